This is an optimization exercise on Yosys and OpenROAD, whose aim is small area, not a production implementation.
RTL that was checked went through simulation tests only; none was proved equivalent to the original.
Order is by start time. A run may have started before the one above it ended, and the first run may already hold edits.
Not every run is shown, and edits may drop behaviour that the tests do not exercise.
For run 4, only the layout was checked, not whether the RTL still works.

===== run.sh =====
#!/bin/bash
# synth_recipe.tcl (not shown) runs the flow's synth.tcl, then flattens the netlist and writes it again
# the make line also repeats each setting of config.mk as NAME=value (left out here)
make -C /OpenROAD-flow-scripts/flow DESIGN_CONFIG=/design/flow/config.mk WORK_HOME=/design/flow/orfs CLKGATE_MAP_FILE= SYNTH_SCRIPT=/design/flow/synth_recipe.tcl finish

===== config.mk =====
export PLATFORM = sky130hd
export DESIGN_NAME = DECA_Gesture_Light_Sensor
export DESIGN_NICKNAME = DECA_Gesture_Light_Sensor
export VERILOG_FILES = /design/flow/design.v
export SDC_FILE = /design/flow/constraint.sdc
export NUM_CORES = 4
export LEC_CHECK = 0
export CAP_MARGIN = 20
export CORE_MARGIN = 2
export CORE_UTILIZATION = 40
export PLACE_DENSITY = 0.6
export SLEW_MARGIN = 20

===== constraint.sdc =====
create_clock -name core_clock -period 20.0 [get_ports {MAX10_CLK1_50}]
set_input_delay 4.0000 -clock core_clock [delete_from_list [all_inputs] [get_ports {MAX10_CLK1_50}]]
set_output_delay 4.0000 -clock core_clock [all_outputs]
set_load 0.01 [all_outputs]

===== design.v =====
module DECA_Gesture_Light_Sensor(
	input 		          		MAX10_CLK1_50,
	input 		          		RESET_N,
	output		     [7:0]		LED,
	output		          		LIGHT_I2C_SCL,
	output		          		LIGHT_I2C_SDA_OE,
	input 		          		LIGHT_I2C_SDA_IN
);
localparam [1:0] OP_G = 2'd0, OP_W = 2'd1, OP_P = 2'd2, OP_R = 2'd3;
wire clk  = MAX10_CLK1_50;
wire sdai = LIGHT_I2C_SDA_IN;
reg [6:0] div;
always @(posedge clk or negedge RESET_N)
  if (!RESET_N) div <= 7'd0; else div <= div + 7'd1;
wire tick = (div == 7'd63);
reg [1:0] op;
reg [6:0] t;
reg       rp;      
reg [3:0] idx;     
reg       nz;      
wire rep = (idx == 4'd3) || (idx >= 4'd5);
wire dz  = (idx == 4'd3) || (idx == 4'd6) || (idx == 4'd8);
wire succ = dz ^ nz;
always @(posedge clk or negedge RESET_N) begin
  if (!RESET_N) begin
    op <= OP_G; t <= 7'd9; rp <= 1'b0; idx <= 4'd0;
  end else if (tick) begin
    case (op)
      OP_G: if (t == 7'd11) begin op <= OP_W; t <= 7'd0; end
            else t <= t + 7'd1;
      OP_W: if (t == 7'd116 && rep) begin op <= OP_P; t <= 7'd0; end
            else if (t == 7'd117) begin op <= OP_W; t <= 7'd0; idx <= idx + 4'd1; end
            else t <= t + 7'd1;
      OP_P: if (t == 7'd41 && sdai) t <= 7'd2;
            else if (t == 7'd85) begin op <= OP_R; t <= 7'd0; end
            else t <= t + 7'd1;
      OP_R: if (t == 7'd83) begin
              if (rp) begin
                if (idx == 4'd10) begin op <= OP_G; t <= 7'd0; rp <= 1'b0; idx <= 4'd0; end
                else begin op <= OP_P; t <= 7'd0; idx <= idx + 4'd1; end
              end else if (succ) t <= 7'd84;
              else begin op <= OP_P; t <= 7'd0; end
            end else if (t == 7'd84) begin
              if (idx == 4'd9) begin op <= OP_P; t <= 7'd0; rp <= 1'b1; idx <= 4'd0; end
              else begin op <= OP_W; t <= 7'd0; idx <= idx + 4'd1; end
            end else t <= t + 7'd1;
    endcase
  end
end
reg [7:0] wptr, wdat, rptr;
always @* begin
  case (idx)
    4'd0: begin wptr = 8'h07; wdat = 8'h17; end
    4'd1: begin wptr = 8'h0F; wdat = 8'hFF; end
    4'd2: begin wptr = 8'h10; wdat = 8'h0F; end
    4'd4: begin wptr = 8'h17; wdat = 8'h37; end
    4'd5: begin wptr = 8'h18; wdat = 8'hA1; end
    4'd7: begin wptr = 8'h18; wdat = 8'h81; end
    4'd9: begin wptr = 8'h18; wdat = 8'h07; end
    default: begin wptr = 8'h18; wdat = 8'h00; end
  endcase
  case (idx)
    4'd0: rptr = 8'h00;
    4'd1: rptr = 8'h26;
    4'd2: rptr = 8'h27;
    4'd3: rptr = 8'h28;
    4'd4: rptr = 8'h29;
    4'd5: rptr = 8'h2A;
    4'd6: rptr = 8'h2B;
    4'd7: rptr = 8'h20;
    4'd8: rptr = 8'h30;
    4'd9: rptr = 8'h21;
    default: rptr = 8'h2E;
  endcase
end
wire [4:0] slot = t[6:2];
wire [1:0] ph   = t[1:0];
wire [7:0] pbyte = rp ? rptr : 8'h20;
reg bw, bp, br;    
always @* begin
  bw = 1'b1; bp = 1'b1; br = 1'b1;
  case (slot)
    5'd1: begin bw = 1'b1; bp = 1'b1; br = 1'b1; end
    5'd2: begin bw = 1'b0; bp = 1'b0; br = 1'b0; end
    5'd3: begin bw = 1'b1; bp = 1'b1; br = 1'b1; end
    5'd4: begin bw = 1'b1; bp = 1'b1; br = 1'b1; end
    5'd5: begin bw = 1'b0; bp = 1'b0; br = 1'b0; end
    5'd6: begin bw = 1'b1; bp = 1'b1; br = 1'b1; end
    5'd7: begin bw = 1'b0; bp = 1'b0; br = 1'b0; end
    5'd8: begin bw = 1'b0; bp = 1'b0; br = 1'b1; end
    5'd9: begin bw = 1'b1; bp = 1'b1; br = 1'b1; end
    5'd10: bw = wptr[7];
    5'd11: begin bw = wptr[6]; bp = pbyte[7]; end
    5'd12: begin bw = wptr[5]; bp = pbyte[6]; end
    5'd13: begin bw = wptr[4]; bp = pbyte[5]; end
    5'd14: begin bw = wptr[3]; bp = pbyte[4]; end
    5'd15: begin bw = wptr[2]; bp = pbyte[3]; end
    5'd16: begin bw = wptr[1]; bp = pbyte[2]; end
    5'd17: begin bw = wptr[0]; bp = pbyte[1]; end
    5'd18: begin bw = 1'b1;    bp = pbyte[0]; end
    5'd19: bw = wdat[7];
    5'd20: bw = wdat[6];
    5'd21: bw = wdat[5];
    5'd22: bw = wdat[4];
    5'd23: bw = wdat[3];
    5'd24: bw = wdat[2];
    5'd25: bw = wdat[1];
    5'd26: bw = wdat[0];
    default: ;
  endcase
end
localparam [31:0] MW = 32'h0FFF_FFFE, MP = 32'h000F_F802 | 32'h0000_03FE, MR = 32'h0000_03FE, MRD = 32'h0007_FC00;
reg sda, scl;
always @* begin
  sda = 1'b1; scl = 1'b1;
  case (op)
    OP_G: ;
    OP_W: begin
      if (MW[slot]) begin
        sda = (ph == 2'd0) ? 1'b0 : bw;
        scl = (ph == 2'd2);
      end else if (t == 7'd3 || t == 7'd113) sda = 1'b0;
      else if (t == 7'd112) begin sda = 1'b0; scl = 1'b0; end
    end
    OP_P: begin
      if (MP[slot] && !(slot == 5'd9 && ph == 2'd3)) begin
        sda = (ph == 2'd0) ? 1'b0 : bp;
        scl = (ph == 2'd2);
      end else if (t == 7'd3 || t == 7'd81) sda = 1'b0;
      else if (t == 7'd42 || t == 7'd43) scl = 1'b0;
      else if (t == 7'd80) begin sda = 1'b0; scl = 1'b0; end
    end
    OP_R: begin
      if (MR[slot]) begin
        sda = (ph == 2'd0) ? 1'b0 : br;
        scl = (ph == 2'd2);
      end else if (MRD[slot]) scl = (ph == 2'd1);
      else if (t == 7'd3 || t == 7'd79) sda = 1'b0;
      else if (t == 7'd76 || t == 7'd77) scl = 1'b0;
      else if (t == 7'd78) begin sda = 1'b0; scl = 1'b0; end
    end
  endcase
end
assign LIGHT_I2C_SCL    = scl;
assign LIGHT_I2C_SDA_OE = ~sda;
localparam [31:0] MS = 32'h0003_FC00;
wire samp = tick && op == OP_R && MS[slot] && ph == 2'd0;
always @(posedge clk)
  if (op == OP_P) nz <= 1'b0;
  else if (samp && sdai) nz <= 1'b1;
reg  [16:0] acc;
wire acc_en = samp && sdai && rp && (idx == 4'd1 || idx == 4'd2 || idx == 4'd3 ||
                                     idx == 4'd4 || idx == 4'd5 || idx == 4'd6);
reg  [16:0] cy;
integer i;
always @* begin
  cy[0] = 1'b0;
  for (i = 0; i < 17; i = i + 1) begin
    if (i < 16)
      cy[i] = (acc_en && slot[2:0] == ((17 - (i % 8)) % 8) && idx[0] == (i < 8))
              || (i > 0 && cy[i-1] && acc[i-1]);
    else
      cy[i] = cy[i-1] && acc[i-1];
  end
end
always @(posedge clk)
  if (!rp) acc <= 17'd0;
  else acc <= {acc[16] | cy[16], acc[15:0] ^ cy[15:0]};
function ge;    
  input [9:0] x; input [9:0] c;
  integer n;
  begin
    ge = 1'b1;
    for (n = 0; n < 10; n = n + 1)
      ge = c[n] ? (x[n] & ge) : (x[n] | ge);
  end
endfunction
wire [9:0] sh = acc[15:6];
reg [7:0] level;
wire latch = tick && op == OP_R && rp && idx == 4'd10 && t == 7'd82;
always @(posedge clk or negedge RESET_N)
  if (!RESET_N) level <= 8'd0;
  else if (latch) level <= {8{acc[16]}} | {
      ge(sh, 10'd675), ge(sh, 10'd582), ge(sh, 10'd489), ge(sh, 10'd396),
      ge(sh, 10'd303), ge(sh, 10'd210), ge(sh, 10'd117), ge(sh, 10'd24) };
assign LED = ~level;
endmodule

==> results of run 1 <==
-- cells by family (layout without fill, tap and decap cells) --
family          Yosys count  count (layout)
xor+xnor                  4               4
flops                    47              47
fa+ha+maj                27              27
buf+inv                  57              50
simple gates            171             171
compound gates          136             136
mux                       6               6
-- metrics by stage --
step | hold slack (ps) | utilization, %
after floorplan | 423 | -
after global placement | 443 | 43.3
final | 453 | 44.3
after global routing | 480 | 44.3
after detailed placement | 452 | 43.3
after CTS | 466 | 44.3
-- area by class of cell --
cell class | instances | share of cell area, %
Clock inverter | 3 | 0.482
Clock buffer | 5 | 1.77
Tap cell | 108 | 3.47
Inverter | 27 | 2.66
Multi-Input combinational cell | 344 | 60.0
Timing Repair Buffer | 15 | 3.66
Sequential cell | 47 | 27.9
-- cells in the final DEF, fill, tap and decap left out, types with 16 or more instances in the layout --
master	Yosys	final
nand2_1	35	35
dfrtp_1	27	27
inv_1	26	26
a21oi_1	26	26
ha_1	26	26
o21ai_0	25	25
nand3_1	25	25
nor2_1	19	19
dfxtp_1	18	18
and2_1	17	17
o21bai_1	16	16
-- registers in the layout, indices dropped and copies added (netlist names) --
name	flops
acc	17
div	7
idx	4
level	8
nz	1
op	2
rp	1
t	7
-- final timing paths --
check                                   startpoint              endpoint  slack, ps
worst max-delay path              LIGHT_I2C_SDA_IN    acc[15]$_SDFF_PN0_       9820
worst min-delay path              div[0]$_DFF_PN0_      div[0]$_DFF_PN0_        450
worst max register to register  idx[0]$_DFFE_PN0P_    acc[15]$_SDFF_PN0_      12590
worst min register to register    div[0]$_DFF_PN0_      div[0]$_DFF_PN0_        450
max in group asynchronous                  RESET_N      t[0]$_DFFE_PN1N_      15580
min in group asynchronous                  RESET_N  level[3]$_DFFE_PN0P_       4090
-- worst max-delay path, delay by kind of cell --
family	cells	cell delay, ps
adder cells (fa/ha/maj)	16	2880
buffers and inverters	1	460
AO/OA/AOI/OAI	15	2260
AND/OR/NAND/NOR	5	790
-- per-layer routing --
layer	share of wire (%)	vias to the layer above	wire length, um	GRT usage, %
li1	-	1628	-	-
met1	48	1632	4500	28.3
met2	47	76	4390	31.8
met3	3.7	8	349	2.32
met4	1.0	0	95	4.21
met5	0	-	0	0
==> results.sh, run 1 <==
export IMPL_status="finished clean"
export IMPL_synth_compound_gate_area_share_pct=25.3
export IMPL_fin_skew_ps=6.91
export IMPL_synth_mux_area_fraction_pct=1.74
export IMPL_via_per_inst=6.09
export IMPL_synthesis_area_sq_mm=0.00366
export IMPL_synth_edf_count=0
export IMPL_period_share_pct=50.9
export IMPL_register_area_sq_mm=0.00109
export IMPL_cts_root_buf="clkbuf_8"
export IMPL_cp_arrival_ps=10380
export IMPL_syn_to_final_growth_pct=6.39
export IMPL_ys_top_cells_by_count="nand2_1, dfrtp_1, a21oi_1, ha_1, inv_1"
export IMPL_ant_nets=0
export IMPL_hpwl_um=6640
export IMPL_fill_cells=887
export IMPL_first_global_vias=3216
export IMPL_synth_seq_cells=47
export IMPL_synth_distinct_cells=76
export IMPL_die_width_um=99.7
export IMPL_synth_yosys_seq_area_share_pct=29.7
export IMPL_synth_top_cell_by_area="dfrtp_1"
export IMPL_hold_viol_final=0
export IMPL_ios=13
export IMPL_fin_crit_ps=10180
export IMPL_synth_simple_gate_area_share_pct=26.7
export IMPL_grt_pass1_wl_um=16200
export IMPL_path_common_cell="ha_1"
export IMPL_crit_slowest_cell="clkdlybuf4s50_1"
export IMPL_drive_gt1_share_pct=6.12
export IMPL_place_area_sq_mm=0.00381
export IMPL_postCtsHoldBufs=0
export IMPL_dp_cells=541
export IMPL_synth_top_cell_area_share_pct=18.4
export IMPL_rsz0062_at_grt="false"
export IMPL_ys_top_cells_by_area="dfrtp_1, dfxtp_1, ha_1, nand2_1, a21oi_1"
export IMPL_cts_resized=0
export IMPL_grt_ovfl_total=0
export IMPL_htreeDepth=2
export IMPL_synth_nets=477
export IMPL_holdPathStages=1
export IMPL_vias=3344
export IMPL_diodes=0
export IMPL_portBuffers=12
export IMPL_clock_fmax_mhz=98.2
export IMPL_clk_pin_slew_worst_paths_ps=90
export IMPL_setup_viol=0
export IMPL_die_area_sq_mm=0.00994
export IMPL_final_area_sq_mm=0.00390
export IMPL_rows=34
export IMPL_synth_xor_area_share_pct=0.956
export IMPL_relSlewSlack_pct=40.2
export IMPL_drc=0
export IMPL_fin_ws_ps=9820
export IMPL_start_util_pct=41.6
export IMPL_drtIter0Drc=246
export IMPL_synth_most_common_cell="nand2_1"
export IMPL_clock_latency_ps=290
export IMPL_max_stage_delay_ps=460
export IMPL_hp_class="flop to flop"
export IMPL_synthAdderAreaFrac_pct=9.15
export IMPL_nNetsFinal=469
export IMPL_critPathMaxFanout=4
export IMPL_cts_made_buffers=5
export IMPL_gp_congestion=0.932
export IMPL_crit_path_end_kind="flop"
export IMPL_cts_tree="yes"
export IMPL_grt_max_degree=37
export IMPL_tightest_slew_ps=890
export IMPL_grt_usage_pct=19.7
export IMPL_postCtsSetupRepairBufs=0
export IMPL_yosysWarnings=3
export IMPL_synthArstFlopShare_pct=61.7
export IMPL_die_height_um=99.7
export IMPL_fin_tns_setup_ps=0
export IMPL_synth_area_per_cell_sq_um=8.18
export IMPL_numClockSinks=47
export IMPL_criticalPathCategory="primary input to flop"
export IMPL_reg2reg_depth=40
export IMPL_wl_per_cell_um=17.0
export IMPL_cap_violations=0
export IMPL_multi_input_area_sq_mm=0.00234
export IMPL_core_area_sq_mm=0.00881
export IMPL_worstPathRequired_ps=20200
export IMPL_drv_slew=0
export IMPL_cts_buffer_depth=2
export IMPL_antenna_found_initial=0
export IMPL_synthCells=448
export IMPL_drtPass1Iterations=5
export IMPL_instances_no_fill=549
export IMPL_ys_dominant_reg_cell="dfrtp_1"
export IMPL_synth_top_family_by_area="simple AND/OR/NAND/NOR gates"
export IMPL_preCtsSetupSlack_ps=9470
export IMPL_crit_path_start_kind="primary input"
export IMPL_routed_wl_um=9330
Power of run 1 is not shown: the default activity estimate is doubtful for this run.
==> run 2, diff against run 1 <==
--- a/design.v
+++ b/design.v
@@ -150,20 +150,19 @@
   else if (samp && sdai) nz <= 1'b1;
-reg  [16:0] acc;
-wire acc_en = samp && sdai && rp && (idx == 4'd1 || idx == 4'd2 || idx == 4'd3 ||
-                                     idx == 4'd4 || idx == 4'd5 || idx == 4'd6);
-reg  [16:0] cy;
-integer i;
-always @* begin
-  cy[0] = 1'b0;
-  for (i = 0; i < 17; i = i + 1) begin
-    if (i < 16)
-      cy[i] = (acc_en && slot[2:0] == ((17 - (i % 8)) % 8) && idx[0] == (i < 8))
-              || (i > 0 && cy[i-1] && acc[i-1]);
-    else
-      cy[i] = cy[i-1] && acc[i-1];
+reg  [15:0] ring;
+reg         sbig, cy, pend;
+wire        in_ps = rp && (idx == 4'd1 || idx == 4'd2 || idx == 4'd3 ||
+                           idx == 4'd4 || idx == 4'd5 || idx == 4'd6);
+wire [3:0]  pos = {~idx[0], 3'd1 - slot[2:0]};
+wire        win = (div[6:4] == 3'd4);
+wire        e   = cy | (pend && win && div[3:0] == pos);
+always @(posedge clk) begin
+  if (tick) pend <= samp && sdai && in_ps;
+  if (!rp) begin
+    ring <= 16'd0; sbig <= 1'b0; cy <= 1'b0;
+  end else begin
+    ring <= {ring[0] ^ e, ring[15:1]};
+    cy   <= ring[0] && e && div[3:0] != 4'd15;
+    if (ring[0] && e && div[3:0] == 4'd15) sbig <= 1'b1;
   end
 end
-always @(posedge clk)
-  if (!rp) acc <= 17'd0;
-  else acc <= {acc[16] | cy[16], acc[15:0] ^ cy[15:0]};
 function ge;    
@@ -177,3 +176,3 @@
 endfunction
-wire [9:0] sh = acc[15:6];
+wire [9:0] sh = {ring[0], ring[15:7]};
 reg [7:0] level;
@@ -182,3 +181,3 @@
   if (!RESET_N) level <= 8'd0;
-  else if (latch) level <= {8{acc[16]}} | {
+  else if (latch) level <= {8{sbig}} | {
       ge(sh, 10'd675), ge(sh, 10'd582), ge(sh, 10'd489), ge(sh, 10'd396),
==> run 2 against run 1 <==
Against the previous run: synthesized area fell by 7.6%; global-route usage is 0.48 points lower; fmax increased by 43%; worst hold slack worse by 16 ps; cell count down 4.7%; via count fell by 7.0%; critical path type is now flop to output port.
==> results.sh, run 2 <==
export IMPL_grt_usage_pct=19.2
export IMPL_ys_dominant_reg_cell="dfrtp_1"
export IMPL_cts_resized=0
export IMPL_fin_tns_setup_ps=0
export IMPL_cts_buffer_depth=2
export IMPL_clk_pin_slew_worst_paths_ps=90
export IMPL_grt_ovfl_total=0
export IMPL_syn_to_final_growth_pct=7.25
export IMPL_reg_top3="ring: 16 flops, level: 8 flops"
export IMPL_rsz0062_at_grt="false"
export IMPL_diodes=0
export IMPL_ios=13
export IMPL_whs_ps=437
export IMPL_ant_nets=0
export IMPL_drtIter0Drc=298
export IMPL_setup_viol=0
export IMPL_hpwl_um=6040
export IMPL_synth_most_common_cell="nand2_1"
export IMPL_postCtsHoldBufs=0
export IMPL_grt_max_degree=30
export IMPL_synth_area_per_cell_sq_um=7.91
export IMPL_rows=33
export IMPL_portBuffers=12
export IMPL_fin_util_pct=44.2
export IMPL_critPathMaxFanout=23
export IMPL_numClockSinks=49
export IMPL_ys_top_cells_by_area="dfrtp_1, dfxtp_1, ha_1, nand2_1, a21oi_1"
export IMPL_synthArstFlopShare_pct=59.2
export IMPL_htreeDepth=2
export IMPL_wl_per_cell_um=16.3
export IMPL_synthCells=428
export IMPL_hp_class="flop to flop"
export IMPL_crit_path_end_kind="output port"
export IMPL_via_per_inst=5.95
export IMPL_worstPathRequired_ps=16000
export IMPL_drtPass1Iterations=5
export IMPL_cp_arrival_ps=3100
export IMPL_grt_pass1_wl_um=13800
export IMPL_routed_wl_um=8500
export IMPL_synth_seq_cells=49
export IMPL_hold_viol_final=0
export IMPL_die_height_um=96.0
export IMPL_crit_path_start_kind="flop"
export IMPL_cts_tree="yes"
export IMPL_tightest_slew_ps=725
export IMPL_max_stage_delay_ps=820
export IMPL_clock_latency_ps=290
export IMPL_final_common_cell="nand2_1"
export IMPL_relSlewSlack_pct=51.7
export IMPL_drc=0
export IMPL_synth_edf_count=1
export IMPL_cts_root_buf="clkbuf_8"
export IMPL_period_share_pct=35.5
export IMPL_synth_top_cell_by_area="dfrtp_1"
export IMPL_path_cells="nor2b_1 -> o21ai_0 -> a21oi_1 -> a21oi_1 -> nor2b_1 -> o21ai_0 -> o211a_1 -> clkdlybuf4s50_1"
export IMPL_first_global_vias=2688
export IMPL_synth_yosys_seq_area_share_pct=33.6
export IMPL_core_area_sq_mm=0.00822
export IMPL_most_common_layout_cells="nand2_1, dfrtp_1, inv_1, nor2_1, a21oi_1"
export IMPL_synthesis_area_sq_mm=0.00338
export IMPL_criticalPathCategory="flop to output port"
export IMPL_die_area_sq_mm=0.00921
export IMPL_nNetsFinal=433
export IMPL_synth_top_cell_area_share_pct=20.0
export IMPL_drive_gt1_share_pct=3.83
export IMPL_ys_top_cells_by_count="nand2_1, dfrtp_1, inv_1, nor2_1, a21oi_1"
export IMPL_clock_fmax_mhz=141
export IMPL_fin_skew_ps=6.74
export IMPL_synth_nets=444
export IMPL_vias=3110
export IMPL_start_util_pct=41.2
export IMPL_antenna_found_initial=0
export IMPL_regMostFlops="ring"
export IMPL_status="finished clean"
export IMPL_cap_violations=0
export IMPL_largest_reg_flops=16
export IMPL_gp_congestion=0.932
export IMPL_drv_slew=0
export IMPL_synth_distinct_cells=68
export IMPL_fin_crit_ps=7100
export IMPL_fill_cells=821
export IMPL_postCtsSetupRepairBufs=0
export IMPL_crit_slowest_cell="dfstp_2"
export IMPL_cts_made_buffers=5
export IMPL_yosysWarnings=1
export IMPL_die_width_um=96.0
==> run 2: per-stage QoR <==
stage               cell area (sq um)  instances  setup slack [ps]
global placement                 3510        515             13230
CTS                              3630        523             12960
floorplan                        3380        428             14060
detailed placement               3510        515             13290
finish                           3630        523             12900
global route                     3630        523             12640
==> run 2: metal layers <==
metal	GRT usage [%]	vias to the layer above	wire, um
met4	4.29	0	142
li1	-	1508	-
met1	28.8	1478	4090
met3	3.99	12	532
met5	0	-	0
met2	28.1	112	3730
==> run 2: area by class of cell <==
cell class / instances / area, sq um / area share, %
well taps: 105 / 131 / 3.62
clock inverters: 2 / 36.3 / 1.00
clock buffers: 6 / 82.6 / 2.28
multi-input cells: 321 / 2010 / 55.4
repair buffers: 13 / 128 / 3.52
inverters: 27 / 101 / 2.79
flip-flops and latches: 49 / 1140 / 31.4
==> run 2: cell families (layout without fill, tap and decap cells) <==
family / after synthesis / count (layout) / synth area share (%)
simple gates: 167 / 167 / 25.5
compound gates: 127 / 127 / 25.2
buf+inv: 58 / 48 / 6.91
flops: 49 / 49 / 33.6
fa+ha+maj: 13 / 13 / 4.81
xor+xnor: 9 / 9 / 2.33
mux: 5 / 5 / 1.55
==> run 2: path summary, 6_finish.rpt <==
kind | from | to | slack [ps] | cells after the start
setup / recovery | t[3]$_DFFE_PN1N_ | LIGHT_I2C_SCL | 12900 | 8
hold / removal | ring[1]$_SDFF_PN0_ | ring[0]$_SDFF_PN0_ | 440 | 1
setup reg to reg | div[0]$_DFF_PN0_ | level[7]$_DFFE_PN0P_ | 17340 | 7
hold reg to reg | ring[1]$_SDFF_PN0_ | ring[0]$_SDFF_PN0_ | 440 | 1
max in group asynchronous | RESET_N | t[3]$_DFFE_PN1N_ | 15580 | 2
min in group asynchronous | RESET_N | t[5]$_DFFE_PN0N_ | 4090 | 2
==> run 2: critical path, delay by kind of cell (launching register included) <==
family	cells	cell delay (ps)
AOI/OAI and AO/OA	5	790
buffers and inverters	1	520
DFF	1	820
and+or+nand+nor	2	680
Power of run 2 is not shown: the default activity estimate is doubtful for this run.
==> run 3, diff against run 2 <==
--- a/config.mk
+++ b/config.mk
@@ -10,2 +10,5 @@
 export CORE_UTILIZATION = 40
+export CTS_BUF_LIST = sky130_fd_sc_hd__clkbuf_8
+export CTS_CLUSTER_DIAMETER = 200
+export CTS_CLUSTER_SIZE = 60
 export PLACE_DENSITY = 0.6
==> run 3 against run 2 <==
Against the previous run: still clean; synthesized cell count is the same; cell count is the same; global-route usage is the same; non-clock buffer count is the same; sequential cell count is the same; die area is the same; synthesized area is the same; sequential share of layout area is the same; count of clock-buffer cells in the layout is the same; via count is the same; critical endpoint unchanged.
==> results.sh, run 3 <==
export IMPL_drv_slew=0
export IMPL_r2r_end="level[7]$_DFFE_PN0P_"
export IMPL_path_cells="nor2b_1 -> o21ai_0 -> a21oi_1 -> a21oi_1 -> nor2b_1 -> o21ai_0 -> o211a_1 -> clkdlybuf4s50_1"
export IMPL_cts_root_buf="clkbuf_8"
export IMPL_rsz0062_at_grt="false"
export IMPL_setup_viol=0
export IMPL_crit_path_start_kind="flop"
export IMPL_ys_top_cells_by_area="dfrtp_1, dfxtp_1, ha_1, nand2_1, a21oi_1"
export IMPL_portBuffers=12
export IMPL_clock_latency_ps=290
export IMPL_fin_crit_ps=7100
export IMPL_die_height_um=96.0
export IMPL_gp_congestion=0.932
export IMPL_fin_skew_ps=6.74
export IMPL_regMostFlops="ring"
export IMPL_yosysWarnings=1
export IMPL_ff2ff_setup_slack_ps=17340
export IMPL_hpwl_um=6040
export IMPL_routed_wl_um=8500
export IMPL_relSlewSlack_pct=51.7
export IMPL_criticalPathCategory="flop to output port"
export IMPL_drtPass1Iterations=5
export IMPL_syn_to_final_growth_pct=7.25
export IMPL_reg2reg_depth=7
export IMPL_min_to="ring[0]$_SDFF_PN0_"
export IMPL_cp_top_family="flip-flops"
export IMPL_ys_dominant_reg_cell="dfrtp_1"
export IMPL_drtIter0Drc=298
export IMPL_synth_edf_count=1
export IMPL_die_area_sq_mm=0.00921
export IMPL_rows=33
export IMPL_synth_nets=444
export IMPL_crit_path_end_kind="output port"
export IMPL_fin_ws_ps=12900
export IMPL_hp_class="flop to flop"
export IMPL_cts_buffer_depth=2
export IMPL_preCtsSetupSlack_ps=13290
export IMPL_synth_top_cell_area_share_pct=20.0
export IMPL_drive_gt1_share_pct=3.83
export IMPL_grt_ovfl_total=0
export IMPL_synth_most_common_cell="nand2_1"
export IMPL_first_global_vias=2688
export IMPL_start_util_pct=41.2
export IMPL_largest_reg_flops=16
export IMPL_grt_pass1_wl_um=13800
export IMPL_path_buf_inv=1
export IMPL_min_from="ring[1]$_SDFF_PN0_"
export IMPL_postCtsHoldBufs=0
export IMPL_tightest_slew_ps=725
export IMPL_drc=0
export IMPL_ios=13
export IMPL_cts_tree="yes"
export IMPL_cap_violations=0
export IMPL_most_common_layout_cells="nand2_1, dfrtp_1, inv_1, nor2_1, a21oi_1"
export IMPL_synthesis_area_sq_mm=0.00338
export IMPL_wl_per_cell_um=16.3
export IMPL_via_per_inst=5.95
export IMPL_synth_seq_cells=49
export IMPL_critPathMaxFanout=23
export IMPL_fill_cells=821
export IMPL_nNetsFinal=433
export IMPL_htreeDepth=2
export IMPL_grt_usage_pct=19.2
export IMPL_vias=3110
export IMPL_r2r_start="div[0]$_DFF_PN0_"
export IMPL_postCtsSetupRepairBufs=0
export IMPL_cts_made_buffers=5
export IMPL_hold_viol_final=0
export IMPL_numClockSinks=49
export IMPL_antenna_found_initial=0
export IMPL_period_share_pct=35.5
export IMPL_clock_fmax_mhz=141
export IMPL_diodes=0
export IMPL_fin_tns_setup_ps=0
export IMPL_ys_top_cells_by_count="nand2_1, dfrtp_1, inv_1, nor2_1, a21oi_1"
export IMPL_whs_ps=437
export IMPL_cp_arrival_ps=3100
export IMPL_cts_resized=0
export IMPL_synthArstFlopShare_pct=59.2
export IMPL_max_stage_delay_ps=820
export IMPL_crit_slowest_cell="dfstp_2"
export IMPL_ant_nets=0
export IMPL_holdPathStages=1
export IMPL_core_area_sq_mm=0.00822
export IMPL_synth_distinct_cells=68
export IMPL_status="finished clean"
export IMPL_grt_max_degree=30
export IMPL_final_common_cell="nand2_1"
export IMPL_reg_top3="ring: 16 flops, level: 8 flops"
export IMPL_clk_pin_slew_worst_paths_ps=90
export IMPL_synth_area_per_cell_sq_um=7.91
export IMPL_synthCells=428
export IMPL_synth_yosys_seq_area_share_pct=33.6
export IMPL_worstPathRequired_ps=16000
export IMPL_die_width_um=96.0
export IMPL_path_depth=8
export IMPL_synth_top_cell_by_area="dfrtp_1"
[run 3: layer usage]
metal / vias to the layer above / part of all wire [%] / routed length, um / track usage [%]
met3: 12 / 6.3 / 532 / 3.99
li1: 1508 / - / - / -
met2: 112 / 44 / 3730 / 28.1
met1: 1478 / 48 / 4090 / 28.8
met4: 0 / 1.7 / 142 / 4.29
met5: - / 0 / 0 / 0
[run 3: through the flow]
stage	std cells	cell area, sq um	utilization [%]
final	523	3630	44.2
after global routing	523	3630	44.2
after floorplan	428	3380	-
after detailed placement	515	3510	42.7
after global placement	515	3510	42.7
after CTS	523	3630	44.2
[run 3: cells by family after synthesis]
kind of cell             count (synthesis)  synth area share [%]
AO/OA/AOI/OAI                          127                  25.2
buffers and inverters                   58                  6.91
multiplexers                             5                  1.55
AND/OR/NAND/NOR                        167                  25.5
XOR/XNOR                                 9                  2.33
adder cells (fa/ha/maj)                 13                  4.81
flip-flops                              49                  33.6
[run 3: worst max-delay path by stage]
stage                       start                to  slack, ps
3_3_place_gp     t[3]$_DFFE_PN1N_     LIGHT_I2C_SCL      13230
6_report         t[3]$_DFFE_PN1N_     LIGHT_I2C_SCL      12900
4_1_cts        idx[0]$_DFFE_PN0P_  LIGHT_I2C_SDA_OE      12960
3_5_place_dp     t[3]$_DFFE_PN1N_     LIGHT_I2C_SCL      13290
5_1_grt        idx[0]$_DFFE_PN0P_  LIGHT_I2C_SDA_OE      12640
2_1_floorplan    t[0]$_DFFE_PN1N_  LIGHT_I2C_SDA_OE      14060
[run 3: cell type report]
| cell class | count | area (sq um) | share of cell area (%) |
|---|---|---|---|
| clock buffer | 6 | 82.6 | 2.28 |
| inverter | 27 | 101 | 2.79 |
| multi-input combinational | 321 | 2010 | 55.4 |
| clock inverter | 2 | 36.3 | 1.00 |
| tap | 105 | 131 | 3.62 |
| timing repair buffer | 13 | 128 | 3.52 |
| sequential | 49 | 1140 | 31.4 |
Power of run 3 is not shown: the default activity estimate is doubtful for this run.
==> run 4, diff against run 3 <==
==> design.v (replaced) <==
module DECA_Gesture_Light_Sensor(
	input 		          		MAX10_CLK1_50,
	input 		          		RESET_N,
	output		     [7:0]		LED,
	output		          		LIGHT_I2C_SCL,
	output		          		LIGHT_I2C_SDA_OE,
	input 		          		LIGHT_I2C_SDA_IN
);
localparam [1:0] OP_G = 2'd0, OP_W = 2'd1, OP_P = 2'd2, OP_R = 2'd3;
wire clk  = MAX10_CLK1_50;
wire sdai = LIGHT_I2C_SDA_IN;
reg [6:0] div;
always @(posedge clk or negedge RESET_N)
  if (!RESET_N) div <= 7'd0; else div <= div + 7'd1;
wire tick = (div == 7'd63);
reg [1:0] op;
reg [6:0] t;
reg       rp;      
reg [3:0] idx;     
reg       f;       
wire [4:0] slot = t[6:2];
wire [1:0] ph   = t[1:0];
wire isG = (op == OP_G), isW = (op == OP_W), isP = (op == OP_P), isR = (op == OP_R);
wire t11  = t[3] & t[1] & t[0];
wire t116 = t[6] & t[5] & t[4] & t[2] & ~t[0];
wire t117 = t[6] & t[5] & t[4] & t[2] & t[0];
wire t41  = (t == 7'd41);
wire t85  = t[6] & t[4] & t[2] & t[0];
wire t82  = t[6] & t[4] & t[1] & ~t[0];
wire t83  = t[6] & t[4] & t[1] & t[0];
wire t84  = t[6] & t[4] & t[2];
wire rep = (idx[3] | idx[2] & idx[0] | idx[2] & idx[1] | idx[1] & idx[0]);
wire dz  = (idx == 4'd3) | (idx == 4'd6) | (idx == 4'd8);
wire succ = dz ^ f;
wire endG  = isG & t11;
wire endW1 = isW & t116 & rep;            
wire x35   = (isW & t117) | (isR & t84);   
wire endP  = isP & t85;
wire endR  = isR & t83;
wire nack  = isP & t41 & sdai;
wire goR84 = endR & ~rp & succ;           
wire last  = (idx == 4'd10);
wire to0   = endG | endW1 | x35 | endP | (endR & ~goR84);
always @(posedge clk or negedge RESET_N) begin
  if (!RESET_N) begin
    op <= OP_G; t <= 7'd9; rp <= 1'b0; idx <= 4'd0;
  end else begin
    if (tick & to0)       t <= 7'd0;
    else if (tick & nack) t <= 7'd2;
    else                  t <= t + {6'd0, tick};
    if (tick) begin
      if (endG | x35 & ~(rp | idx == 4'd9) ) op <= OP_W;
      else if (endW1 | endR & ~goR84 & ~(rp & last) | x35 & idx == 4'd9) op <= OP_P;
      else if (endP) op <= OP_R;
      else if (endR & rp & last) op <= OP_G;
    end
    if (tick & (x35 & idx == 4'd9 | endR & rp & last)) idx <= 4'd0;
    else idx <= idx + {3'd0, tick & (x35 | endR & rp)};
    if (tick & x35 & idx == 4'd9) rp <= 1'b1;
    else if (tick & endR & rp & last) rp <= 1'b0;
  end
end
reg [7:0] wptr, wdat, rptr;
always @* begin
  case (idx)
    4'd0: begin wptr = 8'h07; wdat = 8'h17; end
    4'd1: begin wptr = 8'h0F; wdat = 8'hFF; end
    4'd2: begin wptr = 8'h10; wdat = 8'h0F; end
    4'd4: begin wptr = 8'h17; wdat = 8'h37; end
    4'd5: begin wptr = 8'h18; wdat = 8'hA1; end
    4'd7: begin wptr = 8'h18; wdat = 8'h81; end
    4'd9: begin wptr = 8'h18; wdat = 8'h07; end
    default: begin wptr = 8'h18; wdat = 8'h00; end
  endcase
  case (idx)
    4'd0: rptr = 8'h00;
    4'd1: rptr = 8'h26;
    4'd2: rptr = 8'h27;
    4'd3: rptr = 8'h28;
    4'd4: rptr = 8'h29;
    4'd5: rptr = 8'h2A;
    4'd6: rptr = 8'h2B;
    4'd7: rptr = 8'h20;
    4'd8: rptr = 8'h30;
    4'd9: rptr = 8'h21;
    default: rptr = 8'h2E;
  endcase
end
wire [7:0] pbyte = rp ? rptr : 8'h20;
reg bitv;
always @* begin
  bitv = 1'b1;
  case (slot)
    5'd2, 5'd5, 5'd7: bitv = 1'b0;
    5'd8:  bitv = isR;
    5'd10: bitv = ~isW | wptr[7];
    5'd11: bitv = isW ? wptr[6] : pbyte[7];
    5'd12: bitv = isW ? wptr[5] : pbyte[6];
    5'd13: bitv = isW ? wptr[4] : pbyte[5];
    5'd14: bitv = isW ? wptr[3] : pbyte[4];
    5'd15: bitv = isW ? wptr[2] : pbyte[3];
    5'd16: bitv = isW ? wptr[1] : pbyte[2];
    5'd17: bitv = isW ? wptr[0] : pbyte[1];
    5'd18: bitv = ~isP | pbyte[0];
    5'd19: bitv = ~isW | wdat[7];
    5'd20: bitv = wdat[6];
    5'd21: bitv = wdat[5];
    5'd22: bitv = wdat[4];
    5'd23: bitv = wdat[3];
    5'd24: bitv = wdat[2];
    5'd25: bitv = wdat[1];
    5'd26: bitv = wdat[0];
    default: ;
  endcase
end
localparam K_IDLE = 3'd0, K_START = 3'd1, K_BIT = 3'd2, K_STOP = 3'd3,
           K_ACK9 = 3'd4, K_ACK10 = 3'd5, K_READ = 3'd6, K_R19 = 3'd7;
reg [2:0] kind;
always @* begin
  kind = K_IDLE;
  if (!isG) begin
    if (slot == 5'd0) kind = K_START;
    else if (isW) kind = (slot == 5'd28) ? K_STOP : (slot < 5'd28) ? K_BIT : K_IDLE;
    else if (isP) kind = (slot == 5'd9) ? K_ACK9 : (slot == 5'd10) ? K_ACK10 :
                         (slot == 5'd20) ? K_STOP : (slot < 5'd20) ? K_BIT : K_IDLE;
    else kind = (slot < 5'd10) ? K_BIT : (slot < 5'd19) ? K_READ :
                (slot == 5'd19) ? K_R19 : K_IDLE;
  end
end
reg sda, scl;
always @* begin
  case (kind)
    K_START: begin scl = 1'b1;         sda = ~(ph == 2'd3); end             
    K_BIT:   begin scl = (ph == 2'd2); sda = (ph != 2'd0) & bitv; end      
    K_STOP:  begin scl = (ph != 2'd0); sda = ph[1]; end                    
    K_ACK9:  begin scl = ph[1];        sda = (ph != 2'd0); end             
    K_ACK10: begin scl = ~ph[1];       sda = 1'b1; end                     
    K_READ:  begin scl = (ph == 2'd1); sda = 1'b1; end                     
    K_R19:   begin scl = (ph == 2'd3); sda = ~ph[1]; end                   
    default: begin scl = 1'b1;         sda = 1'b1; end
  endcase
end
assign LIGHT_I2C_SCL    = scl;
assign LIGHT_I2C_SDA_OE = ~sda;
wire samp = isR & ph == 2'd0 & (slot >= 5'd10) & (slot <= 5'd17);
always @(posedge clk)
  if (tick) f <= (samp & sdai) | (f & ~rp & ~isP);
reg  [15:0] ring;
reg         sbig, cy;
wire        in_ps = (idx != 4'd0) & (idx <= 4'd6);
wire [3:0]  pos = {~idx[0], 3'd1 - slot[2:0]};
wire        e   = cy | (f & in_ps & div[6:4] == 3'd4 & div[3:0] == pos);
wire        top = (div[3:0] == 4'd15);
always @(posedge clk) begin
  ring <= {rp & (ring[0] ^ e), ring[15:1]};
  cy   <= ring[0] & e & ~top;
  sbig <= rp & (sbig | ring[0] & e & top);
end
function ge;    
  input [9:0] x; input [9:0] c;
  integer n;
  begin
    ge = 1'b1;
    for (n = 0; n < 10; n = n + 1)
      ge = c[n] ? (x[n] & ge) : (x[n] | ge);
  end
endfunction
wire [9:0] sh = {ring[0], ring[15:7]};
reg [7:0] level;
always @(posedge clk or negedge RESET_N)
  if (!RESET_N) level <= 8'd0;
  else if (tick & isR & rp & last & t82) level <= {8{sbig}} | {
      ge(sh, 10'd675), ge(sh, 10'd582), ge(sh, 10'd489), ge(sh, 10'd396),
      ge(sh, 10'd303), ge(sh, 10'd210), ge(sh, 10'd117), ge(sh, 10'd24) };
assign LED = ~level;
endmodule
==> flow/run.sh (new file) <==
#!/bin/bash
# Own flow: the standard synthesis (standard.sh synth, unchanged), then the
# combinational logic between the registers is mapped again with an
# area-oriented ABC script (flip-flop cells, their names and types are kept),
# then the standard layout from the floorplan on (standard.sh).
# Each tool writes its full output to a log file in this folder.
set -euo pipefail
W=$(pwd)
R=$W/orfs/results/$FLOW_PLATFORM/DECA_Gesture_Light_Sensor/base
PDIR=$FLOW_HOME/platforms/$FLOW_PLATFORM
LIB=$PDIR/lib/sky130_fd_sc_hd__tt_025C_1v80.lib
YOSYS=$FLOW_HOME/../tools/install/yosys/bin/yosys
[ -x "$YOSYS" ] || YOSYS=yosys

bash standard.sh synth > synth_standard.log 2>&1
cp "$R/1_2_yosys.v" std_synth.v

python3 flow/mkmap.py "$LIB" std_synth.v > cellmap.v 2> mkmap.log
DU=$(sed -n '/DONT_USE_CELLS/,/^$/p' "$PDIR/config.mk" | grep -o 'sky130_fd_sc_hd__[a-z0-9_]*' | sed 's/^/-dont_use /' | tr '\n' ' ')
sed -e "s#{LIB}#$LIB#g; s#{NET}#$W/std_synth.v#; s#{TOP}#$FLOW_TOP#; s#{MAP}#$W/cellmap.v#; s#{DONTUSE}#$DU#; s#{ABC}#$W/flow/deepsyn.abc#; s#{OUT}#$W/reopt.v#" flow/reopt.ys > reopt_run.ys
"$YOSYS" -l reopt.log reopt_run.ys > reopt_stdout.log 2>&1

cp reopt.v "$R/1_2_yosys.v"
bash standard.sh synth > synth_odb.log 2>&1
bash standard.sh > layout.log 2>&1
test -f out/final.def
==> flow/deepsyn.abc (new file) <==
strash
&get -n
&deepsyn -T 60
&put
dch -f
map -a
topo
==> flow/mkmap.py (new file) <==
# mkmap.py LIB NETLIST > map.v : behavioural models (for techmap) of the
# combinational sky130 cells the netlist uses; flip-flops are left alone
import re, sys
lib, net = sys.argv[1], sys.argv[2]
used = set(re.findall(r'\b(sky130_fd_sc_hd__\w+)\s+\S+\s*\(', open(net).read()))
txt = open(lib).read()
for chunk in re.split(r'\n\s*cell\s*\(', txt)[1:]:
    name = re.match(r'\s*"?(\w+)"?', chunk).group(1)
    if name not in used or re.search(r'\b(ff|latch|statetable)\s*\(', chunk):
        continue
    pins = []
    for pm in re.finditer(r'pin\s*\(\s*"?(\w+)"?\s*\)\s*\{(.*?)\n\s{8}\}', chunk, re.S):
        d = re.search(r'direction\s*:\s*"?(\w+)"?', pm.group(2))
        f = re.search(r'function\s*:\s*"([^"]*)"', pm.group(2))
        pins.append((pm.group(1), d.group(1) if d else None, f.group(1) if f else None))
    ins = [p for p, d, f in pins if d == 'input']
    outs = [(p, f) for p, d, f in pins if d == 'output']
    if not outs or any(f is None for p, f in outs):
        continue
    print('module %s(%s);' % (name, ', '.join(ins + [p for p, f in outs])))
    for p in ins:
        print('  input %s;' % p)
    for p, f in outs:
        e = f.replace('!', '~').replace('+', '|').replace('*', '&')
        e = re.sub(r'(\w|\))\s+(?=[\w(~])', r'\1 & ', e)
        print('  output %s;\n  assign %s = %s;' % (p, p, e))
    print('endmodule')
==> flow/reopt.ys (new file) <==
# Re-map the combinational logic of the standard synthesis for area.
# The flip-flop cells (blackboxes here) keep their names and cell types.
read_liberty -lib {LIB}
read_verilog -defer {NET}
hierarchy -top {TOP}
techmap -map {MAP}
techmap
opt -fast
opt_clean
abc -liberty {LIB} {DONTUSE} -script {ABC}
opt_clean -purge
hilomap -singleton -hicell sky130_fd_sc_hd__conb_1 HI -locell sky130_fd_sc_hd__conb_1 LO
opt_clean -purge
stat -liberty {LIB}
check -assert -mapped
write_verilog -noattr -nohex -nodec {OUT}
==> standard.sh (new file) <==
#!/bin/bash
# synth_recipe.tcl (not shown) runs the flow's synth.tcl, then flattens the netlist and writes it again
# the make line also repeats each setting of config.mk as NAME=value (left out here)
make -C /OpenROAD-flow-scripts/flow DESIGN_CONFIG=/design/flow/config.mk WORK_HOME=/design/flow/orfs CLKGATE_MAP_FILE= SYNTH_SCRIPT=/design/flow/synth_recipe.tcl "${@:-finish}"
--- a/config.mk
+++ b/config.mk
@@ -10,5 +10,2 @@
 export CORE_UTILIZATION = 40
-export CTS_BUF_LIST = sky130_fd_sc_hd__clkbuf_8
-export CTS_CLUSTER_DIAMETER = 200
-export CTS_CLUSTER_SIZE = 60
 export PLACE_DENSITY = 0.6
removed: run.sh
==> run 4 against run 3 <==
Against the previous run: cell count decreased by 20%; sequential cell count decreased by 1; first-iteration DRC count decreased by 24%; non-clock buffer count unchanged; largest cell class is now registers; sequential share of layout area increased by 9.5 points; cell area decreased by 25%; via count decreased by 27%; critical path type unchanged; still clean on timing, DRC and antenna; critical path depth increased by 7; clock skew increased by 8.5 ps.
==> results.sh, run 4 <==
export IMPL_status="finished clean"
export IMPL_cts_made_buffers=5
export IMPL_cts_tree="yes"
export IMPL_critPathLaunch="t[3]$_DFF_PN1_"
export IMPL_worstPathRequired_ps=16000
export IMPL_tightest_slew_ps=650
export IMPL_htreeDepth=2
export IMPL_largest_reg_flops=16
export IMPL_regMostFlops="ring"
export IMPL_die_area_sq_mm=0.00666
export IMPL_relSlewSlack_pct=55.5
export IMPL_routed_wl_um=6260
export IMPL_fin_tns_setup_ps=0
export IMPL_clock_fmax_mhz=133
export IMPL_drtPass1Iterations=4
export IMPL_portBuffers=12
export IMPL_fin_skew_ps=15.3
export IMPL_r2r_end="idx[3]$_DFF_PN0_"
export IMPL_setup_viol=0
export IMPL_postCtsSetupRepairBufs=0
export IMPL_cts_resized=0
export IMPL_grt_ovfl_total=0
export IMPL_r2r_start="div[0]$_DFF_PN0_"
export IMPL_cts_buffer_depth=2
export IMPL_drtIter0Drc=226
export IMPL_final_area_sq_mm=0.00274
export IMPL_place_area_sq_mm=0.00263
export IMPL_synthesis_area_sq_mm=0.00241
export IMPL_via_per_inst=5.42
export IMPL_drive_gt1_share_pct=3.76
export IMPL_grt_max_degree=30
export IMPL_grt_pass1_wl_um=10900
export IMPL_syn_to_final_growth_pct=13.5
export IMPL_reg2reg_depth=20
export IMPL_cp_endpoint="LIGHT_I2C_SDA_OE"
export IMPL_drv_slew=0
export IMPL_synth_nets=328
export IMPL_start_util_pct=41.0
export IMPL_hp_class="flop to flop"
export IMPL_rows=28
export IMPL_first_global_vias=2280
export IMPL_postCtsHoldBufs=0
export IMPL_die_height_um=81.6
export IMPL_synth_area_per_cell_sq_um=7.42
export IMPL_critPathMaxFanout=8
export IMPL_clock_latency_ps=300
export IMPL_synthCells=325
export IMPL_final_common_cell="nor2_1"
export IMPL_cap_violations=0
export IMPL_hpwl_um=4750
export IMPL_crit_path_end_kind="output port"
export IMPL_ios=13
export IMPL_grt_usage_pct=21.4
export IMPL_core_area_sq_mm=0.00589
export IMPL_most_common_layout_cells="nor2_1, clkinv_1, nand2_1"
export IMPL_reg_top3="ring: 16 flops, level: 8 flops"
export IMPL_ant_nets=0
export IMPL_hold_viol_final=0
export IMPL_fill_cells=604
export IMPL_multi_input_area_sq_mm=0.00109
export IMPL_cp_arrival_ps=3530
export IMPL_rsz0062_at_grt="false"
export IMPL_crit_path_start_kind="flop"
export IMPL_criticalPathCategory="flop to output port"
export IMPL_drc=0
export IMPL_numClockSinks=48
export IMPL_cts_root_buf="clkbuf_8"
export IMPL_wl_per_cell_um=14.9
export IMPL_yosysWarnings=1
export IMPL_register_area_sq_mm=0.00112
export IMPL_nNetsFinal=348
export IMPL_fin_crit_ps=7530
export IMPL_vias=2283
export IMPL_antenna_found_initial=0
export IMPL_die_width_um=81.6
export IMPL_period_share_pct=37.6
export IMPL_diodes=0
export IMPL_ff2ff_setup_slack_ps=16260
export IMPL_gp_congestion=0.944
export IMPL_clk_pin_slew_worst_paths_ps=90
==> run 4: layout make-up <==
| type | instances | share of cell area (%) |
|---|---|---|
| multi-input combinational | 223 | 39.8 |
| timing repair buffer | 13 | 4.66 |
| inverter | 54 | 7.40 |
| clock inverter | 2 | 0.411 |
| clock buffer | 6 | 3.43 |
| sequential | 48 | 40.9 |
| tap | 75 | 3.43 |
==> run 4: worst max-delay path: stages (launching register included) <==
cell and delay (ps):
dfstp_2 620, clkinv_1 260, nor2_1 310, o21ai_0 210, nor2_1 190, clkinv_1 150, a21oi_1 160, o21ai_0 90
nand2_1 80, nor2_1 40, a31oi_1 190, nor2_1 60, a21oi_1 160, nand2_1 60, o21ai_0 80, clkdlybuf4s50_1 560
==> run 4: how the worst min path moves through the flow <==
stage / startpoint / cells after the start / end / slack, ps
6_report: ring[3]$_DFF_P_ / 0 / ring[2]$_DFF_P_ / 330
5_1_grt: ring[4]$_DFF_P_ / 0 / ring[3]$_DFF_P_ / 340
4_1_cts: ring[4]$_DFF_P_ / 0 / ring[3]$_DFF_P_ / 340
3_5_place_dp: ring[3]$_DFF_P_ / 0 / ring[2]$_DFF_P_ / 310
3_3_place_gp: ring[5]$_DFF_P_ / 0 / ring[4]$_DFF_P_ / 310
2_1_floorplan: ring[1]$_DFF_P_ / 0 / ring[0]$_DFF_P_ / 310
==> run 4: per-layer routing <==
metal | track usage, % | vias to the layer above | wire length [um]
li1 | - | 1150 | -
met1 | 31.5 | 1038 | 3100
met2 | 30.3 | 83 | 2590
met3 | 5.38 | 12 | 441
met4 | 7.67 | 0 | 121
met5 | 0 | - | 0
==> run 4: per-stage QoR <==
stage               setup WS, ps  hold WS, ps  std cells  utilization, %
floorplan                  13900          310        325               -
global placement           12770          311        413            44.7
detailed placement         12820          312        413            44.7
CTS                        12470          335        421            46.5
global route               12150          341        421            46.5
finish                     12470          334        421            46.5
Power of run 4 is not shown: the default activity estimate is doubtful for this run.
==> run 5, diff against run 4 <==
--- a/design.v
+++ b/design.v
@@ -168,9 +168,14 @@
 wire [9:0] sh = {ring[0], ring[15:7]};
-reg [7:0] level;
-always @(posedge clk or negedge RESET_N)
-  if (!RESET_N) level <= 8'd0;
-  else if (tick & isR & rp & last & t82) level <= {8{sbig}} | {
+wire [7:0] th = {8{sbig}} | {
       ge(sh, 10'd675), ge(sh, 10'd582), ge(sh, 10'd489), ge(sh, 10'd396),
       ge(sh, 10'd303), ge(sh, 10'd210), ge(sh, 10'd117), ge(sh, 10'd24) };
-assign LED = ~level;
+wire [3:0] lvn = {th[7], th[3] & ~th[7], th[1] & ~th[3] | th[5] & ~th[7],
+                  th[0] & ~th[1] | th[2] & ~th[3] | th[4] & ~th[5] | th[6] & ~th[7]};
+reg [3:0] lv;
+always @(posedge clk or negedge RESET_N)
+  if (!RESET_N) lv <= 4'd0;
+  else if (tick & isR & rp & last & t82) lv <= lvn;
+assign LED = ~{lv[3], lv[3] | (lv[2] & lv[1] & lv[0]), lv[3] | (lv[2] & lv[1]),
+               lv[3] | (lv[2] & (lv[1] | lv[0])), lv[3] | lv[2],
+               lv[3] | lv[2] | (lv[1] & lv[0]), lv[3] | lv[2] | lv[1], |lv};
 endmodule
--- a/flow/run.sh
+++ b/flow/run.sh
@@ -24,2 +24,5 @@
 bash standard.sh synth > synth_odb.log 2>&1
+# small port buffers; a one-level clock tree without dummy loads
+export BUFFER_PORTS_ARGS="-buffer_cell sky130_fd_sc_hd__buf_1"
+export CTS_ARGS="-sink_clustering_enable -repair_clock_nets -dont_use_dummy_load -sink_clustering_size 64 -sink_clustering_max_diameter 500 -root_buf sky130_fd_sc_hd__clkbuf_16 -buf_list sky130_fd_sc_hd__clkbuf_16"
 bash standard.sh > layout.log 2>&1
==> run 5 against run 4 <==
Against the previous run: still clean; first-iteration DRC count decreased by 10%; cell area down 4.5%; setup slack improved by 770 ps; synthesized cell count decreased by 1.5%; sequential share of layout area decreased by 1.9 points; cell count is 2.6% lower; non-clock buffer count unchanged; die area fell by 2.5%; core utilization grew 0.40 points; sequential cell count fell by 4; routed wire length decreased by 8.0%; highest routed layer unchanged.
==> results.sh, run 5 <==
export IMPL_wl_per_cell_um=14.0
export IMPL_routed_wl_um=5760
export IMPL_synthCells=320
export IMPL_drtIter0Drc=203
export IMPL_clock_fmax_mhz=148
export IMPL_grt_ovfl_total=0
export IMPL_reg2reg_depth=16
export IMPL_htreeDepth=2
export IMPL_fin_skew_ps=7.67
export IMPL_nNetsFinal=343
export IMPL_drtPass1Iterations=5
export IMPL_via_per_inst=5.65
export IMPL_grt_max_degree=26
export IMPL_largest_reg_flops=16
export IMPL_criticalPathCategory="flop to output port"
export IMPL_clk_pin_slew_worst_paths_ps=50
export IMPL_rows=27
export IMPL_drc=0
export IMPL_regMostFlops="ring"
export IMPL_cp_top_family="compound AO/OA/AOI/OAI gates"
export IMPL_path_common_cell="a21oi_1"
export IMPL_core_area_sq_mm=0.00557
export IMPL_ios=13
export IMPL_status="finished clean"
export IMPL_rsz0062_at_grt="false"
export IMPL_critPathMaxFanout=9
export IMPL_first_global_vias=2109
export IMPL_path_cells="clkinv_1 -> nor2_1 -> a31oi_1 -> o22ai_1 -> a21oi_1 -> nor2_1 -> a21oi_1 -> a21oi_1 -> nor2_1 -> a21oi_1 -> buf_1"
export IMPL_path_buf_inv=2
export IMPL_holdPathStages=0
export IMPL_hpwl_um=4380
export IMPL_die_width_um=80.6
export IMPL_grt_usage_pct=19.6
export IMPL_synth_area_per_cell_sq_um=7.34
export IMPL_cap_violations=0
export IMPL_synthesis_area_sq_mm=0.00235
export IMPL_postCtsHoldBufs=0
export IMPL_period_share_pct=33.8
export IMPL_path_depth=11
export IMPL_max_stage_delay_ps=630
export IMPL_diodes=0
export IMPL_tightest_slew_ps=554
export IMPL_numClockSinks=44
export IMPL_start_util_pct=42.1
export IMPL_cts_resized=0
export IMPL_hp_class="flop to flop"
export IMPL_fin_tns_setup_ps=0
export IMPL_crit_path_start_kind="flop"
export IMPL_ff2ff_setup_slack_ps=16450
export IMPL_relSlewSlack_pct=62.8
export IMPL_crit_path_end_kind="output port"
export IMPL_fill_cells=563
export IMPL_cts_tree="yes"
export IMPL_syn_to_final_growth_pct=11.4
export IMPL_antenna_found_initial=0
export IMPL_ant_nets=0
export IMPL_cp_arrival_ps=2760
export IMPL_die_height_um=80.6
export IMPL_grt_pass1_wl_um=9890
export IMPL_cts_root_buf="clkbuf_16"
export IMPL_vias=2317
export IMPL_portBuffers=12
export IMPL_reg_top3="ring: 16 flops, div: 7 flops, t: 7 flops"
export IMPL_synth_nets=323
export IMPL_fin_crit_ps=6760
export IMPL_postCtsSetupRepairBufs=0
export IMPL_worstPathRequired_ps=16000
export IMPL_most_common_layout_cells="nor2_1, clkinv_1, a21oi_1"
export IMPL_final_common_cell="nor2_1"
export IMPL_setup_viol=0
export IMPL_drv_slew=0
export IMPL_drive_gt1_share_pct=3.55
export IMPL_yosysWarnings=1
export IMPL_hold_viol_final=0
export IMPL_cts_buffer_depth=2
export IMPL_clock_latency_ps=280
export IMPL_die_area_sq_mm=0.00650
export IMPL_crit_slowest_cell="dfstp_2"
export IMPL_cts_made_buffers=5
export IMPL_gp_congestion=1.04
==> run 5: cell count changes in the layout (fill, tap and decap cells not counted), sizes merged, moves of 2 or more <==
cell / previous run / this run
buf: 1 / 13
clkdlybuf4s50: 12 / 0
a21oi: 23 / 33
nor2: 72 / 65
nand3: 16 / 10
o22ai: 1 / 6
dfrtp: 27 / 23
nand2: 29 / 25
nor3: 23 / 19
a31oi: 8 / 5
o21a: 0 / 3
o21ai: 20 / 23
a32oi: 0 / 2
o31ai: 3 / 1
==> run 5: metal layers <==
layer / global-route usage [%] / wire, um
met5: 0 / 0
met4: 8.98 / 248
met1: 25.7 / 2500
met3: 4.04 / 391
met2: 30.8 / 2620
==> run 5: final cells by class <==
| type | instances | area, sq um | area share (%) |
|---|---|---|---|
| flip-flops and latches | 44 | 1020 | 38.9 |
| well taps | 72 | 90.1 | 3.44 |
| inverters | 54 | 203 | 7.75 |
| multi-input cells | 222 | 1130 | 43.1 |
| clock buffers | 5 | 125 | 4.78 |
| repair buffers | 13 | 52.6 | 2.01 |
==> run 5: path summary, 6_finish.rpt <==
path                                  start          endpoint
setup / recovery             t[3]$_DFF_PN1_  LIGHT_I2C_SDA_OE
hold / removal              ring[4]$_DFF_P_   ring[3]$_DFF_P_
setup reg to reg           div[0]$_DFF_PN0_  idx[3]$_DFF_PN0_
hold reg to reg             ring[4]$_DFF_P_   ring[3]$_DFF_P_
max in group asynchronous           RESET_N    t[3]$_DFF_PN1_
min in group asynchronous           RESET_N  div[0]$_DFF_PN0_
==> run 5: through the flow <==
stage	worst slack, ps	instances	util (%)	instance area (sq um)	hold slack [ps]
final	13240	410	46.9	2620	326
after global routing	13040	410	46.9	2620	334
after CTS	13320	410	46.9	2620	328
after detailed placement	13620	405	44.7	2490	316
after global placement	13720	405	44.7	2490	313
after floorplan	14030	320	-	2350	310
Power of run 5 is not shown: the default activity estimate is doubtful for this run.
==> run 6, diff against run 5 <==
--- a/flow/run.sh
+++ b/flow/run.sh
@@ -26,3 +26,3 @@
 export BUFFER_PORTS_ARGS="-buffer_cell sky130_fd_sc_hd__buf_1"
-export CTS_ARGS="-sink_clustering_enable -repair_clock_nets -dont_use_dummy_load -sink_clustering_size 64 -sink_clustering_max_diameter 500 -root_buf sky130_fd_sc_hd__clkbuf_16 -buf_list sky130_fd_sc_hd__clkbuf_16"
+export CTS_ARGS="-sink_clustering_enable -repair_clock_nets -dont_use_dummy_load -root_buf sky130_fd_sc_hd__clkbuf_8 -buf_list sky130_fd_sc_hd__clkbuf_8"
 bash standard.sh > layout.log 2>&1
==> flow/deepsyn.abc (replaced) <==
strash
&get -n
&deepsyn -T 60
&put
dch -f
amap -F 8 -A 8
topo
==> run 6 against run 5 <==
Against the previous run: die area down 1.5%; clock skew increased by 7.7 ps; worst hold slack better by 5.6 ps; setup slack lost 280 ps; cell count fell by 5.6%; routed wire length increased by 4.1%; count of clock-buffer cells in the layout is the same; cell area fell by 3.5%; register-to-register slack better by 150 ps; global-route usage rose by 0.68 points; critical path depth increased by 2; fmax shrank 4.0%.
==> results.sh, run 6 <==
export IMPL_status="finished clean"
export IMPL_postCtsSetupRepairBufs=0
export IMPL_period_share_pct=35.2
export IMPL_fin_crit_ps=7040
export IMPL_most_common_layout_cells="nor2_1, clkinv_1, o21ai_0"
export IMPL_die_width_um=80.0
export IMPL_ios=13
export IMPL_critPathMaxFanout=12
export IMPL_cap_violations=0
export IMPL_hold_viol_final=0
export IMPL_largest_reg_flops=16
export IMPL_fin_ws_ps=12960
export IMPL_clk_pin_slew_worst_paths_ps=80
export IMPL_cts_made_buffers=5
export IMPL_max_stage_delay_ps=680
export IMPL_clock_fmax_mhz=142
export IMPL_grt_pass1_wl_um=9960
export IMPL_crit_slowest_cell="dfstp_2"
export IMPL_r2r_start="div[1]$_DFF_PN0_"
export IMPL_htreeDepth=2
export IMPL_setup_viol=0
export IMPL_synthCells=297
export IMPL_rsz0062_at_grt="false"
export IMPL_relSlewSlack_pct=57.1
export IMPL_synth_area_per_cell_sq_um=7.78
export IMPL_rows=27
export IMPL_fin_tns_setup_ps=0
export IMPL_regMostFlops="ring"
export IMPL_grt_ovfl_total=0
export IMPL_crit_path_start_kind="flop"
export IMPL_core_area_sq_mm=0.00554
export IMPL_die_area_sq_mm=0.00640
export IMPL_reg2reg_depth=15
export IMPL_yosysWarnings=1
export IMPL_fin_skew_ps=15.4
export IMPL_synth_nets=300
export IMPL_cp_arrival_ps=3040
export IMPL_min_from="ring[1]$_DFF_P_"
export IMPL_antenna_found_initial=0
export IMPL_cts_buffer_depth=2
export IMPL_nNetsFinal=320
export IMPL_reg_top3="ring: 16 flops, div: 7 flops, t: 7 flops"
export IMPL_syn_to_final_growth_pct=9.15
export IMPL_via_per_inst=5.77
export IMPL_critPathLaunch="t[3]$_DFF_PN1_"
export IMPL_tightest_slew_ps=635
export IMPL_die_height_um=80.0
export IMPL_cts_resized=0
export IMPL_cts_root_buf="clkbuf_8"
export IMPL_vias=2232
export IMPL_clock_latency_ps=290
export IMPL_path_cells="clkinv_1 -> nor2_1 -> clkinv_1 -> nor4_1 -> a31oi_1 -> nor2_1 -> a31oi_1 -> o32a_1 -> nor2_1 -> clkinv_1 -> o32ai_1 -> o21a_1 -> buf_1"
export IMPL_criticalPathCategory="flop to output port"
export IMPL_hp_class="flop to flop"
export IMPL_drive_gt1_share_pct=2.54
export IMPL_hpwl_um=4420
export IMPL_drtIter0Drc=205
export IMPL_worstPathRequired_ps=16000
export IMPL_holdPathStages=0
export IMPL_postCtsHoldBufs=0
export IMPL_drv_slew=0
export IMPL_synthesis_area_sq_mm=0.00231
export IMPL_drtPass1Iterations=8
export IMPL_wl_per_cell_um=15.5
export IMPL_start_util_pct=41.7
export IMPL_numClockSinks=44
export IMPL_cts_tree="yes"
export IMPL_grt_usage_pct=20.2
export IMPL_diodes=0
export IMPL_portBuffers=12
export IMPL_gp_congestion=0.927
export IMPL_preCtsSetupSlack_ps=13360
export IMPL_routed_wl_um=5990
export IMPL_grt_max_degree=26
export IMPL_final_common_cell="nor2_1"
export IMPL_first_global_vias=2003
export IMPL_drc=0
export IMPL_ant_nets=0
export IMPL_crit_path_end_kind="output port"
-- run 6: area by class of cell --
type,instances,area (sq um)
fill,549,3020
clock buffer,5,68.8
inverter,50,188
tap,72,90.1
multi-input combinational,203,1100
sequential,44,1020
timing repair buffer,13,52.6
-- run 6: stage by stage --
stage | cells | area, sq um | hold WS [ps] | util, %
detailed placement | 382 | 2450 | 312 | 44.3
global route | 387 | 2520 | 341 | 45.5
global placement | 382 | 2450 | 310 | 44.3
CTS | 387 | 2520 | 334 | 45.5
finish | 387 | 2520 | 332 | 45.5
floorplan | 297 | 2310 | 310 | -
-- run 6: metal layers --
metal,global-route usage [%],share of wire (%),up-vias
li1,-,-,1121
met1,28.2,48,1003
met3,4.41,5.6,20
met4,10.8,3.6,0
met5,0,0,-
met2,29.1,43,88
-- run 6: path summary, 6_finish.rpt --
path | slack, ps | to
min in group asynchronous | 3690 | div[6]$_DFF_PN0_
worst max-delay path | 12960 | LIGHT_I2C_SDA_OE
worst max register to register | 16600 | idx[3]$_DFF_PN0_
worst min-delay path | 330 | ring[0]$_DFF_P_
worst min register to register | 330 | ring[0]$_DFF_P_
max in group asynchronous | 16010 | t[3]$_DFF_PN1_
-- run 6: worst max-delay path, delay by kind of cell (launching register included) --
family	cells	cell delay, ps
AND/OR/NAND/NOR	4	770
AO/OA/AOI/OAI	5	640
flip-flops	1	680
buffers and inverters	4	670
Power of run 6 is not shown: the default activity estimate is doubtful for this run.
==> run 7, diff against run 6 <==
--- a/design.v
+++ b/design.v
@@ -8,3 +8,3 @@
 );
-localparam [1:0] OP_G = 2'd0, OP_W = 2'd1, OP_P = 2'd2, OP_R = 2'd3;
+localparam [1:0] OP_W = 2'd0, OP_P = 2'd1, OP_R = 2'd2;
 wire clk  = MAX10_CLK1_50;
@@ -22,4 +22,3 @@
 wire [1:0] ph   = t[1:0];
-wire isG = (op == OP_G), isW = (op == OP_W), isP = (op == OP_P), isR = (op == OP_R);
-wire t11  = t[3] & t[1] & t[0];
+wire isW = ~op[1] & ~op[0], isP = op[0], isR = op[1];
 wire t116 = t[6] & t[5] & t[4] & t[2] & ~t[0];
@@ -28,5 +27,6 @@
 wire t85  = t[6] & t[4] & t[2] & t[0];
-wire t82  = t[6] & t[4] & t[1] & ~t[0];
-wire t83  = t[6] & t[4] & t[1] & t[0];
-wire t84  = t[6] & t[4] & t[2];
+wire t82  = (t == 7'd82);
+wire t83  = (t == 7'd83);
+wire t84  = (t == 7'd84);
+wire t95  = t[6] & t[4] & t[3] & t[2] & t[1] & t[0];
 wire rep = (idx[3] | idx[2] & idx[0] | idx[2] & idx[1] | idx[1] & idx[0]);
@@ -34,5 +34,5 @@
 wire succ = dz ^ f;
-wire endG  = isG & t11;
+wire endG  = isR & t95;
 wire endW1 = isW & t116 & rep;            
-wire x35   = (isW & t117) | (isR & t84);   
+wire x35   = (isW & t117) | (isR & t84 & ~rp);   
 wire endP  = isP & t85;
@@ -42,6 +42,6 @@
 wire last  = (idx == 4'd10);
-wire to0   = endG | endW1 | x35 | endP | (endR & ~goR84);
+wire to0   = endG | endW1 | x35 | endP | (endR & ~goR84 & ~(rp & last));
 always @(posedge clk or negedge RESET_N) begin
   if (!RESET_N) begin
-    op <= OP_G; t <= 7'd9; rp <= 1'b0; idx <= 4'd0;
+    op <= OP_R; t <= 7'd93; rp <= 1'b0; idx <= 4'd0;
   end else begin
@@ -54,8 +54,7 @@
       else if (endP) op <= OP_R;
-      else if (endR & rp & last) op <= OP_G;
     end
-    if (tick & (x35 & idx == 4'd9 | endR & rp & last)) idx <= 4'd0;
-    else idx <= idx + {3'd0, tick & (x35 | endR & rp)};
+    if (tick & (x35 & idx == 4'd9 | endG)) idx <= 4'd0;
+    else idx <= idx + {3'd0, tick & (x35 | endR & rp & ~last)};
     if (tick & x35 & idx == 4'd9) rp <= 1'b1;
-    else if (tick & endR & rp & last) rp <= 1'b0;
+    else if (tick & endG) rp <= 1'b0;
   end
@@ -120,3 +119,3 @@
   kind = K_IDLE;
-  if (!isG) begin
+  begin
     if (slot == 5'd0) kind = K_START;
@@ -146,3 +145,3 @@
 always @(posedge clk)
-  if (tick) f <= (samp & sdai) | (f & ~rp & ~isP);
+  f <= (f & ~(tick & (rp | isP))) | (tick & samp & sdai);
 reg  [15:0] ring;
--- a/flow/run.sh
+++ b/flow/run.sh
@@ -26,3 +26,3 @@
 export BUFFER_PORTS_ARGS="-buffer_cell sky130_fd_sc_hd__buf_1"
-export CTS_ARGS="-sink_clustering_enable -repair_clock_nets -dont_use_dummy_load -root_buf sky130_fd_sc_hd__clkbuf_8 -buf_list sky130_fd_sc_hd__clkbuf_8"
+export CTS_ARGS="-sink_clustering_enable -repair_clock_nets -dont_use_dummy_load -root_buf sky130_fd_sc_hd__clkbuf_4 -buf_list sky130_fd_sc_hd__clkbuf_8"
 bash standard.sh > layout.log 2>&1
==> flow/deepsyn.abc (replaced) <==
strash
&get -n
&deepsyn -J 300 -T 900
&put
dch -f
amap -F 8 -A 8
topo
==> run 7 against run 6 <==
Against the previous run: first-iteration DRC count increased by 2.0%; global-route usage decreased by 0.98 points; register-to-register slack worse by 900 ps; cell area fell by 2.6%.
==> results.sh, run 7 <==
export IMPL_cts_resized=0
export IMPL_status="finished clean"
export IMPL_clock_fmax_mhz=149
export IMPL_cts_root_buf="clkbuf_4"
export IMPL_cap_violations=0
export IMPL_place_area_sq_mm=0.00242
export IMPL_htreeDepth=2
export IMPL_period_share_pct=33.6
export IMPL_final_area_sq_mm=0.00246
export IMPL_reg_top3="ring: 16 flops, div: 7 flops, t: 7 flops"
export IMPL_holdPathStages=0
export IMPL_cts_tree="yes"
export IMPL_grt_ovfl_total=0
export IMPL_die_area_sq_mm=0.00631
export IMPL_tightest_slew_ps=762
export IMPL_drv_slew=0
export IMPL_drtPass1Iterations=5
export IMPL_core_area_sq_mm=0.00551
export IMPL_synth_nets=298
export IMPL_routed_wl_um=5640
export IMPL_grt_pass1_wl_um=9560
export IMPL_nNetsFinal=318
export IMPL_met3_usage_pct=4.30
export IMPL_fin_skew_ps=25.0
export IMPL_grt_usage_pct=19.3
export IMPL_busiest_layer="met2"
export IMPL_gp_congestion=0.968
export IMPL_setup_viol=0
export IMPL_numClockSinks=44
export IMPL_die_width_um=79.4
export IMPL_via_per_inst=5.73
export IMPL_relSlewSlack_pct=48.8
export IMPL_rows=27
export IMPL_fin_crit_ps=6710
export IMPL_fin_ws_ps=13290
export IMPL_drive_gt1_share_pct=3.83
export IMPL_hold_viol_final=0
export IMPL_ff2ff_setup_slack_ps=15700
export IMPL_instances_no_fill=385
export IMPL_grt_max_degree=26
export IMPL_syn_to_final_growth_pct=7.92
export IMPL_ios=13
export IMPL_largest_reg_flops=16
export IMPL_drc=0
export IMPL_ant_nets=0
export IMPL_diodes=0
export IMPL_worstPathRequired_ps=16000
export IMPL_final_common_cell="nor2_1"
export IMPL_dp_cells=380
export IMPL_fill_cells=563
export IMPL_criticalPathCategory="flop to output port"
export IMPL_postCtsSetupRepairBufs=0
export IMPL_clk_pin_slew_worst_paths_ps=130
export IMPL_cp_arrival_ps=2710
export IMPL_regMostFlops="ring"
export IMPL_fin_tns_setup_ps=0
export IMPL_reg2reg_depth=17
export IMPL_synth_area_per_cell_sq_um=7.72
export IMPL_synthesis_area_sq_mm=0.00228
export IMPL_most_common_layout_cells="nor2_1, clkinv_1, o21ai_0"
export IMPL_yosysWarnings=1
export IMPL_hp_class="flop to flop"
export IMPL_start_util_pct=41.3
export IMPL_crit_path_end_kind="output port"
export IMPL_synthCells=295
export IMPL_rsz0062_at_grt="false"
export IMPL_clock_latency_ps=350
export IMPL_antenna_found_initial=0
export IMPL_preCtsSetupSlack_ps=13690
export IMPL_drtIter0Drc=209
export IMPL_crit_path_start_kind="flop"
export IMPL_cts_made_buffers=5
export IMPL_grtUsageMet1_pct=26.9
export IMPL_critPathMaxFanout=7
export IMPL_first_global_vias=1979
export IMPL_postCtsHoldBufs=0
export IMPL_hpwl_um=4310
export IMPL_die_height_um=79.4
export IMPL_vias=2205
export IMPL_wl_per_cell_um=14.6
export IMPL_portBuffers=12
export IMPL_grt_util_met2_pct=29.4
export IMPL_cts_buffer_depth=2
run 7: metal layers:
layer,wire (um),vias to the layer above
li1,-,1100
met1,2690,1008
met2,2540,83
met3,303,14
met4,102,0
met5,0,-
run 7: per-stage QoR:
stage	utilization, %	hold WS (ps)
final	44.6	345
after global routing	44.6	353
after CTS	44.6	346
after detailed placement	43.9	312
after global placement	43.9	311
after floorplan	-	310
run 7: area by class of cell:
class	instances	area, sq um	share of cell area (%)
inverters	43	161	6.57
clock buffers	5	37.5	1.53
multi-input cells	208	1100	44.8
flip-flops and latches	44	1010	41.3
well taps	72	90.1	3.67
repair buffers	13	52.6	2.14
run 7: worst max-delay path, cell delays in order (launching register included):
cell and delay [ps]:
dfstp_2 610, clkinv_1 210, a21oi_1 180, nor3_1 100
a311oi_1 510, clkinv_1 180, a32oi_1 220, nor2_1 50
o21ai_0 150, buf_1 160
run 7: worst paths after layout:
kind,startpoint,to
max,t[6]$_DFF_PN1_,LIGHT_I2C_SCL
min,ring[5]$_DFF_P_,ring[4]$_DFF_P_
max reg2reg,div[1]$_DFF_PN0_,t[2]$_DFF_PN1_
min reg2reg,ring[5]$_DFF_P_,ring[4]$_DFF_P_
max in group asynchronous,RESET_N,t[0]$_DFF_PN1_
min in group asynchronous,RESET_N,div[2]$_DFF_PN0_
Power of run 7 is not shown: the default activity estimate is doubtful for this run.
==> run 8, diff against run 7 <==
--- a/flow/run.sh
+++ b/flow/run.sh
@@ -26,3 +26,3 @@
 export BUFFER_PORTS_ARGS="-buffer_cell sky130_fd_sc_hd__buf_1"
-export CTS_ARGS="-sink_clustering_enable -repair_clock_nets -dont_use_dummy_load -root_buf sky130_fd_sc_hd__clkbuf_4 -buf_list sky130_fd_sc_hd__clkbuf_8"
+export CTS_ARGS="-sink_clustering_enable -repair_clock_nets -dont_use_dummy_load -root_buf sky130_fd_sc_hd__clkbuf_8 -buf_list sky130_fd_sc_hd__clkbuf_8"
 bash standard.sh > layout.log 2>&1
==> run 8 against run 7 <==
Against the previous run: sequential cell count did not move; die area did not move; count of clock-buffer cells in the layout did not move; core utilization rose by 0.57 points; still clean on timing, DRC and antenna; cell area rose by 1.3%; setup slack improved by 68 ps; non-clock buffer count did not move; fmax rose by 1.0%; clock skew fell by 10 ps; sequential share of layout area fell by 0.52 points; largest cell class unchanged; via count fell by 0.59%; synthesized area did not move.
==> results.sh, run 8 <==
export IMPL_status="finished clean"
export IMPL_syn_to_final_growth_pct=9.29
export IMPL_drc=0
export IMPL_postCtsSetupRepairBufs=0
export IMPL_regMostFlops="ring"
export IMPL_grt_pass1_wl_um=9560
export IMPL_numClockSinks=44
export IMPL_setup_viol=0
export IMPL_tightest_slew_ps=797
export IMPL_rows=27
export IMPL_cp_arrival_ps=2650
export IMPL_period_share_pct=33.2
export IMPL_drtIter0Drc=200
export IMPL_synth_nets=298
export IMPL_cts_root_buf="clkbuf_8"
export IMPL_start_util_pct=41.3
export IMPL_grt_ovfl_total=0
export IMPL_cts_made_buffers=5
export IMPL_cts_tree="yes"
export IMPL_hpwl_um=4310
export IMPL_cts_resized=0
export IMPL_drv_slew=0
export IMPL_core_area_sq_mm=0.00551
export IMPL_fin_skew_ps=14.6
export IMPL_die_width_um=79.4
export IMPL_ant_nets=0
export IMPL_gp_congestion=0.968
export IMPL_fill_cells=562
export IMPL_synthCells=295
export IMPL_most_common_layout_cells="nor2_1, clkinv_1, o21ai_0"
export IMPL_fin_tns_setup_ps=0
export IMPL_crit_path_end_kind="output port"
export IMPL_wl_per_cell_um=14.7
export IMPL_synthesis_area_sq_mm=0.00228
export IMPL_largest_reg_flops=16
export IMPL_criticalPathCategory="flop to output port"
export IMPL_clk_pin_slew_worst_paths_ps=80
export IMPL_drive_gt1_share_pct=3.83
export IMPL_reg_top3="ring: 16 flops, div: 7 flops, t: 7 flops"
export IMPL_critPathMaxFanout=7
export IMPL_rsz0062_at_grt="false"
export IMPL_htreeDepth=2
export IMPL_clock_latency_ps=290
export IMPL_holdPathStages=0
export IMPL_first_global_vias=1978
export IMPL_cts_buffer_depth=2
export IMPL_via_per_inst=5.69
export IMPL_cap_violations=0
export IMPL_routed_wl_um=5660
export IMPL_clock_fmax_mhz=150
export IMPL_ios=13
export IMPL_hp_class="flop to flop"
export IMPL_antenna_found_initial=0
export IMPL_fin_util_pct=45.2
export IMPL_hold_viol_final=0
export IMPL_drtPass1Iterations=5
export IMPL_worstPathRequired_ps=16000
export IMPL_crit_path_start_kind="flop"
export IMPL_grt_max_degree=26
export IMPL_synth_area_per_cell_sq_um=7.72
export IMPL_postCtsHoldBufs=0
export IMPL_relSlewSlack_pct=46.5
export IMPL_fin_crit_ps=6650
export IMPL_yosysWarnings=1
export IMPL_die_height_um=79.4
export IMPL_portBuffers=12
export IMPL_nNetsFinal=318
export IMPL_diodes=0
export IMPL_grt_usage_pct=19.3
export IMPL_reg2reg_depth=17
export IMPL_final_common_cell="nor2_1"
export IMPL_die_area_sq_mm=0.00631
export IMPL_vias=2192
==> run 8: cell type report <==
cell class                      count  area (sq um)  area share (%)
Inverter                           43           161            6.49
Clock buffer                        5          68.8            2.77
Timing Repair Buffer               13          52.6            2.11
Tap cell                           72          90.1            3.62
Sequential cell                    44          1010            40.7
Multi-Input combinational cell    208          1100            44.3
==> run 8: stage by stage <==
stage	hold slack, ps	cell area, sq um	setup WS (ps)	instances
after CTS	338	2490	13370	385
final	334	2490	13350	385
after floorplan	310	2280	14000	295
after detailed placement	312	2420	13690	380
after global routing	347	2490	13020	385
after global placement	311	2420	13610	380
==> run 8: worst paths after layout <==
check | startpoint | to | slack [ps]
setup reg to reg | div[1]$_DFF_PN0_ | t[2]$_DFF_PN1_ | 15650
hold reg to reg | ring[5]$_DFF_P_ | ring[4]$_DFF_P_ | 330
min in group asynchronous | RESET_N | div[2]$_DFF_PN0_ | 3680
setup / recovery | t[6]$_DFF_PN1_ | LIGHT_I2C_SCL | 13350
hold / removal | ring[5]$_DFF_P_ | ring[4]$_DFF_P_ | 330
max in group asynchronous | RESET_N | t[0]$_DFF_PN1_ | 16010
==> run 8: layer usage <==
layer | global-route usage [%] | routed length, um | up-vias
met5 | 0 | 0 | -
met4 | 6.55 | 100 | 0
met3 | 4.30 | 263 | 14
met2 | 29.4 | 2570 | 70
met1 | 26.9 | 2730 | 1011
li1 | - | - | 1097
==> run 8: critical path: stages, from the launching register on <==
cell and delay, ps:
dfstp_2 590, clkinv_1 210, a21oi_1 180, nor3_1 100
a311oi_1 510, clkinv_1 180, a32oi_1 220, nor2_1 50
o21ai_0 150, buf_1 160
Power of run 8 is not shown: the default activity estimate is doubtful for this run.
==> run 9, diff against run 8 <==
--- a/design.v
+++ b/design.v
@@ -8,3 +8,3 @@
 );
-localparam [1:0] OP_W = 2'd0, OP_P = 2'd1, OP_R = 2'd2;
+localparam [1:0] OP_W = 2'd3, OP_P = 2'd1, OP_R = 2'd2;
 wire clk  = MAX10_CLK1_50;
@@ -22,3 +22,3 @@
 wire [1:0] ph   = t[1:0];
-wire isW = ~op[1] & ~op[0], isP = op[0], isR = op[1];
+wire isW = op[0] & op[1], isP = ~op[1], isR = ~op[0];
 wire t116 = t[6] & t[5] & t[4] & t[2] & ~t[0];
==> run 9 against run 8 <==
Against the previous run: register-to-register slack improved by 430 ps; via count increased by 3.0%; worst hold slack got worse by 5.8 ps; global-route usage about the same; clock skew decreased by 5.8 ps; cell area decreased by 0.50%; synthesized cell count decreased by 4.1%; still clean on timing, DRC and antenna; core utilization increased by 0.050 points; fmax decreased by 4.7%; setup slack got worse by 330 ps; die area decreased by 0.52%.
==> results.sh, run 9 <==
export IMPL_fin_crit_ps=6970
export IMPL_crit_path_end_kind="output port"
export IMPL_numClockSinks=44
export IMPL_die_height_um=79.2
export IMPL_synth_nets=286
export IMPL_first_global_vias=2011
export IMPL_period_share_pct=34.9
export IMPL_synth_area_per_cell_sq_um=8.00
export IMPL_final_area_sq_mm=0.00247
export IMPL_synthCells=283
export IMPL_tightest_slew_ps=963
export IMPL_synthesis_area_sq_mm=0.00226
export IMPL_ios=13
export IMPL_fin_tns_setup_ps=0
export IMPL_core_area_sq_mm=0.00547
export IMPL_hold_viol_final=0
export IMPL_cts_root_buf="clkbuf_8"
export IMPL_cp_arrival_ps=2970
export IMPL_wl_per_cell_um=15.3
export IMPL_regMostFlops="ring"
export IMPL_yosysWarnings=1
export IMPL_rsz0062_at_grt="false"
export IMPL_postCtsHoldBufs=0
export IMPL_cts_tree="yes"
export IMPL_portBuffers=12
export IMPL_grt_max_degree=26
export IMPL_cts_resized=0
export IMPL_drv_slew=0
export IMPL_fin_skew_ps=8.82
export IMPL_rows=27
export IMPL_htreeDepth=2
export IMPL_die_width_um=79.2
export IMPL_relSlewSlack_pct=35.2
export IMPL_die_area_sq_mm=0.00628
export IMPL_drtPass1Iterations=5
export IMPL_diodes=0
export IMPL_ant_nets=0
export IMPL_gp_congestion=0.984
export IMPL_hpwl_um=4200
export IMPL_status="finished clean"
export IMPL_start_util_pct=41.4
export IMPL_crit_path_start_kind="flop"
export IMPL_antenna_found_initial=0
export IMPL_postCtsSetupRepairBufs=0
export IMPL_nNetsFinal=306
export IMPL_reg_top3="ring: 16 flops, div: 7 flops, t: 7 flops"
export IMPL_grt_usage_pct=19.2
export IMPL_via_per_inst=6.05
export IMPL_drtIter0Drc=259
export IMPL_most_common_layout_cells="nor2_1, clkinv_1, o21ai_0"
export IMPL_final_common_cell="nor2_1"
export IMPL_drive_gt1_share_pct=3.99
export IMPL_hp_class="flop to flop"
export IMPL_place_area_sq_mm=0.00241
export IMPL_clock_latency_ps=290
export IMPL_syn_to_final_growth_pct=9.34
export IMPL_whs_ps=329
export IMPL_criticalPathCategory="flop to output port"
export IMPL_worstPathRequired_ps=16000
export IMPL_cap_violations=0
export IMPL_grt_pass1_wl_um=9580
export IMPL_clk_pin_slew_worst_paths_ps=70
export IMPL_clock_fmax_mhz=143
export IMPL_critPathMaxFanout=11
export IMPL_setup_viol=0
export IMPL_grt_ovfl_total=0
export IMPL_routed_wl_um=5720
export IMPL_vias=2257
export IMPL_drc=0
export IMPL_cts_made_buffers=5
export IMPL_largest_reg_flops=16
export IMPL_cts_buffer_depth=2
[run 9: path summary, 6_finish.rpt]
path	start	end	slack, ps	cells past startpoint
worst max-delay path	t[4]$_DFF_PN1_	LIGHT_I2C_SDA_OE	13030	11
worst min-delay path	ring[4]$_DFF_P_	ring[3]$_DFF_P_	330	0
worst max register to register	div[1]$_DFF_PN0_	t[5]$_DFF_PN0_	16080	18
worst min register to register	ring[4]$_DFF_P_	ring[3]$_DFF_P_	330	0
max in group asynchronous	RESET_N	t[3]$_DFF_PN1_	16020	2
min in group asynchronous	RESET_N	lv[2]$_DFFE_PN0P_	3680	2
[run 9: metal layers]
| layer | global-route usage (%) | up-vias | routed length (um) |
|---|---|---|---|
| met2 | 30.1 | 130 | 2660 |
| met1 | 25.8 | 1026 | 2510 |
| met3 | 3.64 | 19 | 410 |
| met4 | 8.62 | 0 | 149 |
| li1 | - | 1082 | - |
| met5 | 0 | - | 0 |
[run 9: per-stage QoR]
stage / utilization [%] / cells / setup slack, ps
4_1_cts: 45.2 / 373 / 13100
6_report: 45.2 / 373 / 13030
3_3_place_gp: 44.0 / 368 / 13460
2_1_floorplan: - / 283 / 13850
5_1_grt: 45.2 / 373 / 12870
3_5_place_dp: 44.0 / 368 / 13420
[run 9: final cells by class]
cell class / instances / area (sq um)
clock buffers: 5 / 68.8
fillers: 571 / 3000
inverters: 43 / 161
multi-input cells: 196 / 1090
flip-flops and latches: 44 / 1010
well taps: 72 / 90.1
repair buffers: 13 / 52.6
[run 9: critical path, stage by stage (launching register included)]
cell and delay [ps]:
dfstp_2 630, clkinv_1 320, a21oi_1 230, o21ai_0 110
or3_1 390, nor4_1 300, nor2_1 110, nor2_1 100
nor2_1 60, o22a_1 150, o32ai_1 100, buf_1 190
Power of run 9 is not shown: the default activity estimate is doubtful for this run.

[static timing again, ports no longer ideal]
In the flow no input, the clock included, has a driving cell. The finished layouts below were timed again as built, in two steps. Step 1: set_driving_cell puts a clkbuf_16 on MAX10_CLK1_50 and a buf_2 on each other input, an assumption about the parent block. Step 2, shift: input delay + t, output delay - t, t = (earliest + latest rising clock arrival at the registers) / 2. This alone moves slack from input paths to output paths. Three values: no drivers, after step 1, after step 2; two values: the first two.
run	t, ns	setup slack, ns	clock arrival spread, ns	pins driven straight from the clock port
run 1	0.322	9.820 / 9.830 / 9.509	0.007 / 0.007	1
run 2	0.321	12.900 / 12.871 / 13.191	0.007 / 0.007	1
run 3	0.321	12.900 / 12.871 / 13.191	0.007 / 0.007	1
run 4	0.324	12.471 / 12.440 / 12.764	0.016 / 0.016	1
run 5	0.307	13.243 / 13.212 / 13.519	0.008 / 0.008	1
run 6	0.308	12.960 / 12.931 / 13.239	0.016 / 0.016	1
run 7	0.361	13.287 / 13.262 / 13.623	0.025 / 0.026	1
run 8	0.312	13.355 / 13.328 / 13.640	0.014 / 0.014	1
run 9	0.312	13.028 / 13.002 / 13.314	0.009 / 0.008	1
After both steps every run listed still meets setup and hold. For run 1, which loses most, drivers alone change the setup slack by +0.010 ns; drivers and shift together by -0.311 ns.
